This design comes from an exercise in tuning for small area on the open sky130 flow, not from production work. Where RTL was checked, it was by simulation tests only, not by an equivalence proof against the original. Runs are listed by start time; runs that overlapped did not see each other's results, and the first one shown may already differ from the original design. The series may have gaps, and a smaller design here may also do less where the tests do not look. No functional check of the RTL was part of runs 3 to 5. Power is estimated from default activity; no workload was simulated.

**flow/config.mk**
```make
export PLATFORM = sky130hd
export DESIGN_NAME = timer
export DESIGN_NICKNAME = timer
export VERILOG_FILES = /design/flow/design.v
export SDC_FILE = /design/flow/constraint.sdc
export NUM_CORES = 4
export LEC_CHECK = 0
export CAP_MARGIN = 20
export CORE_MARGIN = 2
export CORE_UTILIZATION = 40
export SLEW_MARGIN = 20
```
**flow/constraint.sdc**
```tcl
create_clock -name core_clock -period 40.0 [get_ports {clk}]
set_input_delay 8.0000 -clock core_clock [delete_from_list [all_inputs] [get_ports {clk}]]
set_output_delay 8.0000 -clock core_clock [all_outputs]
set_load 0.01 [all_outputs]
```
**flow/design.v**
```verilog
`timescale 1ns / 1ps
module counter(input clk, input nRst, output reg clk_1khz, output tick_1khz);
reg [14:0] cnt;
assign tick_1khz = ~(cnt < 12500) & ~clk_1khz;
always @(posedge clk) begin
    if (~nRst) begin
        cnt <= 0;
        clk_1khz <= 1'b0;
    end else if (cnt < 12500) begin
        cnt <= cnt + 1;
    end else begin
        cnt <= 0;
        clk_1khz <= ~clk_1khz;
    end
end
endmodule
`timescale 1ns / 1ps
module debounce(input clk, nRst, button_in, output reg DB_out);
parameter N = 11;
reg [N-1:0] q_reg;
reg [N-1:0] q_next;
reg DFF1, DFF2;
wire q_add;
wire q_reset;
assign q_reset = (DFF1^DFF2);
assign q_add = ~(q_reg[N-1]);
always @ (*) begin
    case( {q_reset , q_add})
        2'b00: q_next = q_reg;
        2'b01: q_next = q_reg + 1;
        default : q_next = { N {1'b0} };
    endcase
end
always @(posedge clk) begin
    if(nRst == 1'b0) begin
        DFF1 <= 1'b0;
        DFF2 <= 1'b0;
        q_reg <= { N {1'b0} };
    end else begin
        DFF1 <= button_in;
        DFF2 <= DFF1;
        q_reg <= q_next;
    end
end
always @(posedge clk) begin
    if(nRst == 1'b0)
        DB_out <= 1'b0;
    else if(q_reg[N-1] == 1'b1)
        DB_out <= DFF2;
    else
        DB_out <= DB_out;
    end
endmodule
`timescale 1ns / 1ps
module increase(input clk, input nRst, input inc, output inc_falling);
wire inc_reg;
reg inc_reg2;
debounce db0(.clk(clk), .nRst(nRst), .button_in(inc), .DB_out(inc_reg) );
assign inc_falling = ~inc_reg && inc_reg2;
always @(posedge clk) begin
    if (~nRst) begin
        inc_reg2 <= 1'b0;
    end else begin
        inc_reg2 <= inc_reg;
    end
end
endmodule
`timescale 1ns / 1ps
module next(input clk, input nRst, input next, output next_falling);
wire next_reg;
reg next_reg2;
debounce db1(.clk(clk), .nRst(nRst), .button_in(next), .DB_out(next_reg) );
assign next_falling = ~next_reg && next_reg2;
always @(posedge clk) begin
    if (~nRst) begin
        next_reg2 <= 1'b0;
    end else begin
        next_reg2 <= next_reg;
    end
end
endmodule
`timescale 1ns / 1ps
module timer(clk, nRst, inc, next, seg_dat, seg_sel);
input clk, nRst, inc, next;
output reg [7:0] seg_dat;
output reg [3:0] seg_sel;
parameter [1:0] S0 = 2'd0, S1 = 2'd1, S2 = 2'd2, S3 = 2'd3;
reg [1:0] state, nxt_state;
reg [3:0] seg;
reg [22:0] cnt1;
reg [22:0] cnt2;
wire [3:0] offvalue = 10;
reg [3:0] value1, value2, value3, value4, value5, value6, value7, value8;
reg [3:0] value5_d, value6_d, value7_d, value8_d;
reg [3:0] onvalue;
wire inc_falling, next_falling;
reg inc_a, next_a;
reg [3:0] dig1, dig2, dig3, dig4;
wire clk_1khz, tick_1khz;
reg [2:0] next_cnt, next_cntv;
counter c0(.clk(clk), .nRst(nRst), .clk_1khz(clk_1khz), .tick_1khz(tick_1khz));
increase in0(.clk(clk), .nRst(nRst), .inc(inc), .inc_falling(inc_falling));
next ne0(.clk(clk), .nRst(nRst), .next(next), .next_falling(next_falling));
always @(*) begin
    if (next_cnt == 4) begin
        inc_a=0;
        next_a=0;
    end else begin
        inc_a=inc_falling;
        next_a=next_falling;
    end
end
always @(*) begin            
    case (seg)
    0 : seg_dat = 8'b00111111;
    1 : seg_dat = 8'b00000110;
    2 : seg_dat = 8'b01011011;
    3 : seg_dat = 8'b01001111;
    4 : seg_dat = 8'b01100110;
    5 : seg_dat = 8'b01101101;
    6 : seg_dat = 8'b01111101;
    7 : seg_dat = 8'b00000111;
    8 : seg_dat = 8'b01111111;
    9 : seg_dat = 8'b01100111;
    default : seg_dat = 8'b00000000;
    endcase
end
always @(posedge clk)
    if (~nRst)
        state <= S0;
    else if (tick_1khz)
        state <= nxt_state;
always @(posedge clk) begin
    if (~nRst) begin
        seg <= 0;
        cnt1 <= 0;
    end else if (tick_1khz) begin
        if (next_cnt == 4) begin
            seg <= onvalue;
        end else begin
            if (cnt1<50) begin
                cnt1 <= cnt1+1;
                seg <= onvalue;
            end else if (cnt1<100) begin
                cnt1 <= cnt1+1;
                seg <= offvalue;
            end else begin
                cnt1 <= 0;
            end
        end
    end
end
always @(posedge clk) begin
    if (~nRst)
        seg_sel <= 4'b1111;
    else if (tick_1khz)
        case (state)
        S0 : seg_sel <= 4'b0111;
        S1 : seg_sel <= 4'b1011;
        S2 : seg_sel <= 4'b1101;
        S3 : seg_sel <= 4'b1110;
        endcase
end
always @(*) begin
    case (state)
        S0 : onvalue = dig1;
        S1 : onvalue = dig2;
        S2 : onvalue = dig3;
        S3 : onvalue = dig4;
    endcase
end
always @(*) begin
    case (state)
    S0 : nxt_state = S1;
    S1 : nxt_state = S2;
    S2 : nxt_state = S3;
    S3 : nxt_state = S0;
    endcase
end
always @(posedge clk) begin
    if (~nRst) begin
        next_cnt <= 0;
    end else if (next_cnt == 4) begin
        if (value5==0 && value6==0 && value7==0 && value8==0) begin
            next_cnt <= 0;
        end
    end else
        next_cnt <= next_cntv;
end
always @(*) begin
    if (next_a) begin
        next_cntv = next_cnt+1;
    end else
        next_cntv = next_cnt;
end
always @(*) begin
    if (~nRst) begin
        dig1 = 0;
        dig2 = 0;
        dig3 = 0;
        dig4 = 0;
    end else begin
        if (next_cnt == 4) begin
            dig1 = value5;
            dig2 = value6;
            dig3 = value7;
            dig4 = value8;
        end else begin
            dig1 = value1;
            dig2 = value2;
            dig3 = value3;
            dig4 = value4;
        end
    end
end
always @(posedge clk) begin
    if (~nRst) begin
        value1 <= 0;
        value2 <= 0;
        value3 <= 0;
        value4 <= 0;
    end else if (inc_a) begin
        if (next_cnt == 0) begin
            value1 <= dig1>=9 ? 0 : dig1+1;
        end else if (next_cnt == 1) begin
            value2 <= dig2>=9 ? 0 : dig2+1;
        end else if (next_cnt == 2) begin
            value3 <= dig3>=9 ? 0 : dig3+1;
        end else if (next_cnt == 3) begin
            value4 <= dig4>=9 ? 0 : dig4+1;
        end
    end else begin
        value1 <= dig1;
        value2 <= dig2;
        value3 <= dig3;
        value4 <= dig4;
    end
end
always @(*) begin
    value8_d = dig4-1;
    value7_d = value7;
    value6_d = value6;
    value5_d = value5;
    if (value8_d>9) begin
        value8_d = 9;
        value7_d = dig3-1;
    end
    if (value7_d>9) begin
        value7_d = 9;
        value6_d = dig2-1;
    end
    if (value6_d>9) begin
        value6_d = 9;
        value5_d = dig1-1;
    end
end
always @(posedge clk) begin
    if (~nRst) begin
        value5 <= 0;
        value6 <= 0;
        value7 <= 0;
        value8 <= 0;
        cnt2 <= 0;
    end else if (tick_1khz) begin
        if (next_cnt == 4) begin
            if (cnt2<=100) begin
                cnt2 <= cnt2+1;
            end else begin
                cnt2 <= 0;
                value8 <= value8_d;
                value7 <= value7_d;
                value6 <= value6_d;
                value5 <= value5_d;
            end
        end else begin
            value5 <= value1;
            value6 <= value2;
            value7 <= value3;
            value8 <= value4;
        end
    end
end
endmodule
```
**flow/run.sh**
```bash
#!/bin/bash
# synth_recipe.tcl (not shown) runs the flow's synth.tcl, then flattens the netlist and writes it again
# the make line also repeats each setting of config.mk as NAME=value (left out here)
make -C /OpenROAD-flow-scripts/flow DESIGN_CONFIG=/design/flow/config.mk WORK_HOME=/design/flow/orfs CLKGATE_MAP_FILE= SYNTH_SCRIPT=/design/flow/synth_recipe.tcl finish
```
==> summary.txt, run 1 <==
Initial Utilization - 40.8%
path length in cells of the critical path - 12
areal power density over the cells - 39.4 nW/um^2
FF+latch area - 2880 sq um
Antenna Cells - 0
portion of the post-synthesis area used by sequential elements - 39.4%
count of state elements after synthesis - 144
Clock Latency Late Sink - 420 ps
worst IR drop on VDD - 40.2 uV
design area - 8240 sq um
Critical Path Fanout Max - 65
first-pass detailed-route iteration total - 4
unrepaired setup endpoints after global routing - no
max incr delay on CP - 520 ps
die width - 139 microns
path class of the lowest-slack min-delay path - reg -> reg
Min-Delay Startpoint - cnt1[19]
capturing point of the worst reg2reg path - value5[0]
number of distinct library cells after synthesis - 72
number of buffers added to fix hold violations after cts - 0
multi-input logic area - 4120 sq um
Hold WS - 463 ps
Worst Reg-to-Reg Cells - 15
Max Buffers Root-to-Sink - 2
crit end category - flip-flop
Data arrival, critical path - 11260 ps
drc violations - 0
WL/cell - 14.5 microns
post-cts gate resize count - 0
registers with the highest flip-flop counts - cnt1 (23), cnt2 (23), c0.cnt (15)
aggregate negative setup slack - 0 ps
die boundary height - 139 microns
total power - 0.324 mW
EDFF count, synth - 0
total vias in the final route - 6063
antenna violations before repair - 0
net count of the finished layout - 928
fraction of final layout cells with drive strength greater than 1 - 6.46%
number of primary I/O pins - 16
post-synthesis cell area - 7320 sq um
Max H-tree Level - 4
run status - finished clean
Root Driver - clkbuf_16
register-to-register setup slack - 35980 ps
mux share of post-synthesis cell area - 3.25%
Post-Route Utilization - 45.9%
crit share post-route - 27.3%
pins over their slew limit - 0
global placement routability congestion - 0.828
Yosys warning count - 5
Worst Setup Path Type - in -> reg
number of global-route vias before repair - 5876
area share of the largest cell type after synthesis - 39.4%
ordered list of cells on the worst path - buf_2, buf_4, clkinv_1, nor2_1, inv_1, ha_1, xor2_1, a22o_1, mux2i_4, mux2_4, o31a_1, o32ai_2
max_slew headroom - 43.2%
Final Skew - 9.16 ps
largest family of logic cells by synthesized area - simple AND/OR/NAND/NOR gates
largest cells by area after synthesis - dfxtp_1, nor2_1, ha_1
placed wire-length estimate after detailed placement - 10900 microns
Area growth syn-to-layout - 12.6%
Hold Crit Endpoint - cnt1[19]
clock transition at the registers of the reported paths - 60 ps
count of buffering cells on the critical path with inverters included - 4
# fillers - 1807
min Tclk post-route - 10940 ps
number of buffers added for setup after CTS - 0
launch instance of the worst register-to-register path - next_cnt[0]
post-layout worst setup margin - 29060 ps
critical path's slowest cell - buf_4
number of nets with antenna violations after routing - 0
most common cell after layout, fill and taps aside - nor2_1
Cell Count, Final, Fillers Out - 1127
async set-reset flop share out of synthesis - 0%
maximum number of pins on one net before global-route repair - 66
total routed wirelength - 16300 microns
clock tree from TritonCTS - built
Cells after DPL - 1096
xor and xnor fraction of the mapped netlist area - 5.26%
launching element type of the critical path - primary input
slew at the pin closest to its max-slew limit - 843 ps
number of clock buffers inserted by TritonCTS - 17
required time of the critical path - 40320 ps
Hold Violations, Final - 0
Cells after Synth - 882
family with the most delay on the worst path - buffers and inverters
initial DRC count - 305
combined global-route utilization of all metal layers - 17.5%
global route total overflow - 0
row cnt - 49
worst slack at placement - 28670 ps
core box area - 18000 sq um
post-place instance area - 7650 sq um
die area - 19400 sq um
peak clock frequency supported by timing - 0.0914 GHz
Final setup violation count - 0
max-cap viol count - 0
commonest cells after routing, fill and taps aside - nor2_1, dfxtp_1, nand2_1
number of I/O port buffers - 14
Hold Crit Depth - 2
syn_area_per_cell - 8.30 sq um
first-pass GRT wire length - 28300 microns
most common flop cell mapped by yosys - dfxtp_1
dominant cell type by area after synthesis - dfxtp_1
compound-cell area share of the yosys netlist - 19.1%
ratio of routed vias to standard cells - 5.38
leakage power - 3.17 nW
Post-Synth Simple-Gate Area - 22.1%
share of synthesized cell area in full adder, half adder and majority cells - 6.49%
Clock Sinks - 144
## cell type report
class,count,area share (%)
multi-input combinational,660,50.0
timing repair buffer,24,2.55
clock inverter,12,1.94
tap,229,3.48
clock buffer,19,5.25
inverter,39,1.78
sequential,144,35.0
## logic make-up (layout without fill, tap and decap cells)
logic type,count (synthesis),in the layout
AND/OR/NAND/NOR,349,349
AO/OA/AOI/OAI,206,206
flip-flops,144,144
buffers and inverters,79,94
XOR/XNOR,44,44
adder cells (fa/ha/maj),38,38
multiplexers,21,21
other,1,2
## layer usage
| metal | wire, microns | GRT usage, % |
|---|---|---|
| met1 | 8230 | 23.9 |
| met2 | 7400 | 27.8 |
| met3 | 460 | 3.92 |
| met4 | 221 | 5.21 |
| met5 | 0 | 0 |
## worst max path at each step
stage,startpoint,to,slack [ps]
4_1_cts,nRst,value5[0],29100
3_5_place_dp,nRst,value5[0],28670
3_3_place_gp,nRst,value5[0],28760
6_report,nRst,value5[0],29060
5_1_grt,nRst,value5[0],28870
2_1_floorplan,nRst,value5[0],29160
## report_power, final
group / switching, mW / leakage (nW) / total, mW / internal, mW
Clock: 0.0625 / 0.282 / 0.161 / 0.0983
Sequential: 0.00206 / 1.17 / 0.148 / 0.146
Combinational: 0.00947 / 1.72 / 0.0155 / 0.00603
## cell usage after synthesis (6+ instances only)
cell	count
o22ai_1	8
mux2i_1	13
nand4_1	10
xor2_1	28
ha_1	38
nand3_1	17
inv_1	37
o211ai_1	9
nand2b_1	7
a211oi_1	7
and4_1	6
a31oi_1	24
nor2_1	145
o21ai_0	32
a21boi_0	6
clkbuf_1	31
a41oi_1	6
nor3_1	8
nor4_1	13
a21oi_1	52
xnor2_1	16
and2_1	14
and3_1	20
nand2_1	86
dfxtp_1	144
## worst register-to-register path: stages, from the launching register on
cell and delay [ps]:
dfxtp_1 340, inv_1 110, ha_1 150, buf_4 260, and2_1 300, buf_4 400, a21o_1 220, and2_1 310
inv_1 80, ha_1 210, xor2_1 180, a22o_1 230, mux2i_4 290, mux2_4 390, o31a_1 260, o32ai_2 200
==> inputs of run 2 (changes only) <==
==> flow/design.v (replaced) <==
`timescale 1ns / 1ps
module counter(input clk, input nRst, output tick_1khz);
reg [14:0] k;
assign tick_1khz = (k == 15'd12500);
always @(posedge clk)
    if (~nRst | (k == 15'd25001))
        k <= 15'd0;
    else
        k <= k + 15'd1;
endmodule
`timescale 1ns / 1ps
module debounce(input clk, nRst, button_in, output reg DB_out);
parameter N = 11;
reg [N-1:0] q;
reg DFF1, DFF2;
always @(posedge clk) begin
    DFF1 <= nRst & button_in;
    DFF2 <= nRst & DFF1;
    if (~nRst | (DFF1 ^ DFF2))
        q <= 0;
    else
        q <= q + 1'b1;
    if (~nRst)
        DB_out <= 1'b0;
    else if (q[N-1])
        DB_out <= DFF2;
end
endmodule
`timescale 1ns / 1ps
module increase(input clk, input nRst, input inc, output inc_falling);
wire db;
reg db_d;
debounce db0(.clk(clk), .nRst(nRst), .button_in(inc), .DB_out(db));
assign inc_falling = ~db & db_d;
always @(posedge clk) db_d <= nRst & db;
endmodule
`timescale 1ns / 1ps
module next(input clk, input nRst, input next, output next_falling);
wire db;
reg db_d;
debounce db1(.clk(clk), .nRst(nRst), .button_in(next), .DB_out(db));
assign next_falling = ~db & db_d;
always @(posedge clk) db_d <= nRst & db;
endmodule
`timescale 1ns / 1ps
module timer(clk, nRst, inc, next, seg_dat, seg_sel);
input clk, nRst, inc, next;
output [7:0] seg_dat;
output [3:0] seg_sel;
wire tick, inc_f, next_f;
counter c0(.clk(clk), .nRst(nRst), .tick_1khz(tick));
increase in0(.clk(clk), .nRst(nRst), .inc(inc), .inc_falling(inc_f));
next ne0(.clk(clk), .nRst(nRst), .next(next), .next_falling(next_f));
core u0(.clk(clk), .nRst(nRst), .tick(tick), .inc_f(inc_f), .next_f(next_f),
        .seg_dat(seg_dat), .seg_sel(seg_sel));
endmodule
module core(clk, nRst, tick, inc_f, next_f, seg_dat, seg_sel);
input clk, nRst, tick, inc_f, next_f;
output [7:0] seg_dat;
output [3:0] seg_sel;
reg pre;             
reg [1:0] sst;       
reg [3:0] seg;
reg [6:0] cnt1, cnt2;
reg [2:0] nc;
reg [3:0] a1, a2, a3, a4, b1, b2, b3, b4;
wire run = nc[2];
wire bz = (b1 == 0) & (b2 == 0) & (b3 == 0) & (b4 == 0);
assign seg_sel = pre ? 4'b1111 : ~(4'b1000 >> sst);
wire [3:0] s = seg;
assign seg_dat[0] = ~((~s[0] & ~s[1] & s[2]) | (s[0] & ~s[1] & ~s[2] & ~s[3]) | (s[1] & s[3]));
assign seg_dat[1] = ((~s[2]) | (~s[0] & ~s[1]) | (s[0] & s[1] & ~s[3]));
assign seg_dat[2] = ~((s[1] & s[3]) | (~s[0] & s[1] & ~s[2]));
assign seg_dat[3] = ~((~s[0] & ~s[1] & s[2]) | (s[0] & ~s[1] & ~s[2]) | (s[0] & s[1] & s[2]));
assign seg_dat[4] = ~((~s[1] & s[2]) | (s[0]));
assign seg_dat[5] = ~((s[1] & ~s[2]) | (s[0] & s[1]) | (s[0] & ~s[2] & ~s[3]));
assign seg_dat[6] = ~((s[0] & s[1] & s[2]) | (~s[1] & ~s[2] & ~s[3]));
assign seg_dat[7] = 1'b0;
reg [3:0] onv;
always @(*)
    case (sst)
    2'd0: onv = run ? b2 : a2;
    2'd1: onv = run ? b3 : a3;
    2'd2: onv = run ? b4 : a4;
    default: onv = run ? b1 : a1;
    endcase
function [3:0] bcdinc(input [3:0] d);
    bcdinc = (d[3] & d[0]) ? 4'd0 : d + 4'd1;
endfunction
wire br4 = (b4 == 0), br3 = br4 & (b3 == 0), br2 = br3 & (b2 == 0);
wire [3:0] d4 = br4 ? 4'd9 : b4 - 4'd1;
wire [3:0] d3 = br4 ? (br3 ? 4'd9 : b3 - 4'd1) : b3;
wire [3:0] d2 = br3 ? (br2 ? 4'd9 : b2 - 4'd1) : b2;
wire [3:0] d1 = br2 ? b1 - 4'd1 : b1;
always @(posedge clk) begin
    if (~nRst) begin
        pre <= 1'b1;
        sst <= 2'd3;
        seg <= 4'd0;
        cnt1 <= 7'd0;
        cnt2 <= 7'd0;
        nc <= 3'd0;
        a1 <= 0; a2 <= 0; a3 <= 0; a4 <= 0;
        b1 <= 0; b2 <= 0; b3 <= 0; b4 <= 0;
    end else begin
        if (tick) begin
            pre <= 1'b0;
            sst <= sst + 2'd1;
            if (run) begin
                seg <= onv;
                if (cnt2 <= 7'd100)
                    cnt2 <= cnt2 + 7'd1;
                else begin
                    cnt2 <= 7'd0;
                    b1 <= d1; b2 <= d2; b3 <= d3; b4 <= d4;
                end
            end else begin
                b1 <= a1; b2 <= a2; b3 <= a3; b4 <= a4;
                if (cnt1 < 7'd50) begin
                    cnt1 <= cnt1 + 7'd1;
                    seg <= onv;
                end else if (cnt1 < 7'd100) begin
                    cnt1 <= cnt1 + 7'd1;
                    seg <= 4'd15;
                end else
                    cnt1 <= 7'd0;
            end
        end
        if (run) begin
            if (bz) begin
                nc <= 3'd0;
                a1 <= 0; a2 <= 0; a3 <= 0; a4 <= 0;
            end
        end else begin
            if (next_f)
                nc <= nc + 3'd1;
            if (inc_f) begin
                if (nc == 3'd0) a1 <= bcdinc(a1);
                if (nc == 3'd1) a2 <= bcdinc(a2);
                if (nc == 3'd2) a3 <= bcdinc(a3);
                if (nc == 3'd3) a4 <= bcdinc(a4);
            end
        end
    end
end
endmodule
==> summary.txt, run 2 <==
design area - 5900 sq um
post-place instance area - 5570 sq um
max_slew headroom - 53.8%
register-to-register setup slack - 37790 ps
number of buffers added to fix hold violations after cts - 0
number of I/O port buffers - 14
total routed wirelength - 11700 microns
top register by number of flip-flops - c0.k
global placement routability congestion - 0.830
async set-reset flop share out of synthesis - 0%
Final setup violation count - 0
Antenna Cells - 0
FF+latch area - 2020 sq um
Cells after Synth - 627
syn_area_per_cell - 8.48 sq um
number of global-route vias before repair - 4044
multi-input logic area - 3080 sq um
Clock Sinks - 101
initial DRC count - 254
crit share post-route - 24.4%
leakage power - 2.14 nW
worst IR drop on VDD - 19.8 uV
post-synthesis cell area - 5320 sq um
number of primary I/O pins - 16
Max H-tree Level - 3
most frequent cells after synthesis - dfxtp_1, nor2_1, nand2_1, a21oi_1, nand3_1
# fillers - 1332
Max Buffers Root-to-Sink - 2
drc violations - 0
Yosys warning count - 5
number of buffers added for setup after CTS - 0
maximum number of pins on one net before global-route repair - 54
slew at the pin closest to its max-slew limit - 689 ps
unrepaired setup endpoints after global routing - no
Hold Violations, Final - 0
WL/cell - 14.5 microns
total vias in the final route - 4382
Area growth syn-to-layout - 10.9%
clock transition at the registers of the reported paths - 70 ps
pins over their slew limit - 0
Post-Route Utilization - 44.9%
Cells after DPL - 793
area share of the largest cell type after synthesis - 38.0%
combined global-route utilization of all metal layers - 17.0%
Initial Utilization - 40.5%
required time of the critical path - 32000 ps
commonest cells after routing, fill and taps aside - dfxtp_1, nor2_1, nand2_1
most common cell after layout, fill and taps aside - dfxtp_1
net count of the finished layout - 659
crit end category - output pin
Data arrival, critical path - 1760 ps
count of state elements after synthesis - 101
first-pass detailed-route iteration total - 5
launching element type of the critical path - flip-flop
antenna violations before repair - 0
fraction of final layout cells with drive strength greater than 1 - 8.53%
number of flip-flops under the largest register name - 15
peak clock frequency supported by timing - 0.102 GHz
die boundary height - 119 microns
die width - 119 microns
Clock Latency Late Sink - 350 ps
Root Driver - clkbuf_16
most instantiated library cell after synthesis - dfxtp_1
Critical Path Fanout Max - 11
placed wire-length estimate after detailed placement - 7950 microns
path class of the lowest-slack min-delay path - reg -> reg
max-cap viol count - 0
Cell Count, Final, Fillers Out - 809
post-cts gate resize count - 0
number of distinct library cells after synthesis - 70
most common flop cell mapped by yosys - dfxtp_1
first-pass GRT wire length - 19700 microns
registers with the highest flip-flop counts - c0.k (15), in0.db0.q (11), ne0.db1.q (11)
EDFF count, synth - 0
Worst Setup Path Type - reg -> out
core box area - 13100 sq um
areal power density over the cells - 34.0 nW/um^2
portion of the post-synthesis area used by sequential elements - 38.0%
Final Skew - 6.78 ps
global route total overflow - 0
die area - 14200 sq um
largest cells by area after synthesis - dfxtp_1, ha_1, nor2_1
run status - finished clean
number of clock buffers inserted by TritonCTS - 9
number of nets with antenna violations after routing - 0
min Tclk post-route - 9760 ps
total power - 0.200 mW
row cnt - 42
dominant cell type by area after synthesis - dfxtp_1
ratio of routed vias to standard cells - 5.42
clock tree from TritonCTS - built
aggregate negative setup slack - 0 ps
-- run 2: cell count changes in the layout (fill, tap and decap cells not counted), sizes merged, moves of 11 or more --
| cell | before | now |
|---|---|---|
| dfxtp | 144 | 101 |
| inv | 41 | 25 |
| nor2 | 145 | 71 |
| nand2 | 86 | 58 |
| nand3 | 17 | 37 |
| ha | 38 | 27 |
| a31oi | 24 | 6 |
| nor4 | 13 | 2 |
-- run 2: critical path, cell delays in order, from the launching register on --
cell and delay, ps:
dfxtp_1 520, o21a_1 180, o21ai_0 70, o21ai_0 80
clkdlybuf4s50_1 560
-- run 2: metal layers --
metal	routed length [microns]	vias up	track usage, %
met4	102	0	6.18
met5	0	-	0
li1	-	2213	-
met1	5750	2081	22.7
met2	5370	80	26.5
met3	497	8	4.50
-- run 2: through the flow --
stage | hold slack [ps] | setup slack, ps
after global placement | 427 | 30030
after detailed placement | 436 | 29960
after global routing | 488 | 30100
final | 447 | 30240
after floorplan | 418 | 31040
after CTS | 451 | 30220
-- run 2: logic make-up after synthesis --
| family | Yosys count | synth area share, % |
|---|---|---|
| adders and majority gates | 27 | 6.35 |
| muxes | 16 | 3.20 |
| buffers and inverters | 53 | 4.19 |
| xor gates and xnor gates | 37 | 6.09 |
| AOI/OAI and AO/OA | 137 | 17.1 |
| DFF | 101 | 38.0 |
| other | 1 | 0.0705 |
| and+or+nand+nor | 255 | 25.0 |
-- run 2: area by class of cell --
class	count	share of cell area, %
clock buffer	9	3.82
clock inverter	7	1.53
inverter	26	1.65
multi-input combinational	473	52.3
sequential	101	34.3
tap	176	3.73
timing repair buffer	17	2.67
-- run 2: final timing paths --
| check | start | depth (start not counted) | to |
|---|---|---|---|
| worst max-delay path | u0.seg[2] | 4 | seg_dat[0] |
| worst max register to register | c0.k[0] | 7 | u0.cnt2[6] |
| worst min register to register | ne0.db1.q[0] | 1 | ne0.db1.q[0] |
| worst min-delay path | ne0.db1.q[0] | 1 | ne0.db1.q[0] |
-- run 2: where the power goes --
group / internal (mW) / switching (mW) / total, mW / leakage, nW
Sequential: 0.101 / 0.000896 / 0.102 / 0.816
Clock: 0.0545 / 0.0389 / 0.0934 / 0.151
Combinational: 0.00155 / 0.00312 / 0.00468 / 1.17
==> inputs of run 3 (changes only) <==
--- a/flow/design.v
+++ b/flow/design.v
@@ -1,28 +1,34 @@
 `timescale 1ns / 1ps
 module counter(input clk, input nRst, output tick_1khz);
-reg [14:0] k;
-assign tick_1khz = (k == 15'd12500);
+localparam [14:0] R = 15'b110010101100110;
+localparam [14:0] W = 15'b101111001110100;
+localparam [14:0] T = 15'b101011101111111;
+localparam [14:0] TMASK = 15'b101010101111111;
+reg [14:0] s;
+assign tick_1khz = ((s & TMASK) == (T & TMASK));
 always @(posedge clk)
-    if (~nRst | (k == 15'd25001))
-        k <= 15'd0;
+    if (~nRst)
+        s <= R;
+    else if (tick_1khz)
+        s <= W;
     else
-        k <= k + 15'd1;
+        s <= {s[13:0], ~(s[14] ^ s[13])};
 endmodule
 `timescale 1ns / 1ps
 module debounce(input clk, nRst, button_in, output reg DB_out);
-parameter N = 11;
-reg [N-1:0] q;
+reg [10:0] q;
 reg DFF1, DFF2;
+wire done = (q[7:0] == 8'b10111111);
 always @(posedge clk) begin
     DFF1 <= nRst & button_in;
     DFF2 <= nRst & DFF1;
     if (~nRst | (DFF1 ^ DFF2))
-        q <= 0;
+        q <= 11'd0;
     else
-        q <= q + 1'b1;
+        q <= {q[9:0], ~(q[10] ^ q[8])};
     if (~nRst)
         DB_out <= 1'b0;
-    else if (q[N-1])
+    else if (done)
         DB_out <= DFF2;
 end
 endmodule
==> flow/flow/run.sh (new file) <==
#!/bin/bash
set -euo pipefail
here=$(pwd)
rm -rf "$here/scripts"
cp -r "$FLOW_HOME/scripts" "$here/scripts"
cp "$here/flow/abc_map.script" "$here/scripts/abc_speed.script"
cp "$here/flow/abc_map.script" "$here/scripts/abc_area.script"
bash standard.sh SCRIPTS_DIR="$here/scripts" ADDER_MAP_FILE= finish > "$here/flow_make.log" 2>&1
==> flow/flow/abc_map.script (new file) <==
strash
dch -f
amap
==> flow/standard.sh (new file) <==
#!/bin/bash
# synth_recipe.tcl (not shown) runs the flow's synth.tcl, then flattens the netlist and writes it again
# the make line also repeats each setting of config.mk as NAME=value (left out here)
make -C /OpenROAD-flow-scripts/flow DESIGN_CONFIG=/design/flow/config.mk WORK_HOME=/design/flow/orfs CLKGATE_MAP_FILE= SYNTH_SCRIPT=/design/flow/synth_recipe.tcl "${@:-finish}"
removed: flow/run.sh
==> summary.txt, run 3 <==
first-pass detailed-route iteration total - 5
net count of the finished layout - 551
Yosys warning count - 5
ratio of routed vias to standard cells - 5.26
Antenna Cells - 0
largest cells by area after synthesis - dfxtp_1, nor2_1, clkinv_1
maximum number of pins on one net before global-route repair - 41
Clock Latency Late Sink - 370 ps
fraction of final layout cells with drive strength greater than 1 - 3.62%
antenna violations before repair - 0
number of buffers added to fix hold violations after cts - 0
registers with the highest flip-flop counts - c0.s (15), in0.db0.q (11), ne0.db1.q (11)
critical path's slowest cell - clkdlybuf4s50_1
launching element type of the critical path - flip-flop
Critical Path Fanout Max - 5
max_slew headroom - 36.6%
number of primary I/O pins - 16
most common flop cell mapped by yosys - dfxtp_1
post-cts gate resize count - 0
die boundary height - 105 microns
areal power density over the cells - 38.1 nW/um^2
Area growth syn-to-layout - 13.4%
launch instance of the worst register-to-register path - u0.nc[2]
worst IR drop on VDD - 23.7 uV
most frequent cells after synthesis - nor2_1, dfxtp_1, clkinv_1, nand2_1, a21oi_1
FF+latch area - 2020 sq um
first-pass GRT wire length - 15200 microns
critical path startpoint - u0.seg[2]
Cells after Synth - 519
core box area - 9820 sq um
family with the most delay on the worst path - buffers and inverters
number of flip-flops under the largest register name - 15
number of I/O port buffers - 14
portion of the post-synthesis area used by sequential elements - 49.8%
aggregate negative setup slack - 0 ps
combined global-route utilization of all metal layers - 16.9%
slew at the pin closest to its max-slew limit - 946 ps
Min-Delay Startpoint - c0.s[9]
Initial Utilization - 41.4%
multi-input logic area - 1810 sq um
Top cell by count, worst path - o21ai_0
Final Skew - 11.6 ps
Data arrival, critical path - 1950 ps
drc violations - 0
max incr delay on CP - 470 ps
pins over their slew limit - 0
dominant cell type by area after synthesis - dfxtp_1
min Tclk post-route - 9950 ps
placed wire-length estimate after detailed placement - 6140 microns
ordered list of cells on the worst path - clkinv_1, o21ai_0, o21ai_0, o21a_1, clkdlybuf4s50_1
Root Driver - clkbuf_8
row cnt - 36
Worst Setup Path Type - reg -> out
path class of the lowest-slack min-delay path - reg -> reg
syn_area_per_cell - 7.83 sq um
post-synthesis cell area - 4060 sq um
number of global-route vias before repair - 3292
number of nets with antenna violations after routing - 0
die width - 105 microns
required time of the critical path - 32000 ps
Max Buffers Root-to-Sink - 2
unrepaired setup endpoints after global routing - no
clock transition at the registers of the reported paths - 100 ps
# fillers - 1025
total routed wirelength - 8730 microns
clock tree from TritonCTS - built
crit share post-route - 24.9%
die area - 11000 sq um
leakage power - 1.57 nW
initial DRC count - 118
number of buffers added for setup after CTS - 0
top register by number of flip-flops - c0.s
crit end category - output pin
max-cap viol count - 0
Max H-tree Level - 3
total vias in the final route - 3601
async set-reset flop share out of synthesis - 0%
Hold Violations, Final - 0
Final setup violation count - 0
count of state elements after synthesis - 101
most common cell after layout, fill and taps aside - nor2_1
Post-Route Utilization - 46.9%
global route total overflow - 0
WL/cell - 12.8 microns
run status - finished clean
number of clock buffers inserted by TritonCTS - 9
count of buffering cells on the critical path with inverters included - 2
Clock Sinks - 101
peak clock frequency supported by timing - 0.101 GHz
area share of the largest cell type after synthesis - 49.8%
number of distinct library cells after synthesis - 35
total power - 0.176 mW
EDFF count, synth - 0
most instantiated library cell after synthesis - nor2_1
global placement routability congestion - 0.802
commonest cells after routing, fill and taps aside - nor2_1, dfxtp_1, clkinv_1
## run 3: path summary, 6_finish.rpt
kind / to / slack (ps) / depth (start not counted)
max: seg_dat[0] / 30050 / 5
min: c0.s[10] / 420 / 1
max reg2reg: u0.a2[2] / 37160 / 8
min reg2reg: c0.s[10] / 420 / 1
## run 3: cell families (layout without fill, tap and decap cells)
| kind of cell | Yosys count | in the layout | share of synthesized area (%) |
|---|---|---|---|
| AOI/OAI and AO/OA | 123 | 123 | 19.1 |
| buffers and inverters | 60 | 93 | 5.63 |
| DFF | 101 | 101 | 49.8 |
| other | 1 | 1 | 0.0923 |
| and+or+nand+nor | 234 | 234 | 25.4 |
## run 3: layer usage
metal | share of wire, % | up-vias | GRT usage, %
met5 | 0 | - | 0
met4 | 1.6 | 0 | 6.00
met3 | 4.4 | 15 | 4.49
met2 | 46 | 64 | 27.4
met1 | 48 | 1658 | 21.6
li1 | - | 1864 | -
## run 3: worst register-to-register path: stages (launching register included)
cell and delay, ps:
dfxtp_1 350, clkinv_1 740, nor2_1 470, clkinv_1 170, o211ai_1 230, clkinv_1 180, and3_1 240, and2_0 170
nor3_1 200
## run 3: metrics by stage
stage	worst slack [ps]	instance area, sq um	std cells	hold WS [ps]
4_1_cts	30040	4610	685	422
3_5_place_dp	30210	4390	669	406
3_3_place_gp	30270	4390	669	390
6_report	30050	4610	685	420
2_1_floorplan	30740	4060	519	384
5_1_grt	29870	4610	685	450
## run 3: final cells by class
class,count,share of cell area (%)
Timing Repair Buffer,18,3.69
Tap cell,133,3.61
Sequential cell,101,43.9
Inverter,59,4.81
Clock inverter,6,1.68
Multi-Input combinational cell,358,39.3
Clock buffer,10,2.99
## run 3: power breakdown
part,internal [mW],switching [mW],leakage (nW)
registers,0.102,0.000707,0.820
logic,0.00143,0.00283,0.647
clock network,0.0318,0.0369,0.107
total,0.135,0.0404,1.57
==> inputs of run 4 (changes only) <==
==> flow/flow/run.sh (replaced) <==
#!/bin/bash
set -euo pipefail
here=$(pwd)
rm -rf "$here/scripts"
cp -r "$FLOW_HOME/scripts" "$here/scripts"
cp "$here/flow/abc_map.script" "$here/scripts/abc_speed.script"
cp "$here/flow/abc_map.script" "$here/scripts/abc_area.script"
bash standard.sh SCRIPTS_DIR="$here/scripts" ADDER_MAP_FILE= \
    BUFFER_PORTS_ARGS="-buffer_cell sky130_fd_sc_hd__buf_1" \
    CTS_ARGS="-sink_clustering_enable -repair_clock_nets -dont_use_dummy_load -sink_clustering_size 40 -buf_list sky130_fd_sc_hd__clkbuf_8" \
    finish > "$here/flow_make.log" 2>&1
==> summary.txt, run 4 <==
run status - finished clean
number of global-route vias before repair - 3223
global route total overflow - 0
worst IR drop on VDD - 21.8 uV
initial DRC count - 158
WL/cell - 12.8 microns
count of state elements after synthesis - 101
async set-reset flop share out of synthesis - 0%
first-pass detailed-route iteration total - 4
portion of the post-synthesis area used by sequential elements - 49.8%
fraction of final layout cells with drive strength greater than 1 - 2.39%
post-cts gate resize count - 0
Worst Setup Path Type - reg -> out
Area growth syn-to-layout - 8.99%
number of primary I/O pins - 16
crit end category - output pin
row cnt - 36
net count of the finished layout - 551
largest cells by area after synthesis - dfxtp_1, nor2_1, clkinv_1
path class of the lowest-slack min-delay path - reg -> reg
combined global-route utilization of all metal layers - 16.2%
required time of the critical path - 32000 ps
post-synthesis cell area - 4060 sq um
unrepaired setup endpoints after global routing - no
Data arrival, critical path - 1550 ps
aggregate negative setup slack - 0 ps
Antenna Cells - 0
registers with the highest flip-flop counts - c0.s (15), in0.db0.q (11), ne0.db1.q (11)
total vias in the final route - 3594
leakage power - 1.49 nW
EDFF count, synth - 0
Initial Utilization - 41.4%
most instantiated library cell after synthesis - nor2_1
die boundary height - 105 microns
antenna violations before repair - 0
Yosys warning count - 5
Critical Path Fanout Max - 5
Cells after Synth - 519
die area - 11000 sq um
global placement routability congestion - 0.841
areal power density over the cells - 35.5 nW/um^2
number of buffers added for setup after CTS - 0
placed wire-length estimate after detailed placement - 6050 microns
launching element type of the critical path - flip-flop
crit share post-route - 23.9%
die width - 105 microns
Root Driver - clkbuf_8
ratio of routed vias to standard cells - 5.30
Final Skew - 19.4 ps
number of distinct library cells after synthesis - 35
most common cell after layout, fill and taps aside - nor2_1
maximum number of pins on one net before global-route repair - 41
Final setup violation count - 0
Post-Route Utilization - 45.1%
max-cap viol count - 0
most frequent cells after synthesis - nor2_1, dfxtp_1, clkinv_1, nand2_1, a21oi_1
core box area - 9820 sq um
commonest cells after routing, fill and taps aside - nor2_1, dfxtp_1, clkinv_1
area share of the largest cell type after synthesis - 49.8%
most common flop cell mapped by yosys - dfxtp_1
syn_area_per_cell - 7.83 sq um
pins over their slew limit - 0
Hold Violations, Final - 0
Hold WS - 427 ps
number of nets with antenna violations after routing - 0
first-pass GRT wire length - 14600 microns
number of flip-flops under the largest register name - 15
number of I/O port buffers - 14
slew at the pin closest to its max-slew limit - 965 ps
dominant cell type by area after synthesis - dfxtp_1
peak clock frequency supported by timing - 0.105 GHz
Clock Latency Late Sink - 350 ps
max_slew headroom - 35.3%
number of clock buffers inserted by TritonCTS - 9
clock tree from TritonCTS - built
# fillers - 1011
clock transition at the registers of the reported paths - 90 ps
Max Buffers Root-to-Sink - 2
drc violations - 0
min Tclk post-route - 9550 ps
top register by number of flip-flops - c0.s
Max H-tree Level - 3
number of buffers added to fix hold violations after cts - 0
Clock Sinks - 101
total routed wirelength - 8670 microns
==> run 4: changes by cell type in the layout (fill, tap and decap cells not counted), sizes merged <==
| cell | previous run | this run |
|---|---|---|
| buf | 4 | 18 |
| bufinv | 1 | 0 |
| clkdlybuf4s50 | 14 | 0 |
| clkbuf | 10 | 9 |
| clkinv | 60 | 59 |
| clkinvlp | 1 | 0 |
| inv | 3 | 0 |
==> run 4: logic make-up (layout without fill, tap and decap cells) <==
| logic type | Yosys count | count (layout) | share of synthesized area (%) |
|---|---|---|---|
| other | 1 | 1 | 0.0923 |
| AND/OR/NAND/NOR | 234 | 234 | 25.4 |
| flip-flops | 101 | 101 | 49.8 |
| AO/OA/AOI/OAI | 123 | 123 | 19.1 |
| buffers and inverters | 60 | 86 | 5.63 |
==> run 4: worst max-delay path, cell delays in order, from the launching register on <==
cell	delay, ps
dfxtp_1	380
clkinv_1	150
o21ai_0	300
o21ai_0	140
o21a_1	120
buf_1	120
==> run 4: per-stage QoR <==
| step | instance area, sq um | setup slack [ps] | power [mW] | cells |
|---|---|---|---|---|
| 6_report | 4430 | 30450 | 0.157 | 678 |
| 5_1_grt | 4430 | 30260 | 0.164 | 678 |
| 4_1_cts | 4430 | 30440 | 0.159 | 678 |
| 3_5_place_dp | 4310 | 30280 | 0.109 | 669 |
| 3_3_place_gp | 4310 | 30300 | 0.109 | 669 |
| 2_1_floorplan | 4060 | 30740 | 0.108 | 519 |
==> run 4: layout make-up <==
type                       count  area (sq um)  share of cell area [%]
tap                          133           166                    3.76
multi-input combinational    358          1810                    40.9
inverter                      59           221                    5.00
sequential                   101          2020                    45.6
clock buffer                   9           124                    2.80
timing repair buffer          18          82.6                    1.86
==> run 4: worst paths after layout <==
| kind | startpoint | to | slack, ps | cells after the start |
|---|---|---|---|---|
| max | u0.seg[2] | seg_dat[0] | 30450 | 5 |
| min | ne0.db1.q[2] | ne0.db1.q[3] | 430 | 2 |
| max reg2reg | u0.nc[2] | u0.a3[3] | 37260 | 9 |
| min reg2reg | ne0.db1.q[2] | ne0.db1.q[3] | 430 | 2 |
==> run 4: routing by layer <==
metal / track usage [%] / vias to the layer above / wire (microns)
li1: - / 1856 / -
met3: 4.62 / 18 / 316
met2: 26.2 / 65 / 3870
met1: 20.5 / 1655 / 4280
met5: 0 / - / 0
met4: 6.29 / 0 / 203
==> run 4: report_power, final <==
part	internal, mW	switching [mW]	leakage, nW
clock	0.0203	0.0301	0.0647
sequential	0.102	0.000700	0.820
combinational	0.00123	0.00281	0.604
==> inputs of run 5 (changes only) <==
--- a/flow/design.v
+++ b/flow/design.v
@@ -64,23 +64,26 @@
 input clk, nRst, tick, inc_f, next_f;
 output [7:0] seg_dat;
 output [3:0] seg_sel;
-reg pre;             
-reg [1:0] sst;       
+reg [1:0] sst;
 reg [3:0] seg;
 reg [6:0] cnt1, cnt2;
 reg [2:0] nc;
 reg [3:0] a1, a2, a3, a4, b1, b2, b3, b4;
 wire run = nc[2];
 wire bz = (b1 == 0) & (b2 == 0) & (b3 == 0) & (b4 == 0);
+wire pre = seg[3] & seg[1] & ~seg[0];
+wire show = ~cnt1[6];
+wire hold = cnt1[6] & cnt1[5] & cnt1[4] & cnt1[1];
+wire step = &cnt2;
 assign seg_sel = pre ? 4'b1111 : ~(4'b1000 >> sst);
 wire [3:0] s = seg;
-assign seg_dat[0] = ~((~s[0] & ~s[1] & s[2]) | (s[0] & ~s[1] & ~s[2] & ~s[3]) | (s[1] & s[3]));
+assign seg_dat[0] = ~((~s[0] & ~s[1] & s[2]) | (s[0] & ~s[1] & ~s[2] & ~s[3]) | (s[2] & s[3]));
 assign seg_dat[1] = ((~s[2]) | (~s[0] & ~s[1]) | (s[0] & s[1] & ~s[3]));
-assign seg_dat[2] = ~((s[1] & s[3]) | (~s[0] & s[1] & ~s[2]));
+assign seg_dat[2] = ~((s[2] & s[3]) | (~s[0] & s[1] & ~s[2] & ~s[3]));
 assign seg_dat[3] = ~((~s[0] & ~s[1] & s[2]) | (s[0] & ~s[1] & ~s[2]) | (s[0] & s[1] & s[2]));
 assign seg_dat[4] = ~((~s[1] & s[2]) | (s[0]));
-assign seg_dat[5] = ~((s[1] & ~s[2]) | (s[0] & s[1]) | (s[0] & ~s[2] & ~s[3]));
-assign seg_dat[6] = ~((s[0] & s[1] & s[2]) | (~s[1] & ~s[2] & ~s[3]));
+assign seg_dat[5] = ~((s[0] & s[1]) | (s[0] & ~s[2] & ~s[3]) | (s[1] & ~s[2] & ~s[3]));
+assign seg_dat[6] = ~((s[0] & s[1] & s[2]) | (~s[1] & ~s[2] & ~s[3]) | (s[1] & s[3]));
 assign seg_dat[7] = 1'b0;
 reg [3:0] onv;
 always @(*)
@@ -100,36 +103,34 @@
 wire [3:0] d1 = br2 ? b1 - 4'd1 : b1;
 always @(posedge clk) begin
     if (~nRst) begin
-        pre <= 1'b1;
         sst <= 2'd3;
-        seg <= 4'd0;
-        cnt1 <= 7'd0;
-        cnt2 <= 7'd0;
+        seg <= 4'd10;
+        cnt1 <= 7'd14;
+        cnt2 <= 7'd26;
         nc <= 3'd0;
         a1 <= 0; a2 <= 0; a3 <= 0; a4 <= 0;
         b1 <= 0; b2 <= 0; b3 <= 0; b4 <= 0;
     end else begin
         if (tick) begin
-            pre <= 1'b0;
             sst <= sst + 2'd1;
             if (run) begin
                 seg <= onv;
-                if (cnt2 <= 7'd100)
+                if (~step)
                     cnt2 <= cnt2 + 7'd1;
                 else begin
-                    cnt2 <= 7'd0;
+                    cnt2 <= 7'd26;
                     b1 <= d1; b2 <= d2; b3 <= d3; b4 <= d4;
                 end
             end else begin
                 b1 <= a1; b2 <= a2; b3 <= a3; b4 <= a4;
-                if (cnt1 < 7'd50) begin
+                if (show) begin
                     cnt1 <= cnt1 + 7'd1;
                     seg <= onv;
-                end else if (cnt1 < 7'd100) begin
+                end else if (~hold) begin
                     cnt1 <= cnt1 + 7'd1;
                     seg <= 4'd15;
                 end else
-                    cnt1 <= 7'd0;
+                    cnt1 <= 7'd14;
             end
         end
         if (run) begin
@@ -141,10 +142,10 @@
             if (next_f)
                 nc <= nc + 3'd1;
             if (inc_f) begin
-                if (nc == 3'd0) a1 <= bcdinc(a1);
-                if (nc == 3'd1) a2 <= bcdinc(a2);
-                if (nc == 3'd2) a3 <= bcdinc(a3);
-                if (nc == 3'd3) a4 <= bcdinc(a4);
+                if (nc[1:0] == 2'd0) a1 <= bcdinc(a1);
+                if (nc[1:0] == 2'd1) a2 <= bcdinc(a2);
+                if (nc[1:0] == 2'd2) a3 <= bcdinc(a3);
+                if (nc[1:0] == 2'd3) a4 <= bcdinc(a4);
             end
         end
     end
==> flow/flow/run.sh (replaced) <==
#!/bin/bash
set -euo pipefail
here=$(pwd)
rm -rf "$here/scripts"
cp -r "$FLOW_HOME/scripts" "$here/scripts"
cp "$here"/flow/abc_try_*.script "$here/flow/abc_best.tcl" "$here/scripts/"
python3 - "$here/scripts/synth.tcl" <<'PY'
import sys
p = sys.argv[1]
s = open(p).read()
old = "  log_cmd abc {*}$abc_args\n"
assert s.count(old) == 1
s = s.replace(old, "  source $::env(SCRIPTS_DIR)/abc_best.tcl\n")
open(p, "w").write(s)
PY
bash standard.sh SCRIPTS_DIR="$here/scripts" ADDER_MAP_FILE= \
    BUFFER_PORTS_ARGS="-buffer_cell sky130_fd_sc_hd__buf_1" \
    CTS_ARGS="-sink_clustering_enable -repair_clock_nets -dont_use_dummy_load -sink_clustering_size 40 -buf_list sky130_fd_sc_hd__clkbuf_8" \
    finish > "$here/flow_make.log" 2>&1
==> flow/flow/abc_best.tcl (new file) <==
# Map the combinational logic with each of several ABC scripts and keep the
# smallest result. The flip-flops are mapped before this and are not touched.
set abc_best_area -1
set abc_best_script ""
design -save abc_best_pre
foreach abc_try [lsort [glob $::env(SCRIPTS_DIR)/abc_try_*.script]] {
  design -load abc_best_pre
  abc {*}[lreplace $abc_args 1 1 $abc_try]
  tee -q -o $::env(OBJECTS_DIR)/abc_try.txt stat {*}$lib_args
  set f [open $::env(OBJECTS_DIR)/abc_try.txt r]
  set txt [read $f]
  close $f
  regexp {Chip area for module '[^']*': ([0-9.]+)} $txt -> area
  puts "ABC try [file tail $abc_try]: area $area"
  if { $abc_best_area < 0 || $area < $abc_best_area } {
    set abc_best_area $area
    set abc_best_script $abc_try
  }
}
design -load abc_best_pre
puts "ABC best: [file tail $abc_best_script] area $abc_best_area"
log_cmd abc {*}[lreplace $abc_args 1 1 $abc_best_script]
==> flow/flow/abc_try_1.script (new file) <==
strash
dch -f
amap
==> flow/flow/abc_try_2.script (new file) <==
strash
dc2
dch -f
amap
==> flow/flow/abc_try_3.script (new file) <==
strash
dc2
dc2
dch -f
amap
==> flow/flow/abc_try_4.script (new file) <==
strash
ifraig
dc2
dc2
dch -f
amap
==> flow/flow/abc_try_5.script (new file) <==
strash
dc2
dch -f
amap
strash
dc2
dch -f
amap
==> flow/flow/abc_try_6.script (new file) <==
strash
drw
dc2
dch -f
amap
==> flow/flow/abc_try_7.script (new file) <==
strash
ifraig
dch -f
amap
==> flow/flow/abc_try_8.script (new file) <==
strash
dc2
dc2
dc2
dch -f
amap
--- a/flow/config.mk
+++ b/flow/config.mk
@@ -7,5 +7,6 @@
 export LEC_CHECK = 0
 export CAP_MARGIN = 20
 export CORE_MARGIN = 2
-export CORE_UTILIZATION = 40
+export CORE_UTILIZATION = 70
+export PLACE_DENSITY = 0.85
 export SLEW_MARGIN = 20
removed: flow/flow/abc_map.script
==> summary.txt, run 5 <==
Initial Utilization - 72.7%
largest cells by area after synthesis - dfxtp_1, nor2_1, clkinv_1
number of nets with antenna violations after routing - 0
areal power density over the cells - 36.1 nW/um^2
leakage power - 1.51 nW
clock tree from TritonCTS - built
Clock Latency Late Sink - 380 ps
max_slew headroom - 32.3%
largest family of logic cells by synthesized area - simple AND/OR/NAND/NOR gates
antenna violations before repair - 0
clock transition at the registers of the reported paths - 80 ps
Max H-tree Level - 3
required time of the critical path - 40280 ps
Hold Violations, Final - 0
number of buffers added to fix hold violations after cts - 0
count of state elements after synthesis - 100
most common cell after layout, fill and taps aside - nor2_1
number of distinct library cells after synthesis - 32
maximum number of pins on one net before global-route repair - 39
pins over their slew limit - 0
mux share of post-synthesis cell area - 0%
most common flop cell mapped by yosys - dfxtp_1
Post-Synth Simple-Gate Area - 27.4%
Clock Sinks - 100
Max Buffers Root-to-Sink - 2
launching element type of the critical path - primary input
Cell Count, Final, Fillers Out - 603
share of synthesized cell area in full adder, half adder and majority cells - 0%
most frequent cells after synthesis - nor2_1, dfxtp_1, clkinv_1, nand2_1, nor3_1
EDFF count, synth - 0
drc violations - 0
row cnt - 27
initial DRC count - 187
first-pass GRT wire length - 14500 microns
number of buffers added for setup after CTS - 0
run status - finished clean
number of global-route vias before repair - 3308
Yosys warning count - 5
area share of the largest cell type after synthesis - 50.0%
xor and xnor fraction of the mapped netlist area - 0%
registers with the highest flip-flop counts - c0.s (15), in0.db0.q (11), ne0.db1.q (11)
compound-cell area share of the yosys netlist - 17.6%
total routed wirelength - 8390 microns
Hold WS - 421 ps
commonest cells after routing, fill and taps aside - nor2_1, dfxtp_1, clkinv_1
slew at the pin closest to its max-slew limit - 1020 ps
die width - 79.6 microns
syn_area_per_cell - 7.91 sq um
Critical Path Fanout Max - 38
number of I/O port buffers - 14
fraction of final layout cells with drive strength greater than 1 - 2.26%
worst IR drop on VDD - 40.4 uV
Worst Setup Path Type - in -> reg
async set-reset flop share out of synthesis - 0%
ordered list of cells on the worst path - buf_1, clkinv_1, buf_4, a21oi_1, o21ai_1, a211oi_1
peak clock frequency supported by timing - 0.100 GHz
count of buffering cells on the critical path with inverters included - 3
max-cap viol count - 0
Final setup violation count - 0
die area - 6340 sq um
total vias in the final route - 3604
most instantiated library cell after synthesis - nor2_1
Data arrival, critical path - 10280 ps
path class of the lowest-slack min-delay path - reg -> reg
Area growth syn-to-layout - 7.03%
family with the most delay on the worst path - buffers and inverters
Final Skew - 34.7 ps
global route total overflow - 0
Cells after Synth - 506
dominant cell type by area after synthesis - dfxtp_1
portion of the post-synthesis area used by sequential elements - 50.0%
number of flip-flops under the largest register name - 15
number of primary I/O pins - 16
aggregate negative setup slack - 0 ps
crit share post-route - 25.0%
Antenna Cells - 0
max incr delay on CP - 730 ps
placed wire-length estimate after detailed placement - 5770 microns
number of clock buffers inserted by TritonCTS - 9
global placement routability congestion - 0.851
net count of the finished layout - 537
WL/cell - 13.9 microns
ratio of routed vias to standard cells - 5.98
Root Driver - clkbuf_8
top register by number of flip-flops - c0.s
critical path's slowest cell - buf_1
unrepaired setup endpoints after global routing - no
post-synthesis cell area - 4000 sq um
die boundary height - 79.6 microns
first-pass detailed-route iteration total - 5
Cells after DPL - 594
min Tclk post-route - 10000 ps
post-cts gate resize count - 0
core box area - 5510 sq um
combined global-route utilization of all metal layers - 29.2%
crit end category - flip-flop
run 5: worst paths after layout:
| path | from | endpoint | slack [ps] | depth (start not counted) |
|---|---|---|---|---|
| min | c0.s[7] | c0.s[8] | 420 | 2 |
| max reg2reg | c0.s[14] | u0.b3[3] | 37000 | 9 |
| max | nRst | in0.db0.q[0] | 30000 | 6 |
| min reg2reg | c0.s[7] | c0.s[8] | 420 | 2 |
run 5: layout make-up:
| class | count | area, sq um |
|---|---|---|
| Multi-Input combinational cell | 355 | 1810 |
| Inverter | 50 | 188 |
| Fill cell | 401 | 1220 |
| Sequential cell | 100 | 2000 |
| Clock buffer | 9 | 124 |
| Tap cell | 72 | 90.1 |
| Timing Repair Buffer | 17 | 75.1 |
run 5: cells by family (layout without fill, tap and decap cells):
kind of cell    Yosys count  count (layout)
simple gates            246             246
flops                   100             100
other cells               1               1
compound gates          108             108
buf+inv                  51              76
run 5: report_power, final:
group          leakage [nW]  internal [mW]  total, mW  switching (mW)
registers             0.812          0.101      0.102        0.000677
logic                 0.632        0.00116    0.00386         0.00270
clock network        0.0647         0.0202     0.0491          0.0289
run 5: stage by stage:
stage	worst slack [ps]	instance area, sq um	power, mW	util (%)
global placement	29600	4160	0.108	75.6
CTS	29860	4290	0.156	77.8
detailed placement	29480	4160	0.108	75.6
global route	29800	4290	0.160	77.8
finish	30000	4290	0.155	77.8
floorplan	30440	4000	0.107	-
run 5: worst register-to-register path, delay by kind of cell (launching register included):
kind,cells,cell delay (ps)
and+or+nand+nor,5,1400
AOI/OAI and AO/OA,2,760
buffers and inverters,2,380
DFF,1,340
run 5: layer usage:
| metal | GRT usage, % | routed length (microns) | vias up |
|---|---|---|---|
| li1 | - | - | 1791 |
| met1 | 37.1 | 3820 | 1669 |
| met2 | 47.4 | 3880 | 120 |
| met3 | 7.58 | 471 | 24 |
| met4 | 12.1 | 212 | 0 |
| met5 | 0 | 0 | - |
==> inputs of run 6 (changes only) <==
--- a/flow/design.v
+++ b/flow/design.v
@@ -69,21 +69,34 @@
 reg [6:0] cnt1, cnt2;
 reg [2:0] nc;
 reg [3:0] a1, a2, a3, a4, b1, b2, b3, b4;
+function dnext(input [3:0] d);
+    dnext = ~((d[0] & ~d[2]) | (~d[0] & ~d[1] & d[2]) | d[3]);
+endfunction
+function dprev(input [3:0] d);
+    dprev = ~((~d[1] & d[3]) | (d[1] & ~d[2] & ~d[3]) | d[0]);
+endfunction
+function [3:0] dinc(input [3:0] d);
+    dinc = {d[2:0], dnext(d)};
+endfunction
+function [3:0] ddec(input [3:0] d);
+    ddec = {dprev(d), d[3:1]};
+endfunction
 wire run = nc[2];
-wire bz = (b1 == 0) & (b2 == 0) & (b3 == 0) & (b4 == 0);
-wire pre = seg[3] & seg[1] & ~seg[0];
+wire z1 = (b1 == 0), z2 = (b2 == 0), z3 = (b3 == 0), z4 = (b4 == 0);
+wire bz = z1 & z2 & z3 & z4;
+wire pre = seg[3] & seg[2] & seg[1];
 wire show = ~cnt1[6];
 wire hold = cnt1[6] & cnt1[5] & cnt1[4] & cnt1[1];
 wire step = &cnt2;
 assign seg_sel = pre ? 4'b1111 : ~(4'b1000 >> sst);
 wire [3:0] s = seg;
-assign seg_dat[0] = ~((~s[0] & ~s[1] & s[2]) | (s[0] & ~s[1] & ~s[2] & ~s[3]) | (s[2] & s[3]));
-assign seg_dat[1] = ((~s[2]) | (~s[0] & ~s[1]) | (s[0] & s[1] & ~s[3]));
-assign seg_dat[2] = ~((s[2] & s[3]) | (~s[0] & s[1] & ~s[2] & ~s[3]));
-assign seg_dat[3] = ~((~s[0] & ~s[1] & s[2]) | (s[0] & ~s[1] & ~s[2]) | (s[0] & s[1] & s[2]));
-assign seg_dat[4] = ~((~s[1] & s[2]) | (s[0]));
-assign seg_dat[5] = ~((s[0] & s[1]) | (s[0] & ~s[2] & ~s[3]) | (s[1] & ~s[2] & ~s[3]));
-assign seg_dat[6] = ~((s[0] & s[1] & s[2]) | (~s[1] & ~s[2] & ~s[3]) | (s[1] & s[3]));
+assign seg_dat[0] = ~(s[0] & ~s[2]);
+assign seg_dat[1] = (~s[1] & ~s[3]) | (~s[0] & ~s[2]) | (s[1] & s[3]);
+assign seg_dat[2] = ~(s[1] & ~s[2] & ~s[3]);
+assign seg_dat[3] = s[2] | (~s[0] & ~s[3]);
+assign seg_dat[4] = ~((s[1] & s[2] & ~s[3]) | (s[0] & ~s[3]) | (~s[2] & s[3]));
+assign seg_dat[5] = ~((~s[0] & s[1] & ~s[2]) | (s[0] & ~s[3]));
+assign seg_dat[6] = ~((~s[0] & s[1] & s[3]) | (s[0] & ~s[2] & ~s[3]) | (~s[1] & ~s[2] & ~s[3]));
 assign seg_dat[7] = 1'b0;
 reg [3:0] onv;
 always @(*)
@@ -93,18 +106,10 @@
     2'd2: onv = run ? b4 : a4;
     default: onv = run ? b1 : a1;
     endcase
-function [3:0] bcdinc(input [3:0] d);
-    bcdinc = (d[3] & d[0]) ? 4'd0 : d + 4'd1;
-endfunction
-wire br4 = (b4 == 0), br3 = br4 & (b3 == 0), br2 = br3 & (b2 == 0);
-wire [3:0] d4 = br4 ? 4'd9 : b4 - 4'd1;
-wire [3:0] d3 = br4 ? (br3 ? 4'd9 : b3 - 4'd1) : b3;
-wire [3:0] d2 = br3 ? (br2 ? 4'd9 : b2 - 4'd1) : b2;
-wire [3:0] d1 = br2 ? b1 - 4'd1 : b1;
 always @(posedge clk) begin
     if (~nRst) begin
         sst <= 2'd3;
-        seg <= 4'd10;
+        seg <= 4'b1110;
         cnt1 <= 7'd14;
         cnt2 <= 7'd26;
         nc <= 3'd0;
@@ -119,7 +124,10 @@
                     cnt2 <= cnt2 + 7'd1;
                 else begin
                     cnt2 <= 7'd26;
-                    b1 <= d1; b2 <= d2; b3 <= d3; b4 <= d4;
+                    b4 <= ddec(b4);
+                    if (z4) b3 <= ddec(b3);
+                    if (z4 & z3) b2 <= ddec(b2);
+                    if (z4 & z3 & z2) b1 <= ddec(b1);
                 end
             end else begin
                 b1 <= a1; b2 <= a2; b3 <= a3; b4 <= a4;
@@ -128,7 +136,7 @@
                     seg <= onv;
                 end else if (~hold) begin
                     cnt1 <= cnt1 + 7'd1;
-                    seg <= 4'd15;
+                    seg <= 4'b0011;
                 end else
                     cnt1 <= 7'd14;
             end
@@ -142,10 +150,10 @@
             if (next_f)
                 nc <= nc + 3'd1;
             if (inc_f) begin
-                if (nc[1:0] == 2'd0) a1 <= bcdinc(a1);
-                if (nc[1:0] == 2'd1) a2 <= bcdinc(a2);
-                if (nc[1:0] == 2'd2) a3 <= bcdinc(a3);
-                if (nc[1:0] == 2'd3) a4 <= bcdinc(a4);
+                if (nc[1:0] == 2'd0) a1 <= dinc(a1);
+                if (nc[1:0] == 2'd1) a2 <= dinc(a2);
+                if (nc[1:0] == 2'd2) a3 <= dinc(a3);
+                if (nc[1:0] == 2'd3) a4 <= dinc(a4);
             end
         end
     end
--- a/flow/config.mk
+++ b/flow/config.mk
@@ -7,6 +7,5 @@
 export LEC_CHECK = 0
 export CAP_MARGIN = 20
 export CORE_MARGIN = 2
-export CORE_UTILIZATION = 70
-export PLACE_DENSITY = 0.85
+export CORE_UTILIZATION = 40
 export SLEW_MARGIN = 20
==> summary.txt, run 6 <==
EDFF count, synth - 0
launch instance of the worst register-to-register path - u0.b4[3]
number of buffers added for setup after CTS - 0
crit share post-route - 23.3%
Hold Violations, Final - 0
path class of the lowest-slack min-delay path - reg -> reg
number of nets with antenna violations after routing - 0
clock tree from TritonCTS - built
Final Skew - 33.8 ps
drc violations - 0
ordered list of cells on the worst path - clkinv_1, o21ai_0, buf_1
number of flip-flops under the largest register name - 15
most common flop cell mapped by yosys - dfxtp_1
leakage power - 1.40 nW
core box area - 9640 sq um
top routing layer used - met4
initial DRC count - 217
met2 wire length - 3650 microns
most common cell after layout, fill and taps aside - dfxtp_1
register-to-register setup slack - 36970 ps
clock transition at the registers of the reported paths - 90 ps
Critical Path Fanout Max - 10
total routed wire length on the met1 layer - 4020 microns
Worst Reg-to-Reg Cells - 9
critical path's slowest cell - dfxtp_1
Max Buffers Root-to-Sink - 2
net count of the finished layout - 518
run status - finished clean
met3 layer wire length in the routed design - 215 microns
min Tclk post-route - 9310 ps
total routed wirelength - 7940 microns
number of clock buffers inserted by TritonCTS - 9
largest cells by area after synthesis - dfxtp_1, nor2_1, clkinv_1
WL/cell - 12.3 microns
Cells after Synth - 486
Yosys warning count - 5
die area - 10600 sq um
pins over their slew limit - 0
total power - 0.156 mW
Data arrival, critical path - 1310 ps
maximum number of pins on one net before global-route repair - 42
area share of the largest cell type after synthesis - 51.3%
first-pass detailed-route iteration total - 5
max_slew headroom - 46.9%
capturing point of the worst reg2reg path - u0.a4[3]
critical path startpoint - u0.seg[2]
path length in cells of the critical path - 3
number of I/O port buffers - 14
registers with the highest flip-flop counts - c0.s (15), in0.db0.q (11), ne0.db1.q (11)
first-pass GRT wire length - 13400 microns
Final setup violation count - 0
number of primary I/O pins - 16
Clock Latency Late Sink - 360 ps
crit end category - output pin
placed wire-length estimate after detailed placement - 5480 microns
most frequent cells after synthesis - dfxtp_1, nor2_1, clkinv_1, a21oi_1, o21ai_0
Worst Setup Path Type - reg -> out
required time of the critical path - 32000 ps
family with the most delay on the worst path - buffers and inverters
post-synthesis cell area - 3900 sq um
Clock Sinks - 100
most instantiated library cell after synthesis - dfxtp_1
slew at the pin closest to its max-slew limit - 792 ps
max-cap viol count - 0
Root Driver - clkbuf_8
fraction of final layout cells with drive strength greater than 1 - 2.54%
unrepaired setup endpoints after global routing - no
antenna violations before repair - 0
Area growth syn-to-layout - 9.37%
Antenna Cells - 0
# fillers - 988
dominant cell type by area after synthesis - dfxtp_1
commonest cells after routing, fill and taps aside - dfxtp_1, nor2_1, clkinv_1
last element of the critical path - seg_sel[0]
ratio of routed vias to standard cells - 5.14
peak clock frequency supported by timing - 0.107 GHz
die width - 103 microns
die boundary height - 103 microns
top register by number of flip-flops - c0.s
areal power density over the cells - 36.5 nW/um^2
launching element type of the critical path - flip-flop
global placement routability congestion - 0.845
row cnt - 36
portion of the post-synthesis area used by sequential elements - 51.3%
Initial Utilization - 40.5%
count of buffering cells on the critical path with inverters included - 2
worst IR drop on VDD - 18.9 uV
count of state elements after synthesis - 100
max incr delay on CP - 360 ps
global route total overflow - 0
async set-reset flop share out of synthesis - 0%
Max H-tree Level - 3
number of buffers added to fix hold violations after cts - 0
combined global-route utilization of all metal layers - 16.0%
syn_area_per_cell - 8.02 sq um
total vias in the final route - 3313
number of global-route vias before repair - 2914
aggregate negative setup slack - 0 ps
number of distinct library cells after synthesis - 29
post-cts gate resize count - 0
run 6: changes by cell type in the layout (fill, tap and decap cells not counted), moves of 4 or more:
cell / previous run / this run
a211oi_1: 10 / 6
a21oi_1: 18 / 39
a221oi_1: 1 / 9
a31oi_1: 5 / 9
clkinv_1: 50 / 69
nand4_1: 4 / 8
nor2_1: 123 / 91
nor2b_1: 22 / 12
nor3_1: 34 / 11
o21ai_0: 23 / 38
o31ai_1: 4 / 0
run 6: metrics by stage:
stage / hold slack, ps / setup WS, ps / utilization, % / instance area (sq um) / instances
2_1_floorplan: 384 / 30550 / - / 3900 / 486
3_3_place_gp: 404 / 30440 / 43.0 / 4140 / 636
3_5_place_dp: 399 / 30440 / 43.0 / 4140 / 636
4_1_cts: 410 / 30670 / 44.2 / 4270 / 645
5_1_grt: 423 / 30540 / 44.2 / 4270 / 645
6_report: 404 / 30690 / 44.2 / 4270 / 645
run 6: where the power goes:
part	switching (mW)	total, mW	internal (mW)
Sequential	0.000626	0.102	0.101
Clock	0.0298	0.0501	0.0203
Combinational	0.00266	0.00386	0.00120
run 6: worst reg2reg max path, cell delays in order (launching register included):
cell	delay [ps]
dfxtp_1	350
nor4_1	380
nand3_1	190
nor4b_1	460
nand4_1	190
nor2b_1	210
nor3_1	560
clkinv_1	270
a22oi_1	240
nor2_1	50
run 6: layout make-up:
class,instances,area [sq um],share of cell area (%)
sequential,100,2000,46.9
timing repair buffer,18,82.6,1.94
multi-input combinational,316,1630,38.3
inverter,69,259,6.07
tap,133,166,3.90
clock buffer,9,124,2.90
run 6: per-layer routing:
metal,vias to the layer above,global-route usage [%]
met2,56,25.6
met4,0,4.15
met1,1519,21.5
met3,6,4.07
li1,1732,-
met5,-,0
run 6: worst min-delay path by stage:
stage,endpoint,start,cells after the start
after detailed placement,c0.s[10],c0.s[9],1
after CTS,ne0.db1.q[0],ne0.db1.q[10],1
after global routing,ne0.db1.q[0],ne0.db1.q[10],1
final,ne0.db1.q[0],ne0.db1.q[10],1
after global placement,c0.s[10],c0.s[9],1
after floorplan,c0.s[10],c0.s[9],1
run 6: cells by family after synthesis:
family,share of synthesized area [%]
buffers and inverters,6.83
AOI/OAI and AO/OA,21.5
and+or+nand+nor,20.3
other,0.0962
DFF,51.3
==> inputs of run 7 (changes only) <==
--- a/flow/design.v
+++ b/flow/design.v
@@ -16,16 +16,16 @@
 endmodule
 `timescale 1ns / 1ps
 module debounce(input clk, nRst, button_in, output reg DB_out);
+localparam [10:0] INV = 11'b01010101010;
 reg [10:0] q;
 reg DFF1, DFF2;
-wire done = (q[7:0] == 8'b10111111);
+wire [10:0] l = q ^ INV;
+wire done = (l[7:0] == 8'b10111111);
+wire rst = ~nRst | (DFF1 ^ DFF2);
 always @(posedge clk) begin
     DFF1 <= nRst & button_in;
     DFF2 <= nRst & DFF1;
-    if (~nRst | (DFF1 ^ DFF2))
-        q <= 11'd0;
-    else
-        q <= {q[9:0], ~(q[10] ^ q[8])};
+    q <= (rst ? 11'd0 : {l[9:0], ~(l[10] ^ l[8])}) ^ INV;
     if (~nRst)
         DB_out <= 1'b0;
     else if (done)
--- a/flow/flow/run.sh
+++ b/flow/flow/run.sh
@@ -15,5 +15,5 @@
 PY
 bash standard.sh SCRIPTS_DIR="$here/scripts" ADDER_MAP_FILE= \
     BUFFER_PORTS_ARGS="-buffer_cell sky130_fd_sc_hd__buf_1" \
-    CTS_ARGS="-sink_clustering_enable -repair_clock_nets -dont_use_dummy_load -sink_clustering_size 40 -buf_list sky130_fd_sc_hd__clkbuf_8" \
+    CTS_ARGS="-sink_clustering_enable -repair_clock_nets -dont_use_dummy_load -sink_clustering_size 30 -sink_clustering_max_diameter 300 -buf_list sky130_fd_sc_hd__clkbuf_8" \
     finish > "$here/flow_make.log" 2>&1
==> flow/flow/abc_try_01.script (new file) <==
strash
dch -f
amap
==> flow/flow/abc_try_02.script (new file) <==
strash
dch
amap
==> flow/flow/abc_try_03.script (new file) <==
strash
dc2
dc2
dch -f
amap
==> flow/flow/abc_try_04.script (new file) <==
strash
dc2
dc2
dc2
dch -f
amap
==> flow/flow/abc_try_05.script (new file) <==
strash
dc2
dc2
dc2
dch
amap
==> flow/flow/abc_try_06.script (new file) <==
strash
ifraig
dc2
dch -f
amap
==> flow/flow/abc_try_07.script (new file) <==
strash
ifraig
dch -f
amap
==> flow/flow/abc_try_08.script (new file) <==
strash
ifraig
dch
amap
==> flow/flow/abc_try_09.script (new file) <==
strash
dc2
drw
dc2
dch -f
amap
==> flow/flow/abc_try_10.script (new file) <==
strash
ifraig
dc2
dc2
dch -f
amap
==> flow/flow/abc_try_11.script (new file) <==
strash
ifraig
dc2
dc2
dch
amap
==> flow/flow/abc_try_12.script (new file) <==
strash
dch
dc2
dch -f
amap
removed: flow/flow/abc_try_1.script
removed: flow/flow/abc_try_2.script
removed: flow/flow/abc_try_3.script
removed: flow/flow/abc_try_4.script
removed: flow/flow/abc_try_5.script
removed: flow/flow/abc_try_6.script
removed: flow/flow/abc_try_7.script
removed: flow/flow/abc_try_8.script
==> summary.txt, run 7 <==
count of state elements after synthesis - 100
combinational share of power - 2.5%
most common flop cell mapped by yosys - dfxtp_1
areal power density over the cells - 36.2 nW/um^2
clock share of power - 31.9%
peak clock frequency supported by timing - 0.106 GHz
largest cells by area after synthesis - dfxtp_1, nor2_1, o21ai_0
global route total overflow - 0
net count of the finished layout - 520
launching element type of the critical path - flip-flop
Cells after Synth - 486
sequential fraction of design power - 65.6%
Yosys warning count - 5
Max Buffers Root-to-Sink - 2
post-cts gate resize count - 0
Clock Sinks - 100
max_slew headroom - 45.8%
die boundary height - 103 microns
die area - 10600 sq um
most frequent cells after synthesis - dfxtp_1, nor2_1, clkinv_1, o21ai_0, nand2_1
Max H-tree Level - 3
crit end category - output pin
clock tree from TritonCTS - built
Worst Setup Path Type - reg -> out
number of distinct library cells after synthesis - 36
net switching share of the total power - 21.1%
Clock Latency Late Sink - 360 ps
core box area - 9640 sq um
Cell Count, Final, Fillers Out - 647
combined global-route utilization of all metal layers - 16.4%
fraction of final layout cells with drive strength greater than 1 - 2.92%
commonest cells after routing, fill and taps aside - dfxtp_1, nor2_1, clkinv_1
initial DRC count - 162
maximum number of pins on one net before global-route repair - 48
number of buffers added for setup after CTS - 0
total vias in the final route - 3334
aggregate negative setup slack - 0 ps
Critical Path Fanout Max - 4
Hold WS - 396 ps
area share of the largest cell type after synthesis - 51.2%
crit share post-route - 23.6%
drc violations - 0
reported net switching power - 0.0328 mW
most common cell after layout, fill and taps aside - dfxtp_1
Root Driver - clkbuf_8
leakage power - 1.41 nW
Final Skew - 29.2 ps
max-cap viol count - 0
clock transition at the registers of the reported paths - 90 ps
most instantiated library cell after synthesis - dfxtp_1
pins over their slew limit - 0
registers with the highest flip-flop counts - c0.s (15), in0.db0.q (11), ne0.db1.q (11)
Hold Violations, Final - 0
post-synthesis cell area - 3910 sq um
design area - 4290 sq um
min Tclk post-route - 9430 ps
run status - finished clean
top register by number of flip-flops - c0.s
die width - 103 microns
number of primary I/O pins - 16
number of global-route vias before repair - 2982
required time of the critical path - 32000 ps
unrepaired setup endpoints after global routing - no
number of nets with antenna violations after routing - 0
Data arrival, critical path - 1430 ps
Antenna Cells - 0
portion of the post-synthesis area used by sequential elements - 51.2%
first-pass detailed-route iteration total - 5
Area growth syn-to-layout - 9.72%
Pint - 0.123 mW
dominant cell type by area after synthesis - dfxtp_1
ratio of routed vias to standard cells - 5.15
global placement routability congestion - 0.805
slew at the pin closest to its max-slew limit - 804 ps
number of buffers added to fix hold violations after cts - 0
number of flip-flops under the largest register name - 15
worst IR drop on VDD - 21.2 uV
path class of the lowest-slack min-delay path - reg -> reg
row cnt - 36
Final setup violation count - 0
EDFF count, synth - 0
syn_area_per_cell - 8.05 sq um
Post-Route Utilization - 44.5%
number of clock buffers inserted by TritonCTS - 9
async set-reset flop share out of synthesis - 0%
total routed wirelength - 8090 microns
Cells after DPL - 638
first-pass GRT wire length - 13600 microns
Initial Utilization - 40.6%
placed wire-length estimate after detailed placement - 5710 microns
post-place instance area - 4170 sq um
antenna violations before repair - 0
WL/cell - 12.5 microns
number of I/O port buffers - 14
==> run 7: cell count changes in the layout (fill, tap and decap cells not counted), moves of 4 or more <==
cell      change
o22ai_1       -6
a221oi_1      -5
nor2_1        +4
nand2_1       +5
nor3_1        +8
o21ai_0       +8
a211oi_1     +13
a21oi_1      -11
clkinv_1      -8
a31oi_1       -8
==> run 7: metrics by stage <==
step	worst slack, ps	power [mW]
floorplan	30500	0.107
global placement	30350	0.108
detailed placement	30310	0.108
CTS	30540	0.158
global route	30450	0.162
finish	30570	0.155
==> run 7: path summary, 6_finish.rpt <==
path,start,end,slack [ps],depth (start not counted)
worst max-delay path,u0.sst[0],seg_sel[0],30570,4
worst min register to register,ne0.db1.q[0],ne0.db1.q[1],400,1
worst min-delay path,ne0.db1.q[0],ne0.db1.q[1],400,1
worst max register to register,u0.b4[3],u0.a3[3],36820,10
==> run 7: logic make-up (layout without fill, tap and decap cells) <==
kind of cell           Yosys count  after routing  synth area share, %
other                            1              1               0.0958
buffers and inverters           62             90                 6.04
DFF                            100            100                 51.2
and+or+nand+nor                191            191                 21.6
AOI/OAI and AO/OA              132            132                 21.1
==> run 7: power groups by stage <==
stage / registers (mW) / logic, mW / clock network, mW
after floorplan: 0.104 / 0.00264 / 0
after global placement: 0.104 / 0.00380 / 0
after detailed placement: 0.104 / 0.00395 / 0
after CTS: 0.102 / 0.00396 / 0.0521
after global routing: 0.102 / 0.00447 / 0.0556
final: 0.102 / 0.00385 / 0.0496
==> run 7: final cells by class <==
cell class,count,area (sq um)
fillers,1010,5350
flip-flops and latches,100,2000
multi-input cells,324,1680
inverters,61,229
well taps,133,166
clock buffers,9,124
repair buffers,20,97.6
==> run 7: routing by layer <==
metal | part of all wire (%) | vias up | track usage, %
met5 | 0 | - | 0
met4 | 1.5 | 0 | 7.19
met3 | 2.6 | 8 | 3.05
met2 | 45 | 37 | 25.7
met1 | 51 | 1541 | 22.1
li1 | - | 1748 | -
==> run 7: critical path, stage by stage (launching register included) <==
cell      delay [ps]
dfxtp_1          380
clkinv_1         110
nor2_1           260
o21ai_0          170
buf_1            160
==> inputs of run 8 (changes only) <==
--- a/flow/config.mk
+++ b/flow/config.mk
@@ -8,4 +8,5 @@
 export CAP_MARGIN = 20
 export CORE_MARGIN = 2
 export CORE_UTILIZATION = 40
+export GPL_TIMING_DRIVEN = 0
 export SLEW_MARGIN = 20
==> summary.txt, run 8 <==
run status - finished clean
top register by number of flip-flops - c0.s
Worst Setup Path Type - in -> reg
number of buffers added for setup after CTS - 0
fraction of final layout cells with drive strength greater than 1 - 2.75%
Worst Reg-to-Reg Cells - 7
syn_area_per_cell - 8.05 sq um
most instantiated library cell after synthesis - dfxtp_1
# fillers - 1021
Antenna Cells - 0
drc violations - 0
path class of the lowest-slack min-delay path - reg -> reg
Clock Sinks - 100
launching element type of the critical path - primary input
share of synthesized cell area in full adder, half adder and majority cells - 0%
max incr delay on CP - 680 ps
portion of the post-synthesis area used by sequential elements - 51.2%
number of buffers added to fix hold violations after cts - 0
clock tree from TritonCTS - built
antenna violations before repair - 0
Hold Violations, Final - 0
placed wire-length estimate after detailed placement - 5720 microns
first-pass detailed-route iteration total - 4
compound-cell area share of the yosys netlist - 21.1%
xor and xnor fraction of the mapped netlist area - 0%
number of primary I/O pins - 16
ordered list of cells on the worst path - clkbuf_2, clkinv_2, a21oi_1, clkinv_1, a211oi_1
most common flop cell mapped by yosys - dfxtp_1
critical path startpoint - nRst
die boundary height - 103 microns
crit share post-route - 24.3%
worst IR drop on VDD - 21.3 uV
async set-reset flop share out of synthesis - 0%
number of distinct library cells after synthesis - 36
global route total overflow - 0
most frequent cells after synthesis - dfxtp_1, nor2_1, clkinv_1, o21ai_0, nand2_1
total routed wirelength - 8160 microns
Post-Synth Simple-Gate Area - 21.6%
number of I/O port buffers - 14
number of nets with antenna violations after routing - 0
commonest cells after routing, fill and taps aside - dfxtp_1, nor2_1, clkinv_1
areal power density over the cells - 36.5 nW/um^2
registers with the highest flip-flop counts - c0.s (15), in0.db0.q (11), ne0.db1.q (11)
crit end category - flip-flop
number of global-route vias before repair - 2978
total power - 0.156 mW
core box area - 9640 sq um
post-place instance area - 4140 sq um
most common cell after layout, fill and taps aside - dfxtp_1
net count of the finished layout - 515
max_slew headroom - 32.5%
WL/cell - 12.7 microns
number of flip-flops under the largest register name - 15
initial DRC count - 127
post-synthesis cell area - 3910 sq um
first-pass GRT wire length - 13700 microns
aggregate negative setup slack - 0 ps
required time of the critical path - 40290 ps
largest cells by area after synthesis - dfxtp_1, nor2_1, o21ai_0
maximum number of pins on one net before global-route repair - 49
die area - 10600 sq um
dominant cell type by area after synthesis - dfxtp_1
total vias in the final route - 3346
Final Skew - 27.0 ps
Root Driver - clkbuf_8
Max H-tree Level - 3
pins over their slew limit - 0
critical path's slowest cell - clkinv_2
post-cts gate resize count - 0
Clock Latency Late Sink - 360 ps
Critical Path Fanout Max - 48
ratio of routed vias to standard cells - 5.21
Cells after Synth - 486
last element of the critical path - u0.cnt2[5]
peak clock frequency supported by timing - 0.103 GHz
slew at the pin closest to its max-slew limit - 1000 ps
number of clock buffers inserted by TritonCTS - 9
max-cap viol count - 0
mux share of post-synthesis cell area - 0%
Area growth syn-to-layout - 8.98%
Final setup violation count - 0
row cnt - 36
count of state elements after synthesis - 100
unrepaired setup endpoints after global routing - no
global placement routability congestion - 0.766
min Tclk post-route - 9730 ps
leakage power - 1.39 nW
register-to-register setup slack - 35990 ps
capturing point of the worst reg2reg path - u0.b1[3]
combined global-route utilization of all metal layers - 16.4%
Initial Utilization - 40.6%
Data arrival, critical path - 10020 ps
EDFF count, synth - 0
clock transition at the registers of the reported paths - 100 ps
area share of the largest cell type after synthesis - 51.2%
largest family of logic cells by synthesized area - simple AND/OR/NAND/NOR gates
die width - 103 microns
design area - 4270 sq um
Yosys warning count - 5
launch instance of the worst register-to-register path - u0.nc[2]
Max Buffers Root-to-Sink - 2
## run 8: cell counts after synthesis
Identical to the previous run, type by type.
## run 8: metrics by stage
stage	hold slack, ps	utilization [%]	worst slack, ps	instances
after floorplan	353	-	30500	486
after detailed placement	367	42.9	29200	633
after global routing	398	44.2	30020	642
after global placement	360	42.9	28480	633
final	389	44.2	30270	642
after CTS	389	44.2	29570	642
## run 8: per-layer routing
layer / share of wire, % / vias up / track usage, %
met5: 0 / - / 0
met4: 1.6 / 0 / 6.38
met3: 3.9 / 12 / 4.34
met2: 44 / 46 / 24.7
met1: 51 / 1548 / 22.6
li1: - / 1740 / -
## run 8: cells by family after synthesis
logic type	count (synthesis)
other	1
AOI/OAI and AO/OA	132
and+or+nand+nor	191
buffers and inverters	62
DFF	100
## run 8: layout make-up
class                           instances  area [sq um]  share of cell area (%)
Buffer                                  1          7.51                   0.176
Clock buffer                            9           124                    2.90
Inverter                               61           230                    5.40
Multi-Input combinational cell        324          1680                    39.4
Sequential cell                       100          2000                    47.0
Tap cell                              133           166                    3.90
Timing Repair Buffer                   14          53.8                    1.26
## run 8: how the worst min path moves through the flow
stage	from	end	depth (start not counted)
final	ne0.db1.q[2]	ne0.db1.q[3]	1
after global routing	ne0.db1.q[9]	ne0.db1.q[10]	1
after CTS	ne0.db1.q[2]	ne0.db1.q[3]	1
after detailed placement	ne0.db1.q[2]	ne0.db1.q[3]	1
after global placement	ne0.db1.q[2]	ne0.db1.q[3]	1
after floorplan	in0.db0.q[6]	in0.db0.q[7]	1
## run 8: power breakdown
part           internal [mW]  switching [mW]
registers              0.101        0.000783
clock network         0.0202          0.0298
logic                0.00116         0.00266
## run 8: critical path, delay by kind of cell
family                 cells  cell delay (ps)
AOI/OAI and AO/OA          2              710
buffers and inverters      3             1300
==> inputs of run 9 (changes only) <==
==> flow/flow/abc_try_01.script (replaced) <==
strash
ifraig
dch -f
amap
==> flow/flow/abc_try_03.script (replaced) <==
strash
dch -f
amap
==> flow/flow/abc_try_04.script (replaced) <==
strash
dc2
dc2
dch -f
amap
==> flow/flow/abc_try_05.script (replaced) <==
strash
&get -n
&deepsyn -J 100 -S 0
&put
dch -f
amap
==> flow/flow/abc_try_06.script (replaced) <==
strash
&get -n
&deepsyn -J 100 -S 1
&put
dch -f
amap
==> flow/flow/abc_try_07.script (replaced) <==
strash
&get -n
&deepsyn -J 100 -S 2
&put
dch -f
amap
==> flow/flow/abc_try_08.script (replaced) <==
strash
&get -n
&deepsyn -J 100 -S 3
&put
dch -f
amap
==> flow/flow/abc_try_09.script (replaced) <==
strash
&get -n
&deepsyn -J 100 -S 4
&put
dch -f
amap
==> flow/flow/abc_try_10.script (replaced) <==
strash
&get -n
&deepsyn -J 100 -S 5
&put
dch -f
amap
==> flow/flow/abc_try_11.script (replaced) <==
strash
&get -n
&deepsyn -J 100 -S 6
&put
dch -f
amap
==> flow/flow/abc_try_12.script (replaced) <==
strash
&get -n
&deepsyn -J 100 -S 7
&put
dch -f
amap
==> flow/flow/abc_try_13.script (new file) <==
strash
&get -n
&deepsyn -J 100 -S 8
&put
dch -f
amap
==> flow/flow/abc_try_14.script (new file) <==
strash
&get -n
&deepsyn -J 100 -S 9
&put
dch -f
amap
==> flow/flow/abc_try_15.script (new file) <==
strash
&get -n
&deepsyn -J 300 -S 5
&put
dch -f
amap
==> flow/flow/abc_try_16.script (new file) <==
strash
&get -n
&deepsyn -J 300 -S 7
&put
dch -f
amap
==> summary.txt, run 9 <==
run status - finished clean
initial DRC count - 121
count of state elements after synthesis - 100
worst slack at placement - 28150 ps
number of primary I/O pins - 16
Pint - 0.123 mW
xor and xnor fraction of the mapped netlist area - 0%
Clock Latency Late Sink - 370 ps
reported net switching power - 0.0329 mW
commonest cells after routing, fill and taps aside - dfxtp_1, clkinv_1, nor2_1
largest family of logic cells by synthesized area - simple AND/OR/NAND/NOR gates
areal power density over the cells - 38.6 nW/um^2
aggregate negative setup slack - 0 ps
Hold Violations, Final - 0
Max H-tree Level - 3
Final setup violation count - 0
global placement routability congestion - 0.873
total routed wirelength - 7640 microns
sequential fraction of design power - 65.5%
crit share post-route - 28.5%
post-synthesis cell area - 3710 sq um
critical path's slowest cell - clkinv_1
max incr delay on CP - 830 ps
share of synthesized cell area in full adder, half adder and majority cells - 0%
most common flop cell mapped by yosys - dfxtp_1
number of distinct library cells after synthesis - 35
leakage power - 1.37 nW
ratio of routed vias to standard cells - 5.35
Max Buffers Root-to-Sink - 2
row cnt - 35
global route total overflow - 0
Root Driver - clkbuf_8
number of nets with antenna violations after routing - 0
crit end category - flip-flop
min Tclk post-route - 11390 ps
Initial Utilization - 40.7%
clock share of power - 32.0%
launching element type of the critical path - primary input
Clock Sinks - 100
antenna violations before repair - 0
number of I/O port buffers - 14
net count of the finished layout - 462
first-pass detailed-route iteration total - 5
# fillers - 916
die area - 10100 sq um
most common cell after layout, fill and taps aside - dfxtp_1
peak clock frequency supported by timing - 0.0878 GHz
async set-reset flop share out of synthesis - 0%
most instantiated library cell after synthesis - dfxtp_1
unrepaired setup endpoints after global routing - no
maximum number of pins on one net before global-route repair - 27
ordered list of cells on the worst path - buf_1, clkinv_1, nor3_1, nand2_1, or3_1, nor2_1, nor3_1, o21ai_0, o221ai_1
clock transition at the registers of the reported paths - 90 ps
EDFF count, synth - 0
post-cts gate resize count - 0
Post-Synth Simple-Gate Area - 20.1%
slew at the pin closest to its max-slew limit - 847 ps
mux share of post-synthesis cell area - 0%
most frequent cells after synthesis - dfxtp_1, clkinv_1, nor2_1, nand2_1, o21ai_0
max_slew headroom - 43.0%
core box area - 9110 sq um
top register by number of flip-flops - c0.s
Yosys warning count - 5
syn_area_per_cell - 8.58 sq um
area share of the largest cell type after synthesis - 54.0%
total vias in the final route - 3034
number of flip-flops under the largest register name - 15
largest cells by area after synthesis - dfxtp_1, clkinv_1, nor2_1
number of global-route vias before repair - 2928
clock tree from TritonCTS - built
Final Skew - 29.0 ps
first-pass GRT wire length - 13400 microns
number of buffers added for setup after CTS - 0
placed wire-length estimate after detailed placement - 5600 microns
pins over their slew limit - 0
compound-cell area share of the yosys netlist - 19.2%
Antenna Cells - 0
post-layout worst setup margin - 28610 ps
Top cell by count, worst path - nor3_1
worst IR drop on VDD - 17.4 uV
number of clock buffers inserted by TritonCTS - 9
registers with the highest flip-flop counts - c0.s (15), in0.db0.q (11), ne0.db1.q (11)
Data arrival, critical path - 11600 ps
required time of the critical path - 40210 ps
die boundary height - 100 microns
dominant cell type by area after synthesis - dfxtp_1
combined global-route utilization of all metal layers - 16.7%
Worst Setup Path Type - in -> reg
drc violations - 0
max-cap viol count - 0
Area growth syn-to-layout - 8.64%
number of buffers added to fix hold violations after cts - 0
WL/cell - 13.5 microns
Critical Path Fanout Max - 26
portion of the post-synthesis area used by sequential elements - 54.0%
Cells after Synth - 432
fraction of final layout cells with drive strength greater than 1 - 2.41%
combinational share of power - 2.5%
path class of the lowest-slack min-delay path - reg -> reg
die width - 100 microns
net switching share of the total power - 21.2%
[run 9: kinds of logic after synthesis]
| kind of cell | Yosys count |
|---|---|
| AOI/OAI and AO/OA | 104 |
| other | 1 |
| buffers and inverters | 64 |
| DFF | 100 |
| and+or+nand+nor | 163 |
[run 9: area by class of cell]
type | instances | area, sq um | share of cell area (%)
plain buffers | 1 | 7.51 | 0.186
clock buffers | 9 | 124 | 3.07
inverters | 63 | 236 | 5.87
multi-input cells | 268 | 1460 | 36.3
flip-flops and latches | 100 | 2000 | 49.7
well taps | 111 | 139 | 3.45
repair buffers | 15 | 57.6 | 1.43
[run 9: power by group through the flow]
stage / Combinational, mW / Clock (mW) / Sequential [mW]
after global placement: 0.00392 / 0 / 0.104
after detailed placement: 0.00401 / 0 / 0.104
after floorplan: 0.00283 / 0 / 0.104
after CTS: 0.00402 / 0.0522 / 0.102
final: 0.00396 / 0.0497 / 0.102
after global routing: 0.00457 / 0.0556 / 0.102
[run 9: stage by stage]
step	hold slack (ps)	area, sq um	utilization, %	cells	power, mW
after floorplan	353	3710	-	432	0.107
after global placement	363	3900	42.8	557	0.108
after detailed placement	366	3900	42.8	557	0.108
after CTS	383	4020	44.2	566	0.158
after global routing	397	4030	44.2	567	0.162
final	382	4030	44.2	567	0.155
[run 9: per-layer routing]
| metal | routed length, microns | up-vias | GRT usage, % |
|---|---|---|---|
| met5 | 0 | - | 0 |
| met4 | 68 | 0 | 5.48 |
| met3 | 325 | 7 | 4.25 |
| met2 | 3650 | 62 | 28.3 |
| met1 | 3590 | 1397 | 20.7 |
| li1 | - | 1568 | - |
[run 9: path summary, 6_finish.rpt]
| kind | startpoint | cells past startpoint | slack, ps | to |
|---|---|---|---|---|
| hold reg to reg | in0.db0.q[4] | 1 | 380 | in0.db0.q[5] |
| setup reg to reg | c0.s[0] | 13 | 36320 | u0.b1[3] |
| hold / removal | in0.db0.q[4] | 1 | 380 | in0.db0.q[5] |
| setup / recovery | nRst | 9 | 28610 | u0.b1[3] |
[run 9: worst max-delay path, delay by kind of cell]
kind	cells	cell delay [ps]
compound gates	2	340
buf+inv	2	1430
simple gates	5	1810
==> inputs of run 10 (changes only) <==
==> flow/flow/abc_try_01.script (replaced) <==
strash
&get -n
&deepsyn -J 300 -S 7
&put
dch -f
amap -A 10 -F 5
==> flow/flow/abc_try_02.script (replaced) <==
strash
&get -n
&deepsyn -J 300 -S 7
&put
dch -f
amap
==> flow/flow/abc_try_03.script (replaced) <==
strash
&get -n
&deepsyn -J 300 -S 18
&put
dch -f
amap -A 10 -F 5
==> flow/flow/abc_try_04.script (replaced) <==
strash
&get -n
&deepsyn -J 300 -S 34
&put
dch -f
amap
==> flow/flow/abc_try_05.script (replaced) <==
strash
ifraig
dch -f
amap
removed: flow/flow/abc_try_06.script
removed: flow/flow/abc_try_07.script
removed: flow/flow/abc_try_08.script
removed: flow/flow/abc_try_09.script
removed: flow/flow/abc_try_10.script
removed: flow/flow/abc_try_11.script
removed: flow/flow/abc_try_12.script
removed: flow/flow/abc_try_13.script
removed: flow/flow/abc_try_14.script
removed: flow/flow/abc_try_15.script
removed: flow/flow/abc_try_16.script
==> summary.txt, run 10 <==
run status - finished clean
design area - 4020 sq um
number of I/O port buffers - 14
commonest cells after routing, fill and taps aside - dfxtp_1, clkinv_1, nor2_1
number of flip-flops under the largest register name - 15
ratio of routed vias to standard cells - 5.51
Hold Violations, Final - 0
first-pass detailed-route iteration total - 5
count of state elements after synthesis - 100
Worst Setup Path Type - in -> reg
Max H-tree Level - 3
combinational share of power - 2.6%
crit share post-route - 26.6%
clock tree from TritonCTS - built
Antenna Cells - 0
max-cap viol count - 0
largest cells by area after synthesis - dfxtp_1, clkinv_1, nor2_1
Data arrival, critical path - 10840 ps
required time of the critical path - 40210 ps
WL/cell - 14.2 microns
most instantiated library cell after synthesis - dfxtp_1
peak clock frequency supported by timing - 0.0941 GHz
Critical Path Fanout Max - 15
row cnt - 35
reported net switching power - 0.0333 mW
top register by number of flip-flops - c0.s
number of global-route vias before repair - 2765
most frequent cells after synthesis - dfxtp_1, clkinv_1, nor2_1, nand2_1, o21ai_0
net switching share of the total power - 21.4%
EDFF count, synth - 0
aggregate negative setup slack - 0 ps
Root Driver - clkbuf_8
placed wire-length estimate after detailed placement - 5700 microns
portion of the post-synthesis area used by sequential elements - 54.1%
Yosys warning count - 5
number of buffers added for setup after CTS - 0
Clock Latency Late Sink - 370 ps
Initial Utilization - 40.6%
core box area - 9110 sq um
dominant cell type by area after synthesis - dfxtp_1
die boundary height - 100 microns
fraction of final layout cells with drive strength greater than 1 - 2.49%
leakage power - 1.38 nW
Final Skew - 37.4 ps
drc violations - 0
max_slew headroom - 45.8%
areal power density over the cells - 38.8 nW/um^2
Max Buffers Root-to-Sink - 2
post-cts gate resize count - 0
clock transition at the registers of the reported paths - 100 ps
maximum number of pins on one net before global-route repair - 27
number of nets with antenna violations after routing - 0
clock share of power - 32.0%
pins over their slew limit - 0
die width - 100 microns
most common cell after layout, fill and taps aside - dfxtp_1
most common flop cell mapped by yosys - dfxtp_1
Hold Crit Depth - 1
# fillers - 898
syn_area_per_cell - 8.83 sq um
area share of the largest cell type after synthesis - 54.1%
slew at the pin closest to its max-slew limit - 804 ps
die area - 10000 sq um
Clock Sinks - 100
net count of the finished layout - 448
total vias in the final route - 3049
Final setup violation count - 0
registers with the highest flip-flop counts - c0.s (15), in0.db0.q (11), ne0.db1.q (11)
path class of the lowest-slack min-delay path - reg -> reg
Cells after Synth - 419
number of primary I/O pins - 16
number of clock buffers inserted by TritonCTS - 9
Area growth syn-to-layout - 8.66%
number of buffers added to fix hold violations after cts - 0
unrepaired setup endpoints after global routing - no
number of distinct library cells after synthesis - 39
launching element type of the critical path - primary input
first-pass GRT wire length - 13200 microns
async set-reset flop share out of synthesis - 0%
Pint - 0.123 mW
global placement routability congestion - 0.879
crit end category - flip-flop
sequential fraction of design power - 65.3%
post-synthesis cell area - 3700 sq um
combined global-route utilization of all metal layers - 16.6%
post-place instance area - 3890 sq um
min Tclk post-route - 10630 ps
worst IR drop on VDD - 20.7 uV
Worst Reg-to-Reg Cells - 14
antenna violations before repair - 0
global route total overflow - 0
initial DRC count - 210
total routed wirelength - 7840 microns
## run 10: cell count changes in the layout (fill, tap and decap cells not counted), moves of 4 or more
cell	previous run	this run
a222oi_1	0	8
nand2_1	47	35
nor3_1	14	10
o21ai_0	25	21
o221ai_1	20	10
o32ai_1	6	10
## run 10: power by group through the flow
stage	combinational [mW]	clock (mW)	sequential, mW
final	0.00412	0.0499	0.102
after floorplan	0.00292	0	0.104
after global placement	0.00405	0	0.104
after CTS	0.00412	0.0519	0.102
after detailed placement	0.00411	0	0.104
after global routing	0.00479	0.0556	0.102
## run 10: worst paths after layout
kind / start / endpoint / slack [ps]
setup / recovery: nRst / u0.b1[2] / 29370
hold reg to reg: in0.db0.q[9] / in0.db0.q[10] / 370
hold / removal: in0.db0.q[9] / in0.db0.q[10] / 370
setup reg to reg: c0.s[0] / u0.b1[2] / 35860
## run 10: worst max-delay path, cell delays in order
cell	delay, ps
buf_1	580
nand4_1	330
nor2_1	370
clkinv_1	180
nor2_1	330
nand2b_1	190
nor2_1	250
nor2_1	120
a222oi_1	390
clkinv_1	100
## run 10: cells by family (layout without fill, tap and decap cells)
logic type	after synthesis	in the layout	share of synthesized area, %
DFF	100	100	54.1
AOI/OAI and AO/OA	105	105	20.7
and+or+nand+nor	146	146	18.2
other	1	1	0.101
buffers and inverters	67	90	6.90
## run 10: area by class of cell
type	count	area [sq um]	share of cell area [%]
inverter	66	248	6.16
tap	111	139	3.46
buffer	1	7.51	0.187
sequential	100	2000	49.8
clock buffer	9	124	3.08
multi-input combinational	252	1450	36.0
timing repair buffer	14	52.6	1.31
## run 10: stage by stage
| step | hold slack (ps) | worst slack [ps] | power, mW | std cells | utilization [%] |
|---|---|---|---|---|---|
| after floorplan | 353 | 30290 | 0.107 | 419 | - |
| after global routing | 377 | 29050 | 0.162 | 553 | 44.1 |
| after global placement | 370 | 29050 | 0.108 | 544 | 42.7 |
| final | 369 | 29370 | 0.156 | 553 | 44.1 |
| after detailed placement | 367 | 29090 | 0.108 | 544 | 42.7 |
| after CTS | 371 | 29450 | 0.158 | 553 | 44.1 |
## run 10: layer usage
layer,track usage [%],up-vias,wire length (microns)
li1,-,1536,-
met5,0,-,0
met2,25.6,81,3490
met1,22.1,1419,3720
met4,6.85,0,160
met3,4.53,13,468

-- port drivers added, routing unchanged --
In the flow no input, the clock included, has a driving cell. The finished layouts below were timed again as built, in two steps.
Step 1, drivers: a clkbuf_16 drives clk and a buf_2 each remaining input, both assumed.
Step 2 moves the port delays by t, midway between the first and last clock arrival at a register: inputs arrive t later, outputs are due t later. That takes back most of the time a late clock gives input paths.
Slacks: ideal / step 1 / step 2; pairs: ideal / step 1.
run	shift t [ns]	setup slack, ns	latest minus earliest clock arrival (ns)	slew at the worst register clock pin (ns)
run 1	0.458	29.063 / 29.085 / 28.627	0.010 / 0.010	0.06 / 0.06
run 2	0.384	30.237 / 30.197 / 29.988	0.007 / 0.006	0.07 / 0.07
run 3	0.398	30.052 / 30.020 / 30.246	0.012 / 0.011	0.10 / 0.10
run 4	0.369	30.454 / 30.424 / 30.292	0.027 / 0.027	0.09 / 0.09
run 5	0.389	29.998 / 30.001 / 29.612	0.035 / 0.034	0.10 / 0.10
run 6	0.372	30.688 / 30.659 / 30.463	0.033 / 0.034	0.10 / 0.10
run 7	0.379	30.574 / 30.539 / 30.281	0.030 / 0.029	0.10 / 0.10
run 8	0.380	30.266 / 30.273 / 29.893	0.027 / 0.027	0.10 / 0.10
run 9	0.384	28.611 / 28.617 / 28.233	0.030 / 0.030	0.10 / 0.10
run 10	0.382	29.371 / 29.380 / 28.998	0.039 / 0.038	0.10 / 0.10
After both steps every run listed still meets setup and hold. The setup slack of run 1, which loses most, moves by +0.022 ns with the drivers and by -0.436 ns with both steps.
